What follows belongs to an exercise in optimizing a design on an open flow for small area; a production flow would make more cautious choices. At most, simulation tests tie the RTL to the original design; equivalence was not proved. Order is by start time. A run may have started before the one above it ended, and the first run may already hold edits. The series may have gaps, and a smaller design here may also do less where the tests do not look. For run 2, only the layout was checked, not whether the RTL still works.

==> flow/design.v <==
module dff
#(
    parameter WIDTH = 32
)
(
    input wire clk, rst, en,
    input wire [WIDTH-1:0] in,
    output reg [WIDTH-1:0] out
);
    always @(posedge clk, negedge rst) begin
        if (!rst)
            out<=0;
        else if (en)
            out<= in;
    end
endmodule
module shift_reg
#(
    parameter len = 2*2,
    parameter WIDTH = 32
)
(
    input wire clk, rst, en,
    input wire [WIDTH-1:0] serial_in,
    output wire [len*WIDTH-1:0] out
);
wire [WIDTH-1:0] dff_in [0:len-1];
wire [WIDTH-1:0] dff_out [0:len-1];
wire [WIDTH-1:0] shift_wire [0:len];
genvar i;
generate
    for ( i = 0; i<len ; i=i+1) begin
        assign out [i*WIDTH +: WIDTH] = dff_out [i];
        assign dff_in [i] = shift_wire[i+1];
    end
endgenerate
assign shift_wire [len] = serial_in;
generate
    for ( i = 0; i<len ; i=i+1) begin
        dff #(
            .WIDTH(WIDTH)
        )mat_reg
        (
            .clk(clk), .rst(rst), .en(en),
            .in(dff_in[i]),
            .out(shift_wire[i])
        );
        assign dff_out[i] = shift_wire[i];
    end
endgenerate
endmodule
module mac
#(
    parameter X_WIDTH = 43,
    parameter X_FRAC = 32,
    parameter Y_WIDTH = 43,
    parameter Y_FRAC = 32,
    parameter OUT_WIDTH = 43,
    parameter OUT_FRAC = 32
)
(
    input wire clk, rst, en, clr,
    input wire signed [X_WIDTH-1:0] x,
    input wire signed [Y_WIDTH-1:0] y,
    output wire signed [OUT_WIDTH-1:0] out
);
wire signed [X_WIDTH+Y_WIDTH-1:0] product;
assign product = x*y;
wire signed [OUT_WIDTH-1:0] acc;
wire signed [OUT_WIDTH-1:0] feedback;
assign feedback = (clr)? product[OUT_FRAC +: OUT_WIDTH] : product[OUT_FRAC +: OUT_WIDTH]+acc;
dff#(
    .WIDTH(OUT_WIDTH)
) accumulator
(
    .clk(clk), .rst(rst), .en(en),
    .in(feedback),
    .out(acc)
);
assign out = feedback;
endmodule
module vect_adder
#(
    parameter WIDTH = 43,
    parameter FRAC = 32
)
(
    input wire [2*WIDTH-1:0] vect_a,
    input wire [2*WIDTH-1:0] vect_b,
    output wire [2*WIDTH-1:0] vect_out
);
genvar i, j;
wire signed [WIDTH-1:0] a_wires  [0:2-1];
wire signed [WIDTH-1:0] b_wires [0:2-1];
wire signed [WIDTH-1:0] out_wires [0:2-1];
generate
    for(i = 0; i<2; i=i+1) begin
        assign a_wires [i] = vect_a[i* WIDTH+:WIDTH];
        assign b_wires [i] = vect_b[i* WIDTH+:WIDTH];
        assign vect_out [i* WIDTH+:WIDTH] = out_wires [i];
    end    
endgenerate
generate
    for(i = 0; i<2; i=i+1) begin
        assign out_wires[i] = a_wires[i] + b_wires[i];
    end 
endgenerate
endmodule
module vect_mul
#(
    parameter MAT_WIDTH = 43,
    parameter MAT_FRAC = 32,
    parameter VECT_WIDTH = 43,
    parameter VECT_FRAC = 32
)
(
    input wire clk, rst, en, clr,
    input wire [2*2*MAT_WIDTH-1:0] mat,
    input wire [2*VECT_WIDTH-1:0] vect,
    input wire [7:0] N_config,
    output wire [2*VECT_WIDTH-1:0] out,
    output wire ready
);
wire signed [MAT_WIDTH-1:0] mat_multiplexed [0:2-1];
wire signed [VECT_WIDTH-1:0] vect_multiplexed;
wire signed [VECT_WIDTH-1:0] out_wires [0:2-1];
genvar i, j;
generate
    for (i = 0; i<2 ; i=i+1) begin
        assign out[i*VECT_WIDTH+:VECT_WIDTH] = out_wires[i];
    end
endgenerate
reg [7:0] count;
always @(posedge clk, negedge rst) begin
    if (!rst)
        count <= 0;
    else if(en)
        count <= (clr)? 0 :
                 (count == N_config)? count : count+1;
end
reg busy;
always @(posedge clk, negedge rst) begin
    if (!rst)
        busy <= 0;
    else if(en)
        busy <= (clr)? 1'b1 :
                (count == N_config)? 1'b0 : busy;
end
wire col_valid;
assign col_valid = (count<2) && (count<N_config) && !clr;
assign vect_multiplexed = col_valid? vect [count*VECT_WIDTH+:VECT_WIDTH]:0;
generate
    for (i = 0; i<2 ; i = i+1) begin
        assign mat_multiplexed[i] = col_valid?mat [((i*2)+count)*MAT_WIDTH +: MAT_WIDTH]:0;
        mac 
        #(
            .X_WIDTH(MAT_WIDTH),
            .X_FRAC(MAT_FRAC),
            .Y_WIDTH(VECT_WIDTH),
            .Y_FRAC(VECT_FRAC),
            .OUT_WIDTH(VECT_WIDTH),
            .OUT_FRAC(VECT_FRAC)
        )mac_vect
        (
            .clk(clk), .rst(rst), .en(en), .clr(clr),
            .x(mat_multiplexed[i]),
            .y(vect_multiplexed),
            .out(out_wires[i])
        );
    end
endgenerate
assign ready = (busy && count == N_config && !clr)? 1 : 0;
endmodule
module compute_blk
#(
    parameter PARAMETER_WIDTH = 43,
    parameter STATE_WIDTH = 43,
    parameter STATE_FRAC = 32,
    parameter PARAMETER_FRAC = 32
)
(
    input wire clk, rst, en, step, clear,
    input wire [2*2*PARAMETER_WIDTH-1:0]Ah_on,
    input wire [2*PARAMETER_WIDTH-1:0]Bh_on,
    input wire [2*2*PARAMETER_WIDTH-1:0]Ah_off,
    input wire [2*PARAMETER_WIDTH-1:0]Bh_off,
    input wire [2*2*PARAMETER_WIDTH-1:0]C,
    input wire [7:0] size,
    input wire signed [13:0] adc_ch1,
    input wire signed [13:0] adc_ch2,
    output wire [13:0] dac_ch1,
    output wire [13:0] dac_ch2,
    output wire signed [STATE_WIDTH-1:0] OUT1,
    output wire signed [STATE_WIDTH-1:0] OUT2,
    output wire comp_ready    
);
localparam signed [31:0] dac_scaling = 32'sh3333_3333;   
reg [2*STATE_WIDTH-1:0] x_reg;
wire [2*STATE_WIDTH-1:0] x_new;
wire x_new_ready;
wire res_ready;
always @(posedge clk, negedge rst) begin
    if (!rst)
        x_reg<=0;
    else if (clear)
        x_reg<=0;
    else if (en && x_new_ready)
        x_reg <= x_new; 
end
wire [2*2*PARAMETER_WIDTH-1:0] Ah;
wire [2*PARAMETER_WIDTH-1:0] Bh;
wire switch_on;
assign switch_on = (adc_ch1 > 14'h20D)? 1:0;
reg switch_reg;
reg delay_step;
always @(posedge clk, negedge rst) begin
    if (!rst) begin
        switch_reg <= 0;
    end
    else if (en && step) begin
        switch_reg <= switch_on;
    end
end
assign Ah = (switch_reg)? Ah_on : Ah_off;
assign Bh = (switch_reg)? Bh_on : Bh_off;
always @(posedge clk, negedge rst) begin
    if (!rst) begin
        delay_step <= 0;
    end
    else if (en) begin
        delay_step <= step;
    end
end
wire [2*STATE_WIDTH-1:0] Ax;
wire [2*STATE_WIDTH-1:0] Cx;
vect_mul #(
    .MAT_WIDTH(PARAMETER_WIDTH),
    .MAT_FRAC(PARAMETER_FRAC),
    .VECT_WIDTH(STATE_WIDTH),
    .VECT_FRAC(STATE_FRAC)
)ax_mul
(
    .clk(clk), .rst(rst), .en(en), .clr(delay_step),
    .mat(Ah),
    .vect(x_reg),
    .N_config(size),
    .out(Ax),
    .ready(x_new_ready)
);
vect_adder #(
    .WIDTH(STATE_WIDTH),
    .FRAC(STATE_FRAC)
)x_add
(
    .vect_a(Ax),
    .vect_b(Bh),
    .vect_out(x_new)
);
vect_mul#(
    .MAT_WIDTH(PARAMETER_WIDTH),
    .MAT_FRAC(PARAMETER_FRAC),
    .VECT_WIDTH(STATE_WIDTH),
    .VECT_FRAC(STATE_FRAC)
)cx_mul
(
    .clk(clk), .rst(rst), .en(en), .clr(delay_step),
    .mat(C),
    .vect(x_reg),
    .N_config(size),
    .out(Cx),
    .ready(res_ready)
);
wire [2*STATE_WIDTH-1:0] out_wires;
assign out_wires = Cx;
reg signed [STATE_WIDTH-1:0] out_1_reg, out_2_reg;
always @(posedge clk or negedge rst) begin
    if (!rst) begin
        out_1_reg <= 0;
        out_2_reg <= 0;
    end else if (en && res_ready) begin
        out_1_reg <= out_wires[0+:STATE_WIDTH];
        out_2_reg <= out_wires[STATE_WIDTH+:STATE_WIDTH];
    end
end
assign OUT1 = out_1_reg;
assign OUT2 = out_2_reg;
reg signed [2*STATE_WIDTH-1:0] out_1_scaled_reg, out_2_scaled_reg;
always @(posedge clk or negedge rst) begin
    if (!rst) begin
        out_1_scaled_reg <= 0;
        out_2_scaled_reg <= 0;
    end else if (en) begin
        out_1_scaled_reg <= out_1_reg * dac_scaling;
        out_2_scaled_reg <= out_2_reg * dac_scaling;
    end
end
reg signed [STATE_WIDTH-1-STATE_FRAC:0] out_1_int_reg, out_2_int_reg;
reg out_1_sign, out_2_sign;
reg [12:0] out_1_mag, out_2_mag;
always @(posedge clk or negedge rst) begin
    if (!rst) begin
        out_1_int_reg <= 0;
        out_2_int_reg <= 0;
        out_1_sign <= 0;
        out_2_sign <= 0;
        out_1_mag <= 0;
        out_2_mag <= 0;
    end else if (en) begin
        out_1_sign <= out_1_scaled_reg[2*STATE_WIDTH-1];
        out_2_sign <= out_2_scaled_reg[2*STATE_WIDTH-1];
        out_1_int_reg <= out_1_scaled_reg[STATE_WIDTH+STATE_FRAC-1 -: (STATE_WIDTH - STATE_FRAC)];
        out_2_int_reg <= out_2_scaled_reg[STATE_WIDTH+STATE_FRAC-1 -: (STATE_WIDTH - STATE_FRAC)];
        out_1_mag <= out_1_scaled_reg[2*STATE_FRAC-1 -: 13];
        out_2_mag <= out_2_scaled_reg[2*STATE_FRAC-1 -: 13];
    end
end
reg [13:0] dac_ch1_reg, dac_ch2_reg;
always @(posedge clk or negedge rst) begin
    if (!rst) begin
        dac_ch1_reg <= 14'd0;
        dac_ch2_reg <= 14'd0;
    end else if (en) begin
        if (!out_1_sign && out_1_int_reg > 0)
            dac_ch1_reg <= 14'sh1FFF;
        else if (out_1_sign && out_1_int_reg < -1)
            dac_ch1_reg <= 14'sh2000;
        else
            dac_ch1_reg <= {out_1_sign, out_1_mag};
        if (!out_2_sign && out_2_int_reg > 0)
            dac_ch2_reg <= 14'sh1FFF;
        else if (out_2_sign && out_2_int_reg < -1)
            dac_ch2_reg <= 14'sh2000;
        else
            dac_ch2_reg <= {out_2_sign, out_2_mag};
    end
end
assign dac_ch1 = dac_ch1_reg;
assign dac_ch2 = dac_ch2_reg;
reg [3:0] ready_pipeline;
always @(posedge clk or negedge rst) begin
    if (!rst)
        ready_pipeline <= 4'd0;
    else if (clear)
        ready_pipeline <= 4'd0;
    else
        ready_pipeline <= {ready_pipeline[2:0], x_new_ready && res_ready};
end
reg comp_ready_reg;
always @(posedge clk or negedge rst) begin
    if (!rst)
        comp_ready_reg <= 1'b0;
    else if (clear || (en && step))
        comp_ready_reg <= 1'b0;
    else if (ready_pipeline[3])
        comp_ready_reg <= 1'b1;
end
assign comp_ready = comp_ready_reg | ready_pipeline[3];
endmodule
module axis_interface
#(
    parameter DMA_WIDTH = 64,
    parameter PARAMETER_WIDTH = 43
)
(
    input wire clk, rst, en,
    input wire [DMA_WIDTH-1:0] s_axis_tdata,
    input wire  [7:0] s_axis_tkeep,
    input wire s_axis_tlast,
    input wire s_axis_tvalid,
    output wire s_axis_tready,
    output wire data_incoming, ready,
    output wire [2*2*PARAMETER_WIDTH-1:0]Ah_on,
    output wire [2*PARAMETER_WIDTH-1:0]Bh_on,
    output wire [2*2*PARAMETER_WIDTH-1:0]Ah_off,
    output wire [2*PARAMETER_WIDTH-1:0]Bh_off,
    output wire [2*2*PARAMETER_WIDTH-1:0]C,
    output wire [7:0] size,
    output wire [7:0] pwm
);
localparam IDLE = 0;
localparam GET_TYPE = 1;
localparam RECEIVING = 2;
localparam GET_AH_ON = 1;
localparam GET_BH_ON = 2;
localparam GET_AH_OFF = 3;
localparam GET_BH_OFF = 4;
localparam GET_C = 5;
localparam GET_SIZE = 6;
localparam DEBUG = 7;
localparam PWM = 8;
wire recv_data;
reg [64-1:0] pkt_type;
reg [2:0] state;
always @(posedge clk, negedge rst) begin
    if (!rst)
        state<= IDLE;
    else if (en)
        case (state)
            IDLE: state <= (recv_data) ? GET_TYPE : state;
            GET_TYPE: state <= (s_axis_tlast && s_axis_tvalid) ? IDLE :
                               ((!s_axis_tlast) && s_axis_tvalid) ? RECEIVING : state;
            RECEIVING: state <= (s_axis_tlast && s_axis_tvalid) ? IDLE : state;
            default: state <= IDLE;
        endcase 
end
assign data_incoming = (state == IDLE) && (s_axis_tvalid==1);
assign recv_data = data_incoming;
assign s_axis_tready = ((en==1) && (state != IDLE))? 1:0;
always @(posedge clk, negedge rst) begin
    if (!rst)
        pkt_type<=0;
    else if (en && state==GET_TYPE && s_axis_tvalid)
        pkt_type<=s_axis_tdata;
end
wire Ah_on_en, Bh_on_en, Ah_off_en, Bh_off_en, C_en, size_en, pwm_en;
assign Ah_on_en = ((en==1) && (state==RECEIVING) && s_axis_tvalid && (pkt_type ==  GET_AH_ON)) ? 1 : 0;
assign Bh_on_en = ((en==1) && (state==RECEIVING) && s_axis_tvalid && (pkt_type ==  GET_BH_ON)) ? 1 : 0;
assign Ah_off_en = ((en==1) && (state==RECEIVING) && s_axis_tvalid && (pkt_type ==  GET_AH_OFF)) ? 1 : 0;
assign Bh_off_en = ((en==1) && (state==RECEIVING) && s_axis_tvalid && (pkt_type ==  GET_BH_OFF)) ? 1 : 0;
assign C_en = ((en==1) && (state==RECEIVING) && s_axis_tvalid && (pkt_type ==  GET_C)) ? 1 : 0;
assign size_en = ((en==1) && (state==RECEIVING) && s_axis_tvalid && (pkt_type ==  GET_SIZE)) ? 1 : 0;
assign pwm_en = ((en==1) && (state==RECEIVING) && s_axis_tvalid && (pkt_type ==  PWM)) ? 1 : 0;
wire [PARAMETER_WIDTH-1:0] tdata_truncated;
assign tdata_truncated = s_axis_tdata[PARAMETER_WIDTH-1:0];
shift_reg
#(
    .len(2*2),
    .WIDTH(PARAMETER_WIDTH)
) reg_Ah_on
(
    .clk(clk), .rst(rst), .en(Ah_on_en),
    .serial_in(tdata_truncated),
    .out(Ah_on)
);
shift_reg 
#(
    .len(2),
    .WIDTH(PARAMETER_WIDTH)
)reg_Bh_on
(
    .clk(clk), .rst(rst), .en(Bh_on_en),
    .serial_in(tdata_truncated),
    .out(Bh_on)
);
shift_reg
#(
    .len(2*2),
    .WIDTH(PARAMETER_WIDTH)
) reg_Ah_off
(
    .clk(clk), .rst(rst), .en(Ah_off_en),
    .serial_in(tdata_truncated),
    .out(Ah_off)
);
shift_reg 
#(
    .len(2),
    .WIDTH(PARAMETER_WIDTH)
)reg_Bh_off
(
    .clk(clk), .rst(rst), .en(Bh_off_en),
    .serial_in(tdata_truncated),
    .out(Bh_off)
);
shift_reg
#(
    .len(2*2),
    .WIDTH(PARAMETER_WIDTH)
)reg_C
(
    .clk(clk), .rst(rst), .en(C_en),
    .serial_in(tdata_truncated),
    .out(C)
);
wire [DMA_WIDTH-1:0] size_64;
shift_reg 
#(
    .len(1),
    .WIDTH(DMA_WIDTH)
)reg_size
(
    .clk(clk), .rst(rst), .en(size_en),
    .serial_in(s_axis_tdata),
    .out(size_64)
);
assign size = size_64 [7:0];
wire [DMA_WIDTH-1:0] pwm_64;
shift_reg 
#(
    .len(1),
    .WIDTH(DMA_WIDTH)
)reg_pwm
(
    .clk(clk), .rst(rst), .en(pwm_en),
    .serial_in(s_axis_tdata),
    .out(pwm_64)
);
assign pwm = pwm_64 [7:0];
assign ready = (state ==  IDLE)? 1:0;
endmodule       
module phil_core
(
    input wire clk,
    input wire rst_n,
    input wire [64-1:0] s_axis_tdata,
    input wire s_axis_tlast,
    input wire s_axis_tvalid,
    output wire s_axis_tready,
    input wire step,
    input wire [13:0] adc_ch1,
    output wire [13:0] dac_ch1,
    output wire [13:0] dac_ch2,
    output wire [43-1:0] out1,
    output wire [43-1:0] out2,
    output wire comp_ready
);
wire data_incoming, load_done;
wire [2*2*43-1:0]Ah_on;
wire [2*43-1:0]Bh_on;
wire [2*2*43-1:0]Ah_off;
wire [2*43-1:0]Bh_off;
wire [2*2*43-1:0]C;
wire [7:0] size;
wire [7:0] pwm;
axis_interface axis_interface
(
    .clk(clk), .rst(rst_n), .en(1'b1),
    .data_incoming(data_incoming),
    .ready(load_done),
    .Ah_on(Ah_on),
    .Bh_on(Bh_on),
    .Ah_off(Ah_off),
    .Bh_off(Bh_off),
    .C(C),
    .size(size),
    .pwm(pwm),
    .s_axis_tdata(s_axis_tdata),
    .s_axis_tkeep(8'hFF),
    .s_axis_tlast(s_axis_tlast),
    .s_axis_tvalid(s_axis_tvalid),
    .s_axis_tready(s_axis_tready)
);
wire signed [43-1:0] cx0, cx1;
compute_blk compute_blk
(
    .clk(clk), .rst(rst_n), .en(1'b1), .step(step), .clear(data_incoming),
    .Ah_on(Ah_on),
    .Bh_on(Bh_on),
    .Ah_off(Ah_off),
    .Bh_off(Bh_off),
    .C(C),
    .size(size),
    .adc_ch1(adc_ch1),
    .adc_ch2(14'd0),
    .dac_ch1(dac_ch1),
    .dac_ch2(dac_ch2),
    .OUT1(cx0),
    .OUT2(cx1),
    .comp_ready(comp_ready)
);
assign out1 = cx0;
assign out2 = cx1;
endmodule
==> flow/config.mk <==
export PLATFORM = sky130hd
export DESIGN_NAME = phil_core
export DESIGN_NICKNAME = phil_core
export VERILOG_FILES = /design/flow/design.v
export SDC_FILE = /design/flow/constraint.sdc
export NUM_CORES = 8
export LEC_CHECK = 0
export CAP_MARGIN = 20
export CORE_MARGIN = 2
export CORE_UTILIZATION = 40
export SLEW_MARGIN = 20
==> flow/constraint.sdc <==
create_clock -name core_clock -period 25.0 [get_ports {clk}]
set_input_delay 5.0000 -clock core_clock [delete_from_list [all_inputs] [get_ports {clk}]]
set_output_delay 5.0000 -clock core_clock [all_outputs]
set_load 0.01 [all_outputs]
==> flow/run.sh <==
#!/bin/bash
# synth_recipe.tcl (not shown) runs the flow's synth.tcl, then flattens the netlist and writes it again
# the make line also repeats each setting of config.mk as NAME=value (left out here)
make -C /OpenROAD-flow-scripts/flow DESIGN_CONFIG=/design/flow/config.mk WORK_HOME=/design/flow/orfs CLKGATE_MAP_FILE= SYNTH_SCRIPT=/design/flow/synth_recipe.tcl finish
==> flow_summary.yaml, run 1 <==
final_layout:
  final_layout_size_suffix_gt1_share_pct: 7.80
  reg.largest.list: "axis_interface.reg_Ah_off.genblk2.mat_reg.out (172), axis_interface.reg_Ah_on.genblk2.mat_reg.out (172), axis_interface.reg_C.genblk2.mat_reg.out (172)"
  num-fill-cells: 81200
  nets: 45300
  fin_cells: 46100
  area_growth_pct: 7.05
logic_synthesis:
  yosys_warnings: 9
  syn_area_um2: 334000
  yosysUniqueCellTypes: 107
  synth-async-reset-ratio_pct: 100
  synth.area.top_cells: "fa_1 51%, inv_1 9.9%, dfrtp_1 9.4%, ha_1 7.4%, nand2_1 6.0%"
  syn_nets: 45600
  synth_seq_area_share_pct: 9.38
  synth.most_common_cell: "inv_1"
  synthTopCellsByCount: "8844 x inv_1, 8442 x fa_1, 5302 x nand2_1"
  avgSynthCellArea_um2: 9.50
  yosys_register_bits: 1251
  yosysTopAreaCellShare_pct: 50.6
  ys.flop_type: "dfrtp_1"
  synth_edf_count: 0
  synth_top_area_cell: "fa_1"
  synthCells: 35100
sta:
  slew_violations: 0
  slew_headroom_pct: 8.42
  rsz0062_at_grt: "no"
  fin_crit_ns: 19.98
  finalSetupViolations: 0
  tightest_slew_ns: 1.37
  hold_viol: 0
  fin_crit_sh_pct: 79.9
  clock.fmax_mhz: 50.0
  skew_ns: 0.0829
  fin_tns_setup_ns: 0
cts:
  cts-hold-fix-buffers: 0
  cts_tree: "yes"
  insertion_delay_ns: 0.96
  cts_resized: 0
  clk_pin_slew_worst_paths_ns: 0.06
  cts.sinks: 1251
  cts_buffer_depth: 4
  numCtsBuffers: 155
  post_cts_buffers: 0
  cts_root_buf: "clkbuf_16"
  htreeDepth: 4
worst_setup_path:
  start_kind: "register"
  endpoint_kind: "register"
  path_class: "register to register"
  critPathRequiredTime_ns: 25.75
  path_common_cell: "fa_1"
  path_max_fanout: 60
  cpPeakStageDelay_ns: 0.91
  reg2reg_depth: 63
  critPathSlowestCell: "a2111oi_1"
  critPathArrivalTime_ns: 20.74
flow_run:
  cap_violations: 0
floorplanning:
  die_area_um2: 842000
  coreArea_um2: 832000
  num_io_pins: 199
  start_util_pct: 40.1
  fp.dieW_um: 917
  rows: 335
  die_h_um: 917
grt:
  overflow: 0
  grt_antenna_before_repair: 137
  grt_max_degree: 183
  grt_pass1_vias: 270000
  grt_first_pass_wirelength_mm: 1940
  grtUsageTotal_pct: 32.3
outcome:
  status: "complete, no violations"
place:
  port_buffers: 197
  place_hpwl_mm: 1060
  gp_congestion: 1.03
  placed_cells: 45700
min_path:
  holdPathStages: 0
  hold_class: "register to register"
drt:
  antenna_left: 0
  drt-wirelength-per-cell_um: 29.3
  vias: 255000
  detail_route.iter0.violations: 26900
  wl_mm: 1350
  drcViolationCount: 0
  dr.pass1.iters: 9
  vias_per_cell: 5.53
per-stage QoR:
stage / hold WS (ns) / worst slack (ns) / instance area, um^2 / util, %
2_1_floorplan: 0.331 / 8.51 / 334000 / -
3_3_place_gp: 0.332 / 5.38 / 351000 / 42.2
3_5_place_dp: 0.335 / 5.43 / 351000 / 42.3
5_1_grt: 0.348 / 4.51 / 357000 / 42.9
6_report: 0.339 / 5.02 / 357000 / 43.0
4_1_cts: 0.342 / 5.30 / 357000 / 42.9
critical path: cells and delay by family (launching register included):
| kind | cells | cell delay [ns] |
|---|---|---|
| adder cells (fa/ha/maj) | 13 | 5.87 |
| AND/OR/NAND/NOR | 16 | 4.21 |
| XOR/XNOR | 3 | 0.93 |
| AO/OA/AOI/OAI | 22 | 5.92 |
| buffers and inverters | 9 | 2.20 |
| flip-flops | 1 | 0.43 |
kinds of logic (layout without fill, tap and decap cells):
| logic type | after synthesis | in the layout | share of synthesized area (%) |
|---|---|---|---|
| adders and majority gates | 10400 | 10400 | 58.1 |
| muxes | 1344 | 1344 | 4.62 |
| other | 0 | 111 | 0 |
| and+or+nand+nor | 9256 | 9256 | 11.0 |
| xor gates and xnor gates | 647 | 647 | 1.71 |
| DFF | 1251 | 1251 | 9.38 |
| AOI/OAI and AO/OA | 1840 | 1840 | 3.50 |
| buffers and inverters | 10400 | 10100 | 11.7 |
placed cells by master (no fill, tap or decap), types with 277 or more instances in the layout:
master / instances
o21ai_0: 517
nand2_1: 5268
nor2_1: 2926
xnor2_1: 438
inv_1: 8842
mux2_2: 1139
ha_1: 1973
a21oi_1: 423
fa_1: 8441
buf_4: 806
a21o_1: 277
dfrtp_1: 1241
path summary, 6_finish.rpt:
| path | startpoint | to | slack (ns) |
|---|---|---|---|
| max in group asynchronous | rst_n | async pin | 16.29 |
| max | compute_blk.ax_mul.count[7] | compute_blk.x_reg[38] | 5.02 |
| min in group asynchronous | rst_n | compute_blk.out_2_reg[40] | 3.93 |
| min reg2reg | compute_blk.out_2_scaled_reg[52] | compute_blk.out_2_mag[1] | 0.34 |
| min | compute_blk.out_2_scaled_reg[52] | compute_blk.out_2_mag[1] | 0.34 |
| max reg2reg | compute_blk.ax_mul.count[7] | compute_blk.x_reg[38] | 5.02 |
layer usage:
metal	track usage, %	vias to the layer above	wire length (um)
met4	16.8	76	88700
met3	11.0	3519	175000
met2	46.7	15400	566000
met1	42.9	134000	521000
li1	-	102000	-
met5	0.241	-	754
area by class of cell:
type	instances	area, um^2	share of cell area [%]
clock inverter	77	1060	0.298
inverter	8845	33200	9.29
timing repair buffer	1016	8200	2.30
multi-input combinational	23500	265000	74.1
tap	11100	13900	3.90
sequential	1251	31300	8.77
antenna	111	278	0.0778
clock buffer	208	4420	1.24
Power of run 1 is not shown: the default activity estimate is doubtful for this run.
==> run 2: changes to the inputs <==
==> flow/design.v (replaced) <==
module pring
(
    input wire clk,
    input wire hb,
    input wire wr,
    input wire [13:0] wd,
    input wire ws,
    output wire [13:0] tap,
    output wire sgn
);
reg [13:0] st0, st1, st2, st3, st4, st5;
reg sa, sb;
always @(posedge clk) begin
    st0 <= st1;
    st1 <= st2;
    st2 <= st3;
    st3 <= st4;
    st4 <= st5;
    st5 <= wr ? wd : st0;
    if (wr && !hb) sa <= ws;
    if (wr &&  hb) sb <= ws;
end
assign tap = st0;
assign sgn = hb ? sb : sa;
endmodule
module phil_mul(
    input  wire [13:0] pc,
    input  wire        ps,
    input  wire        pprev,
    input  wire        d2,
    input  wire [42:0] x,
    input  wire [43:0] r,
    input  wire [42:0] ex,
    output wire [57:0] s
);
wire [15:0] pb = {ps, ps, pc};
wire [16:0] pe = {pb, pprev};   
wire [44:0] xs = {x[42], x[42], x};   
wire b0_m1 = pe[0], b0_0 = pe[1], b0_p1 = pe[2];
wire one0 = b0_m1 ^ b0_0;
wire two0 = (b0_p1 & ~b0_0 & ~b0_m1) | (~b0_p1 & b0_0 & b0_m1);
wire neg0 = b0_p1;
wire [43:0] m0 = ({44{one0}} & xs[43:0]) | ({44{two0}} & {xs[42:0],1'b0});
wire [43:0] q0 = m0 ^ {44{neg0}};
wire b1_m1 = pe[2], b1_0 = pe[3], b1_p1 = pe[4];
wire one1 = b1_m1 ^ b1_0;
wire two1 = (b1_p1 & ~b1_0 & ~b1_m1) | (~b1_p1 & b1_0 & b1_m1);
wire neg1 = b1_p1;
wire [43:0] m1 = ({44{one1}} & xs[43:0]) | ({44{two1}} & {xs[42:0],1'b0});
wire [43:0] q1 = m1 ^ {44{neg1}};
wire b2_m1 = pe[4], b2_0 = pe[5], b2_p1 = pe[6];
wire one2 = b2_m1 ^ b2_0;
wire two2 = (b2_p1 & ~b2_0 & ~b2_m1) | (~b2_p1 & b2_0 & b2_m1);
wire neg2 = b2_p1;
wire [43:0] m2 = ({44{one2}} & xs[43:0]) | ({44{two2}} & {xs[42:0],1'b0});
wire [43:0] q2 = m2 ^ {44{neg2}};
wire b3_m1 = pe[6], b3_0 = pe[7], b3_p1 = pe[8];
wire one3 = b3_m1 ^ b3_0;
wire two3 = (b3_p1 & ~b3_0 & ~b3_m1) | (~b3_p1 & b3_0 & b3_m1);
wire neg3 = b3_p1;
wire [43:0] m3 = ({44{one3}} & xs[43:0]) | ({44{two3}} & {xs[42:0],1'b0});
wire [43:0] q3 = m3 ^ {44{neg3}};
wire b4_m1 = pe[8], b4_0 = pe[9], b4_p1 = pe[10];
wire one4 = b4_m1 ^ b4_0;
wire two4 = (b4_p1 & ~b4_0 & ~b4_m1) | (~b4_p1 & b4_0 & b4_m1);
wire neg4 = b4_p1;
wire [43:0] m4 = ({44{one4}} & xs[43:0]) | ({44{two4}} & {xs[42:0],1'b0});
wire [43:0] q4 = m4 ^ {44{neg4}};
wire b5_m1 = pe[10], b5_0 = pe[11], b5_p1 = pe[12];
wire one5 = b5_m1 ^ b5_0;
wire two5 = (b5_p1 & ~b5_0 & ~b5_m1) | (~b5_p1 & b5_0 & b5_m1);
wire neg5 = b5_p1;
wire [43:0] m5 = ({44{one5}} & xs[43:0]) | ({44{two5}} & {xs[42:0],1'b0});
wire [43:0] q5 = m5 ^ {44{neg5}};
wire b6_m1 = pe[12], b6_0 = pe[13], b6_p1 = pe[14];
wire one6 = b6_m1 ^ b6_0;
wire two6 = (b6_p1 & ~b6_0 & ~b6_m1) | (~b6_p1 & b6_0 & b6_m1);
wire neg6 = b6_p1;
wire [43:0] m6 = ({44{one6}} & xs[43:0]) | ({44{two6}} & {xs[42:0],1'b0});
wire [43:0] q6 = m6 ^ {44{neg6}};
wire one7 = d2 & (pc[13] ^ ps);
wire neg7 = d2 & ps & ~pc[13];
wire [42:0] q7 = ({43{one7}} & x) ^ {43{neg7}};
wire hs1 = q0[12] ^ q1[10];
wire hc1 = q0[12] & q1[10];
wire hs2 = q0[13] ^ q1[11];
wire hc2 = q0[13] & q1[11];
wire fs3 = q0[14] ^ q1[12] ^ q2[10];
wire fc3 = (q0[14] & q1[12]) | (q0[14] & q2[10]) | (q1[12] & q2[10]);
wire hs4 = q3[8] ^ q4[6];
wire hc4 = q3[8] & q4[6];
wire fs5 = q0[15] ^ q1[13] ^ q2[11];
wire fc5 = (q0[15] & q1[13]) | (q0[15] & q2[11]) | (q1[13] & q2[11]);
wire hs6 = q3[9] ^ q4[7];
wire hc6 = q3[9] & q4[7];
wire fs7 = q0[16] ^ q1[14] ^ q2[12];
wire fc7 = (q0[16] & q1[14]) | (q0[16] & q2[12]) | (q1[14] & q2[12]);
wire hs8 = q3[10] ^ q4[8];
wire hc8 = q3[10] & q4[8];
wire fs9 = q0[17] ^ q1[15] ^ q2[13];
wire fc9 = (q0[17] & q1[15]) | (q0[17] & q2[13]) | (q1[15] & q2[13]);
wire hs10 = q3[11] ^ q4[9];
wire hc10 = q3[11] & q4[9];
wire fs11 = q0[18] ^ q1[16] ^ q2[14];
wire fc11 = (q0[18] & q1[16]) | (q0[18] & q2[14]) | (q1[16] & q2[14]);
wire hs12 = q3[12] ^ q4[10];
wire hc12 = q3[12] & q4[10];
wire fs13 = q0[19] ^ q1[17] ^ q2[15];
wire fc13 = (q0[19] & q1[17]) | (q0[19] & q2[15]) | (q1[17] & q2[15]);
wire hs14 = q3[13] ^ q4[11];
wire hc14 = q3[13] & q4[11];
wire fs15 = q0[20] ^ q1[18] ^ q2[16];
wire fc15 = (q0[20] & q1[18]) | (q0[20] & q2[16]) | (q1[18] & q2[16]);
wire hs16 = q3[14] ^ q4[12];
wire hc16 = q3[14] & q4[12];
wire fs17 = q0[21] ^ q1[19] ^ q2[17];
wire fc17 = (q0[21] & q1[19]) | (q0[21] & q2[17]) | (q1[19] & q2[17]);
wire hs18 = q3[15] ^ q4[13];
wire hc18 = q3[15] & q4[13];
wire fs19 = q0[22] ^ q1[20] ^ q2[18];
wire fc19 = (q0[22] & q1[20]) | (q0[22] & q2[18]) | (q1[20] & q2[18]);
wire hs20 = q3[16] ^ q4[14];
wire hc20 = q3[16] & q4[14];
wire fs21 = q0[23] ^ q1[21] ^ q2[19];
wire fc21 = (q0[23] & q1[21]) | (q0[23] & q2[19]) | (q1[21] & q2[19]);
wire hs22 = q3[17] ^ q4[15];
wire hc22 = q3[17] & q4[15];
wire fs23 = q0[24] ^ q1[22] ^ q2[20];
wire fc23 = (q0[24] & q1[22]) | (q0[24] & q2[20]) | (q1[22] & q2[20]);
wire hs24 = q3[18] ^ q4[16];
wire hc24 = q3[18] & q4[16];
wire fs25 = q0[25] ^ q1[23] ^ q2[21];
wire fc25 = (q0[25] & q1[23]) | (q0[25] & q2[21]) | (q1[23] & q2[21]);
wire hs26 = q3[19] ^ q4[17];
wire hc26 = q3[19] & q4[17];
wire fs27 = q0[26] ^ q1[24] ^ q2[22];
wire fc27 = (q0[26] & q1[24]) | (q0[26] & q2[22]) | (q1[24] & q2[22]);
wire hs28 = q3[20] ^ q4[18];
wire hc28 = q3[20] & q4[18];
wire fs29 = q0[27] ^ q1[25] ^ q2[23];
wire fc29 = (q0[27] & q1[25]) | (q0[27] & q2[23]) | (q1[25] & q2[23]);
wire hs30 = q3[21] ^ q4[19];
wire hc30 = q3[21] & q4[19];
wire fs31 = q0[28] ^ q1[26] ^ q2[24];
wire fc31 = (q0[28] & q1[26]) | (q0[28] & q2[24]) | (q1[26] & q2[24]);
wire hs32 = q3[22] ^ q4[20];
wire hc32 = q3[22] & q4[20];
wire fs33 = q0[29] ^ q1[27] ^ q2[25];
wire fc33 = (q0[29] & q1[27]) | (q0[29] & q2[25]) | (q1[27] & q2[25]);
wire hs34 = q3[23] ^ q4[21];
wire hc34 = q3[23] & q4[21];
wire fs35 = q0[30] ^ q1[28] ^ q2[26];
wire fc35 = (q0[30] & q1[28]) | (q0[30] & q2[26]) | (q1[28] & q2[26]);
wire hs36 = q3[24] ^ q4[22];
wire hc36 = q3[24] & q4[22];
wire fs37 = q0[31] ^ q1[29] ^ q2[27];
wire fc37 = (q0[31] & q1[29]) | (q0[31] & q2[27]) | (q1[29] & q2[27]);
wire hs38 = q3[25] ^ q4[23];
wire hc38 = q3[25] & q4[23];
wire fs39 = q0[32] ^ q1[30] ^ q2[28];
wire fc39 = (q0[32] & q1[30]) | (q0[32] & q2[28]) | (q1[30] & q2[28]);
wire hs40 = q3[26] ^ q4[24];
wire hc40 = q3[26] & q4[24];
wire fs41 = q0[33] ^ q1[31] ^ q2[29];
wire fc41 = (q0[33] & q1[31]) | (q0[33] & q2[29]) | (q1[31] & q2[29]);
wire hs42 = q3[27] ^ q4[25];
wire hc42 = q3[27] & q4[25];
wire fs43 = q0[34] ^ q1[32] ^ q2[30];
wire fc43 = (q0[34] & q1[32]) | (q0[34] & q2[30]) | (q1[32] & q2[30]);
wire hs44 = q3[28] ^ q4[26];
wire hc44 = q3[28] & q4[26];
wire fs45 = q0[35] ^ q1[33] ^ q2[31];
wire fc45 = (q0[35] & q1[33]) | (q0[35] & q2[31]) | (q1[33] & q2[31]);
wire hs46 = q3[29] ^ q4[27];
wire hc46 = q3[29] & q4[27];
wire fs47 = q0[36] ^ q1[34] ^ q2[32];
wire fc47 = (q0[36] & q1[34]) | (q0[36] & q2[32]) | (q1[34] & q2[32]);
wire hs48 = q3[30] ^ q4[28];
wire hc48 = q3[30] & q4[28];
wire fs49 = q0[37] ^ q1[35] ^ q2[33];
wire fc49 = (q0[37] & q1[35]) | (q0[37] & q2[33]) | (q1[35] & q2[33]);
wire hs50 = q3[31] ^ q4[29];
wire hc50 = q3[31] & q4[29];
wire fs51 = q0[38] ^ q1[36] ^ q2[34];
wire fc51 = (q0[38] & q1[36]) | (q0[38] & q2[34]) | (q1[36] & q2[34]);
wire hs52 = q3[32] ^ q4[30];
wire hc52 = q3[32] & q4[30];
wire fs53 = q0[39] ^ q1[37] ^ q2[35];
wire fc53 = (q0[39] & q1[37]) | (q0[39] & q2[35]) | (q1[37] & q2[35]);
wire hs54 = q3[33] ^ q4[31];
wire hc54 = q3[33] & q4[31];
wire fs55 = q0[40] ^ q1[38] ^ q2[36];
wire fc55 = (q0[40] & q1[38]) | (q0[40] & q2[36]) | (q1[38] & q2[36]);
wire hs56 = q3[34] ^ q4[32];
wire hc56 = q3[34] & q4[32];
wire fs57 = q0[41] ^ q1[39] ^ q2[37];
wire fc57 = (q0[41] & q1[39]) | (q0[41] & q2[37]) | (q1[39] & q2[37]);
wire hs58 = q3[35] ^ q4[33];
wire hc58 = q3[35] & q4[33];
wire fs59 = q0[42] ^ q1[40] ^ q2[38];
wire fc59 = (q0[42] & q1[40]) | (q0[42] & q2[38]) | (q1[40] & q2[38]);
wire hs60 = q3[36] ^ q4[34];
wire hc60 = q3[36] & q4[34];
wire fs61 = ~q0[43] ^ q1[41] ^ q2[39];
wire fc61 = (~q0[43] & q1[41]) | (~q0[43] & q2[39]) | (q1[41] & q2[39]);
wire hs62 = q3[37] ^ q4[35];
wire hc62 = q3[37] & q4[35];
wire fs63 = q1[42] ^ q2[40] ^ q3[38];
wire fc63 = (q1[42] & q2[40]) | (q1[42] & q3[38]) | (q2[40] & q3[38]);
wire hs64 = q0[6] ^ q1[4];
wire hc64 = q0[6] & q1[4];
wire hs65 = q0[7] ^ q1[5];
wire hc65 = q0[7] & q1[5];
wire fs66 = q0[8] ^ q1[6] ^ q2[4];
wire fc66 = (q0[8] & q1[6]) | (q0[8] & q2[4]) | (q1[6] & q2[4]);
wire hs67 = q3[2] ^ q4[0];
wire hc67 = q3[2] & q4[0];
wire fs68 = q0[9] ^ q1[7] ^ q2[5];
wire fc68 = (q0[9] & q1[7]) | (q0[9] & q2[5]) | (q1[7] & q2[5]);
wire hs69 = q3[3] ^ q4[1];
wire hc69 = q3[3] & q4[1];
wire fs70 = q0[10] ^ q1[8] ^ q2[6];
wire fc70 = (q0[10] & q1[8]) | (q0[10] & q2[6]) | (q1[8] & q2[6]);
wire fs71 = q3[4] ^ q4[2] ^ q5[0];
wire fc71 = (q3[4] & q4[2]) | (q3[4] & q5[0]) | (q4[2] & q5[0]);
wire hs72 = neg5 ^ r[10];
wire hc72 = neg5 & r[10];
wire fs73 = q0[11] ^ q1[9] ^ q2[7];
wire fc73 = (q0[11] & q1[9]) | (q0[11] & q2[7]) | (q1[9] & q2[7]);
wire fs74 = q3[5] ^ q4[3] ^ q5[1];
wire fc74 = (q3[5] & q4[3]) | (q3[5] & q5[1]) | (q4[3] & q5[1]);
wire hs75 = r[11] ^ ex[7];
wire hc75 = r[11] & ex[7];
wire fs76 = hs1 ^ q2[8] ^ q3[6];
wire fc76 = (hs1 & q2[8]) | (hs1 & q3[6]) | (q2[8] & q3[6]);
wire fs77 = q4[4] ^ q5[2] ^ q6[0];
wire fc77 = (q4[4] & q5[2]) | (q4[4] & q6[0]) | (q5[2] & q6[0]);
wire fs78 = neg6 ^ r[12] ^ ex[8];
wire fc78 = (neg6 & r[12]) | (neg6 & ex[8]) | (r[12] & ex[8]);
wire fs79 = hs2 ^ q2[9] ^ q3[7];
wire fc79 = (hs2 & q2[9]) | (hs2 & q3[7]) | (q2[9] & q3[7]);
wire fs80 = q4[5] ^ q5[3] ^ q6[1];
wire fc80 = (q4[5] & q5[3]) | (q4[5] & q6[1]) | (q5[3] & q6[1]);
wire fs81 = r[13] ^ ex[9] ^ hc1;
wire fc81 = (r[13] & ex[9]) | (r[13] & hc1) | (ex[9] & hc1);
wire fs82 = fs3 ^ hs4 ^ q5[4];
wire fc82 = (fs3 & hs4) | (fs3 & q5[4]) | (hs4 & q5[4]);
wire fs83 = q6[2] ^ q7[0] ^ neg7;
wire fc83 = (q6[2] & q7[0]) | (q6[2] & neg7) | (q7[0] & neg7);
wire fs84 = r[14] ^ ex[10] ^ hc2;
wire fc84 = (r[14] & ex[10]) | (r[14] & hc2) | (ex[10] & hc2);
wire fs85 = fs5 ^ hs6 ^ q5[5];
wire fc85 = (fs5 & hs6) | (fs5 & q5[5]) | (hs6 & q5[5]);
wire fs86 = q6[3] ^ q7[1] ^ r[15];
wire fc86 = (q6[3] & q7[1]) | (q6[3] & r[15]) | (q7[1] & r[15]);
wire fs87 = ex[11] ^ fc3 ^ hc4;
wire fc87 = (ex[11] & fc3) | (ex[11] & hc4) | (fc3 & hc4);
wire fs88 = fs7 ^ hs8 ^ q5[6];
wire fc88 = (fs7 & hs8) | (fs7 & q5[6]) | (hs8 & q5[6]);
wire fs89 = q6[4] ^ q7[2] ^ r[16];
wire fc89 = (q6[4] & q7[2]) | (q6[4] & r[16]) | (q7[2] & r[16]);
wire fs90 = ex[12] ^ fc5 ^ hc6;
wire fc90 = (ex[12] & fc5) | (ex[12] & hc6) | (fc5 & hc6);
wire fs91 = fs9 ^ hs10 ^ q5[7];
wire fc91 = (fs9 & hs10) | (fs9 & q5[7]) | (hs10 & q5[7]);
wire fs92 = q6[5] ^ q7[3] ^ r[17];
wire fc92 = (q6[5] & q7[3]) | (q6[5] & r[17]) | (q7[3] & r[17]);
wire fs93 = ex[13] ^ fc7 ^ hc8;
wire fc93 = (ex[13] & fc7) | (ex[13] & hc8) | (fc7 & hc8);
wire fs94 = fs11 ^ hs12 ^ q5[8];
wire fc94 = (fs11 & hs12) | (fs11 & q5[8]) | (hs12 & q5[8]);
wire fs95 = q6[6] ^ q7[4] ^ r[18];
wire fc95 = (q6[6] & q7[4]) | (q6[6] & r[18]) | (q7[4] & r[18]);
wire fs96 = ex[14] ^ fc9 ^ hc10;
wire fc96 = (ex[14] & fc9) | (ex[14] & hc10) | (fc9 & hc10);
wire fs97 = fs13 ^ hs14 ^ q5[9];
wire fc97 = (fs13 & hs14) | (fs13 & q5[9]) | (hs14 & q5[9]);
wire fs98 = q6[7] ^ q7[5] ^ r[19];
wire fc98 = (q6[7] & q7[5]) | (q6[7] & r[19]) | (q7[5] & r[19]);
wire fs99 = ex[15] ^ fc11 ^ hc12;
wire fc99 = (ex[15] & fc11) | (ex[15] & hc12) | (fc11 & hc12);
wire fs100 = fs15 ^ hs16 ^ q5[10];
wire fc100 = (fs15 & hs16) | (fs15 & q5[10]) | (hs16 & q5[10]);
wire fs101 = q6[8] ^ q7[6] ^ r[20];
wire fc101 = (q6[8] & q7[6]) | (q6[8] & r[20]) | (q7[6] & r[20]);
wire fs102 = ex[16] ^ fc13 ^ hc14;
wire fc102 = (ex[16] & fc13) | (ex[16] & hc14) | (fc13 & hc14);
wire fs103 = fs17 ^ hs18 ^ q5[11];
wire fc103 = (fs17 & hs18) | (fs17 & q5[11]) | (hs18 & q5[11]);
wire fs104 = q6[9] ^ q7[7] ^ r[21];
wire fc104 = (q6[9] & q7[7]) | (q6[9] & r[21]) | (q7[7] & r[21]);
wire fs105 = ex[17] ^ fc15 ^ hc16;
wire fc105 = (ex[17] & fc15) | (ex[17] & hc16) | (fc15 & hc16);
wire fs106 = fs19 ^ hs20 ^ q5[12];
wire fc106 = (fs19 & hs20) | (fs19 & q5[12]) | (hs20 & q5[12]);
wire fs107 = q6[10] ^ q7[8] ^ r[22];
wire fc107 = (q6[10] & q7[8]) | (q6[10] & r[22]) | (q7[8] & r[22]);
wire fs108 = ex[18] ^ fc17 ^ hc18;
wire fc108 = (ex[18] & fc17) | (ex[18] & hc18) | (fc17 & hc18);
wire fs109 = fs21 ^ hs22 ^ q5[13];
wire fc109 = (fs21 & hs22) | (fs21 & q5[13]) | (hs22 & q5[13]);
wire fs110 = q6[11] ^ q7[9] ^ r[23];
wire fc110 = (q6[11] & q7[9]) | (q6[11] & r[23]) | (q7[9] & r[23]);
wire fs111 = ex[19] ^ fc19 ^ hc20;
wire fc111 = (ex[19] & fc19) | (ex[19] & hc20) | (fc19 & hc20);
wire fs112 = fs23 ^ hs24 ^ q5[14];
wire fc112 = (fs23 & hs24) | (fs23 & q5[14]) | (hs24 & q5[14]);
wire fs113 = q6[12] ^ q7[10] ^ r[24];
wire fc113 = (q6[12] & q7[10]) | (q6[12] & r[24]) | (q7[10] & r[24]);
wire fs114 = ex[20] ^ fc21 ^ hc22;
wire fc114 = (ex[20] & fc21) | (ex[20] & hc22) | (fc21 & hc22);
wire fs115 = fs25 ^ hs26 ^ q5[15];
wire fc115 = (fs25 & hs26) | (fs25 & q5[15]) | (hs26 & q5[15]);
wire fs116 = q6[13] ^ q7[11] ^ r[25];
wire fc116 = (q6[13] & q7[11]) | (q6[13] & r[25]) | (q7[11] & r[25]);
wire fs117 = ex[21] ^ fc23 ^ hc24;
wire fc117 = (ex[21] & fc23) | (ex[21] & hc24) | (fc23 & hc24);
wire fs118 = fs27 ^ hs28 ^ q5[16];
wire fc118 = (fs27 & hs28) | (fs27 & q5[16]) | (hs28 & q5[16]);
wire fs119 = q6[14] ^ q7[12] ^ r[26];
wire fc119 = (q6[14] & q7[12]) | (q6[14] & r[26]) | (q7[12] & r[26]);
wire fs120 = ex[22] ^ fc25 ^ hc26;
wire fc120 = (ex[22] & fc25) | (ex[22] & hc26) | (fc25 & hc26);
wire fs121 = fs29 ^ hs30 ^ q5[17];
wire fc121 = (fs29 & hs30) | (fs29 & q5[17]) | (hs30 & q5[17]);
wire fs122 = q6[15] ^ q7[13] ^ r[27];
wire fc122 = (q6[15] & q7[13]) | (q6[15] & r[27]) | (q7[13] & r[27]);
wire fs123 = ex[23] ^ fc27 ^ hc28;
wire fc123 = (ex[23] & fc27) | (ex[23] & hc28) | (fc27 & hc28);
wire fs124 = fs31 ^ hs32 ^ q5[18];
wire fc124 = (fs31 & hs32) | (fs31 & q5[18]) | (hs32 & q5[18]);
wire fs125 = q6[16] ^ q7[14] ^ r[28];
wire fc125 = (q6[16] & q7[14]) | (q6[16] & r[28]) | (q7[14] & r[28]);
wire fs126 = ex[24] ^ fc29 ^ hc30;
wire fc126 = (ex[24] & fc29) | (ex[24] & hc30) | (fc29 & hc30);
wire fs127 = fs33 ^ hs34 ^ q5[19];
wire fc127 = (fs33 & hs34) | (fs33 & q5[19]) | (hs34 & q5[19]);
wire fs128 = q6[17] ^ q7[15] ^ r[29];
wire fc128 = (q6[17] & q7[15]) | (q6[17] & r[29]) | (q7[15] & r[29]);
wire fs129 = ex[25] ^ fc31 ^ hc32;
wire fc129 = (ex[25] & fc31) | (ex[25] & hc32) | (fc31 & hc32);
wire fs130 = fs35 ^ hs36 ^ q5[20];
wire fc130 = (fs35 & hs36) | (fs35 & q5[20]) | (hs36 & q5[20]);
wire fs131 = q6[18] ^ q7[16] ^ r[30];
wire fc131 = (q6[18] & q7[16]) | (q6[18] & r[30]) | (q7[16] & r[30]);
wire fs132 = ex[26] ^ fc33 ^ hc34;
wire fc132 = (ex[26] & fc33) | (ex[26] & hc34) | (fc33 & hc34);
wire fs133 = fs37 ^ hs38 ^ q5[21];
wire fc133 = (fs37 & hs38) | (fs37 & q5[21]) | (hs38 & q5[21]);
wire fs134 = q6[19] ^ q7[17] ^ r[31];
wire fc134 = (q6[19] & q7[17]) | (q6[19] & r[31]) | (q7[17] & r[31]);
wire fs135 = ex[27] ^ fc35 ^ hc36;
wire fc135 = (ex[27] & fc35) | (ex[27] & hc36) | (fc35 & hc36);
wire fs136 = fs39 ^ hs40 ^ q5[22];
wire fc136 = (fs39 & hs40) | (fs39 & q5[22]) | (hs40 & q5[22]);
wire fs137 = q6[20] ^ q7[18] ^ r[32];
wire fc137 = (q6[20] & q7[18]) | (q6[20] & r[32]) | (q7[18] & r[32]);
wire fs138 = ex[28] ^ fc37 ^ hc38;
wire fc138 = (ex[28] & fc37) | (ex[28] & hc38) | (fc37 & hc38);
wire fs139 = fs41 ^ hs42 ^ q5[23];
wire fc139 = (fs41 & hs42) | (fs41 & q5[23]) | (hs42 & q5[23]);
wire fs140 = q6[21] ^ q7[19] ^ r[33];
wire fc140 = (q6[21] & q7[19]) | (q6[21] & r[33]) | (q7[19] & r[33]);
wire fs141 = ex[29] ^ fc39 ^ hc40;
wire fc141 = (ex[29] & fc39) | (ex[29] & hc40) | (fc39 & hc40);
wire fs142 = fs43 ^ hs44 ^ q5[24];
wire fc142 = (fs43 & hs44) | (fs43 & q5[24]) | (hs44 & q5[24]);
wire fs143 = q6[22] ^ q7[20] ^ r[34];
wire fc143 = (q6[22] & q7[20]) | (q6[22] & r[34]) | (q7[20] & r[34]);
wire fs144 = ex[30] ^ fc41 ^ hc42;
wire fc144 = (ex[30] & fc41) | (ex[30] & hc42) | (fc41 & hc42);
wire fs145 = fs45 ^ hs46 ^ q5[25];
wire fc145 = (fs45 & hs46) | (fs45 & q5[25]) | (hs46 & q5[25]);
wire fs146 = q6[23] ^ q7[21] ^ r[35];
wire fc146 = (q6[23] & q7[21]) | (q6[23] & r[35]) | (q7[21] & r[35]);
wire fs147 = ex[31] ^ fc43 ^ hc44;
wire fc147 = (ex[31] & fc43) | (ex[31] & hc44) | (fc43 & hc44);
wire fs148 = fs47 ^ hs48 ^ q5[26];
wire fc148 = (fs47 & hs48) | (fs47 & q5[26]) | (hs48 & q5[26]);
wire fs149 = q6[24] ^ q7[22] ^ r[36];
wire fc149 = (q6[24] & q7[22]) | (q6[24] & r[36]) | (q7[22] & r[36]);
wire fs150 = ex[32] ^ fc45 ^ hc46;
wire fc150 = (ex[32] & fc45) | (ex[32] & hc46) | (fc45 & hc46);
wire fs151 = fs49 ^ hs50 ^ q5[27];
wire fc151 = (fs49 & hs50) | (fs49 & q5[27]) | (hs50 & q5[27]);
wire fs152 = q6[25] ^ q7[23] ^ r[37];
wire fc152 = (q6[25] & q7[23]) | (q6[25] & r[37]) | (q7[23] & r[37]);
wire fs153 = ex[33] ^ fc47 ^ hc48;
wire fc153 = (ex[33] & fc47) | (ex[33] & hc48) | (fc47 & hc48);
wire fs154 = fs51 ^ hs52 ^ q5[28];
wire fc154 = (fs51 & hs52) | (fs51 & q5[28]) | (hs52 & q5[28]);
wire fs155 = q6[26] ^ q7[24] ^ r[38];
wire fc155 = (q6[26] & q7[24]) | (q6[26] & r[38]) | (q7[24] & r[38]);
wire fs156 = ex[34] ^ fc49 ^ hc50;
wire fc156 = (ex[34] & fc49) | (ex[34] & hc50) | (fc49 & hc50);
wire fs157 = fs53 ^ hs54 ^ q5[29];
wire fc157 = (fs53 & hs54) | (fs53 & q5[29]) | (hs54 & q5[29]);
wire fs158 = q6[27] ^ q7[25] ^ r[39];
wire fc158 = (q6[27] & q7[25]) | (q6[27] & r[39]) | (q7[25] & r[39]);
wire fs159 = ex[35] ^ fc51 ^ hc52;
wire fc159 = (ex[35] & fc51) | (ex[35] & hc52) | (fc51 & hc52);
wire fs160 = fs55 ^ hs56 ^ q5[30];
wire fc160 = (fs55 & hs56) | (fs55 & q5[30]) | (hs56 & q5[30]);
wire fs161 = q6[28] ^ q7[26] ^ r[40];
wire fc161 = (q6[28] & q7[26]) | (q6[28] & r[40]) | (q7[26] & r[40]);
wire fs162 = ex[36] ^ fc53 ^ hc54;
wire fc162 = (ex[36] & fc53) | (ex[36] & hc54) | (fc53 & hc54);
wire fs163 = fs57 ^ hs58 ^ q5[31];
wire fc163 = (fs57 & hs58) | (fs57 & q5[31]) | (hs58 & q5[31]);
wire fs164 = q6[29] ^ q7[27] ^ r[41];
wire fc164 = (q6[29] & q7[27]) | (q6[29] & r[41]) | (q7[27] & r[41]);
wire fs165 = ex[37] ^ fc55 ^ hc56;
wire fc165 = (ex[37] & fc55) | (ex[37] & hc56) | (fc55 & hc56);
wire fs166 = fs59 ^ hs60 ^ q5[32];
wire fc166 = (fs59 & hs60) | (fs59 & q5[32]) | (hs60 & q5[32]);
wire fs167 = q6[30] ^ q7[28] ^ r[42];
wire fc167 = (q6[30] & q7[28]) | (q6[30] & r[42]) | (q7[28] & r[42]);
wire fs168 = ex[38] ^ fc57 ^ hc58;
wire fc168 = (ex[38] & fc57) | (ex[38] & hc58) | (fc57 & hc58);
wire fs169 = fs61 ^ hs62 ^ q5[33];
wire fc169 = (fs61 & hs62) | (fs61 & q5[33]) | (hs62 & q5[33]);
wire fs170 = q6[31] ^ q7[29] ^ ~r[43];
wire fc170 = (q6[31] & q7[29]) | (q6[31] & ~r[43]) | (q7[29] & ~r[43]);
wire fs171 = ex[39] ^ fc59 ^ hc60;
wire fc171 = (ex[39] & fc59) | (ex[39] & hc60) | (fc59 & hc60);
wire fs172 = fs63 ^ q4[36] ^ q5[34];
wire fc172 = (fs63 & q4[36]) | (fs63 & q5[34]) | (q4[36] & q5[34]);
wire fs173 = q6[32] ^ q7[30] ^ ex[40];
wire fc173 = (q6[32] & q7[30]) | (q6[32] & ex[40]) | (q7[30] & ex[40]);
wire fs174 = 1'b1 ^ fc61 ^ hc62;
wire fc174 = (1'b1 & fc61) | (1'b1 & hc62) | (fc61 & hc62);
wire fs175 = ~q1[43] ^ q2[41] ^ q3[39];
wire fc175 = (~q1[43] & q2[41]) | (~q1[43] & q3[39]) | (q2[41] & q3[39]);
wire fs176 = q4[37] ^ q5[35] ^ q6[33];
wire fc176 = (q4[37] & q5[35]) | (q4[37] & q6[33]) | (q5[35] & q6[33]);
wire fs177 = q7[31] ^ ex[41] ^ fc63;
wire fc177 = (q7[31] & ex[41]) | (q7[31] & fc63) | (ex[41] & fc63);
wire fs178 = q2[42] ^ q3[40] ^ q4[38];
wire fc178 = (q2[42] & q3[40]) | (q2[42] & q4[38]) | (q3[40] & q4[38]);
wire fs179 = q5[36] ^ q6[34] ^ q7[32];
wire fc179 = (q5[36] & q6[34]) | (q5[36] & q7[32]) | (q6[34] & q7[32]);
wire hs180 = ex[42] ^ 1'b1;
wire hc180 = ex[42] & 1'b1;
wire fs181 = ~q2[43] ^ q3[41] ^ q4[39];
wire fc181 = (~q2[43] & q3[41]) | (~q2[43] & q4[39]) | (q3[41] & q4[39]);
wire hs182 = q5[37] ^ q6[35];
wire hc182 = q5[37] & q6[35];
wire fs183 = q3[42] ^ q4[40] ^ q5[38];
wire fc183 = (q3[42] & q4[40]) | (q3[42] & q5[38]) | (q4[40] & q5[38]);
wire fs184 = q0[4] ^ q1[2] ^ q2[0];
wire fc184 = (q0[4] & q1[2]) | (q0[4] & q2[0]) | (q1[2] & q2[0]);
wire fs185 = q0[5] ^ q1[3] ^ q2[1];
wire fc185 = (q0[5] & q1[3]) | (q0[5] & q2[1]) | (q1[3] & q2[1]);
wire fs186 = hs64 ^ q2[2] ^ q3[0];
wire fc186 = (hs64 & q2[2]) | (hs64 & q3[0]) | (q2[2] & q3[0]);
wire hs187 = neg3 ^ r[6];
wire hc187 = neg3 & r[6];
wire fs188 = hs65 ^ q2[3] ^ q3[1];
wire fc188 = (hs65 & q2[3]) | (hs65 & q3[1]) | (q2[3] & q3[1]);
wire fs189 = r[7] ^ ex[3] ^ hc64;
wire fc189 = (r[7] & ex[3]) | (r[7] & hc64) | (ex[3] & hc64);
wire fs190 = fs66 ^ hs67 ^ neg4;
wire fc190 = (fs66 & hs67) | (fs66 & neg4) | (hs67 & neg4);
wire fs191 = r[8] ^ ex[4] ^ hc65;
wire fc191 = (r[8] & ex[4]) | (r[8] & hc65) | (ex[4] & hc65);
wire fs192 = fs68 ^ hs69 ^ r[9];
wire fc192 = (fs68 & hs69) | (fs68 & r[9]) | (hs69 & r[9]);
wire fs193 = ex[5] ^ fc66 ^ hc67;
wire fc193 = (ex[5] & fc66) | (ex[5] & hc67) | (fc66 & hc67);
wire fs194 = fs70 ^ fs71 ^ hs72;
wire fc194 = (fs70 & fs71) | (fs70 & hs72) | (fs71 & hs72);
wire fs195 = ex[6] ^ fc68 ^ hc69;
wire fc195 = (ex[6] & fc68) | (ex[6] & hc69) | (fc68 & hc69);
wire fs196 = fs73 ^ fs74 ^ hs75;
wire fc196 = (fs73 & fs74) | (fs73 & hs75) | (fs74 & hs75);
wire fs197 = fc70 ^ fc71 ^ hc72;
wire fc197 = (fc70 & fc71) | (fc70 & hc72) | (fc71 & hc72);
wire fs198 = fs76 ^ fs77 ^ fs78;
wire fc198 = (fs76 & fs77) | (fs76 & fs78) | (fs77 & fs78);
wire fs199 = fc73 ^ fc74 ^ hc75;
wire fc199 = (fc73 & fc74) | (fc73 & hc75) | (fc74 & hc75);
wire fs200 = fs79 ^ fs80 ^ fs81;
wire fc200 = (fs79 & fs80) | (fs79 & fs81) | (fs80 & fs81);
wire fs201 = fc76 ^ fc77 ^ fc78;
wire fc201 = (fc76 & fc77) | (fc76 & fc78) | (fc77 & fc78);
wire fs202 = fs82 ^ fs83 ^ fs84;
wire fc202 = (fs82 & fs83) | (fs82 & fs84) | (fs83 & fs84);
wire fs203 = fc79 ^ fc80 ^ fc81;
wire fc203 = (fc79 & fc80) | (fc79 & fc81) | (fc80 & fc81);
wire fs204 = fs85 ^ fs86 ^ fs87;
wire fc204 = (fs85 & fs86) | (fs85 & fs87) | (fs86 & fs87);
wire fs205 = fc82 ^ fc83 ^ fc84;
wire fc205 = (fc82 & fc83) | (fc82 & fc84) | (fc83 & fc84);
wire fs206 = fs88 ^ fs89 ^ fs90;
wire fc206 = (fs88 & fs89) | (fs88 & fs90) | (fs89 & fs90);
wire fs207 = fc85 ^ fc86 ^ fc87;
wire fc207 = (fc85 & fc86) | (fc85 & fc87) | (fc86 & fc87);
wire fs208 = fs91 ^ fs92 ^ fs93;
wire fc208 = (fs91 & fs92) | (fs91 & fs93) | (fs92 & fs93);
wire fs209 = fc88 ^ fc89 ^ fc90;
wire fc209 = (fc88 & fc89) | (fc88 & fc90) | (fc89 & fc90);
wire fs210 = fs94 ^ fs95 ^ fs96;
wire fc210 = (fs94 & fs95) | (fs94 & fs96) | (fs95 & fs96);
wire fs211 = fc91 ^ fc92 ^ fc93;
wire fc211 = (fc91 & fc92) | (fc91 & fc93) | (fc92 & fc93);
wire fs212 = fs97 ^ fs98 ^ fs99;
wire fc212 = (fs97 & fs98) | (fs97 & fs99) | (fs98 & fs99);
wire fs213 = fc94 ^ fc95 ^ fc96;
wire fc213 = (fc94 & fc95) | (fc94 & fc96) | (fc95 & fc96);
wire fs214 = fs100 ^ fs101 ^ fs102;
wire fc214 = (fs100 & fs101) | (fs100 & fs102) | (fs101 & fs102);
wire fs215 = fc97 ^ fc98 ^ fc99;
wire fc215 = (fc97 & fc98) | (fc97 & fc99) | (fc98 & fc99);
wire fs216 = fs103 ^ fs104 ^ fs105;
wire fc216 = (fs103 & fs104) | (fs103 & fs105) | (fs104 & fs105);
wire fs217 = fc100 ^ fc101 ^ fc102;
wire fc217 = (fc100 & fc101) | (fc100 & fc102) | (fc101 & fc102);
wire fs218 = fs106 ^ fs107 ^ fs108;
wire fc218 = (fs106 & fs107) | (fs106 & fs108) | (fs107 & fs108);
wire fs219 = fc103 ^ fc104 ^ fc105;
wire fc219 = (fc103 & fc104) | (fc103 & fc105) | (fc104 & fc105);
wire fs220 = fs109 ^ fs110 ^ fs111;
wire fc220 = (fs109 & fs110) | (fs109 & fs111) | (fs110 & fs111);
wire fs221 = fc106 ^ fc107 ^ fc108;
wire fc221 = (fc106 & fc107) | (fc106 & fc108) | (fc107 & fc108);
wire fs222 = fs112 ^ fs113 ^ fs114;
wire fc222 = (fs112 & fs113) | (fs112 & fs114) | (fs113 & fs114);
wire fs223 = fc109 ^ fc110 ^ fc111;
wire fc223 = (fc109 & fc110) | (fc109 & fc111) | (fc110 & fc111);
wire fs224 = fs115 ^ fs116 ^ fs117;
wire fc224 = (fs115 & fs116) | (fs115 & fs117) | (fs116 & fs117);
wire fs225 = fc112 ^ fc113 ^ fc114;
wire fc225 = (fc112 & fc113) | (fc112 & fc114) | (fc113 & fc114);
wire fs226 = fs118 ^ fs119 ^ fs120;
wire fc226 = (fs118 & fs119) | (fs118 & fs120) | (fs119 & fs120);
wire fs227 = fc115 ^ fc116 ^ fc117;
wire fc227 = (fc115 & fc116) | (fc115 & fc117) | (fc116 & fc117);
wire fs228 = fs121 ^ fs122 ^ fs123;
wire fc228 = (fs121 & fs122) | (fs121 & fs123) | (fs122 & fs123);
wire fs229 = fc118 ^ fc119 ^ fc120;
wire fc229 = (fc118 & fc119) | (fc118 & fc120) | (fc119 & fc120);
wire fs230 = fs124 ^ fs125 ^ fs126;
wire fc230 = (fs124 & fs125) | (fs124 & fs126) | (fs125 & fs126);
wire fs231 = fc121 ^ fc122 ^ fc123;
wire fc231 = (fc121 & fc122) | (fc121 & fc123) | (fc122 & fc123);
wire fs232 = fs127 ^ fs128 ^ fs129;
wire fc232 = (fs127 & fs128) | (fs127 & fs129) | (fs128 & fs129);
wire fs233 = fc124 ^ fc125 ^ fc126;
wire fc233 = (fc124 & fc125) | (fc124 & fc126) | (fc125 & fc126);
wire fs234 = fs130 ^ fs131 ^ fs132;
wire fc234 = (fs130 & fs131) | (fs130 & fs132) | (fs131 & fs132);
wire fs235 = fc127 ^ fc128 ^ fc129;
wire fc235 = (fc127 & fc128) | (fc127 & fc129) | (fc128 & fc129);
wire fs236 = fs133 ^ fs134 ^ fs135;
wire fc236 = (fs133 & fs134) | (fs133 & fs135) | (fs134 & fs135);
wire fs237 = fc130 ^ fc131 ^ fc132;
wire fc237 = (fc130 & fc131) | (fc130 & fc132) | (fc131 & fc132);
wire fs238 = fs136 ^ fs137 ^ fs138;
wire fc238 = (fs136 & fs137) | (fs136 & fs138) | (fs137 & fs138);
wire fs239 = fc133 ^ fc134 ^ fc135;
wire fc239 = (fc133 & fc134) | (fc133 & fc135) | (fc134 & fc135);
wire fs240 = fs139 ^ fs140 ^ fs141;
wire fc240 = (fs139 & fs140) | (fs139 & fs141) | (fs140 & fs141);
wire fs241 = fc136 ^ fc137 ^ fc138;
wire fc241 = (fc136 & fc137) | (fc136 & fc138) | (fc137 & fc138);
wire fs242 = fs142 ^ fs143 ^ fs144;
wire fc242 = (fs142 & fs143) | (fs142 & fs144) | (fs143 & fs144);
wire fs243 = fc139 ^ fc140 ^ fc141;
wire fc243 = (fc139 & fc140) | (fc139 & fc141) | (fc140 & fc141);
wire fs244 = fs145 ^ fs146 ^ fs147;
wire fc244 = (fs145 & fs146) | (fs145 & fs147) | (fs146 & fs147);
wire fs245 = fc142 ^ fc143 ^ fc144;
wire fc245 = (fc142 & fc143) | (fc142 & fc144) | (fc143 & fc144);
wire fs246 = fs148 ^ fs149 ^ fs150;
wire fc246 = (fs148 & fs149) | (fs148 & fs150) | (fs149 & fs150);
wire fs247 = fc145 ^ fc146 ^ fc147;
wire fc247 = (fc145 & fc146) | (fc145 & fc147) | (fc146 & fc147);
wire fs248 = fs151 ^ fs152 ^ fs153;
wire fc248 = (fs151 & fs152) | (fs151 & fs153) | (fs152 & fs153);
wire fs249 = fc148 ^ fc149 ^ fc150;
wire fc249 = (fc148 & fc149) | (fc148 & fc150) | (fc149 & fc150);
wire fs250 = fs154 ^ fs155 ^ fs156;
wire fc250 = (fs154 & fs155) | (fs154 & fs156) | (fs155 & fs156);
wire fs251 = fc151 ^ fc152 ^ fc153;
wire fc251 = (fc151 & fc152) | (fc151 & fc153) | (fc152 & fc153);
wire fs252 = fs157 ^ fs158 ^ fs159;
wire fc252 = (fs157 & fs158) | (fs157 & fs159) | (fs158 & fs159);
wire fs253 = fc154 ^ fc155 ^ fc156;
wire fc253 = (fc154 & fc155) | (fc154 & fc156) | (fc155 & fc156);
wire fs254 = fs160 ^ fs161 ^ fs162;
wire fc254 = (fs160 & fs161) | (fs160 & fs162) | (fs161 & fs162);
wire fs255 = fc157 ^ fc158 ^ fc159;
wire fc255 = (fc157 & fc158) | (fc157 & fc159) | (fc158 & fc159);
wire fs256 = fs163 ^ fs164 ^ fs165;
wire fc256 = (fs163 & fs164) | (fs163 & fs165) | (fs164 & fs165);
wire fs257 = fc160 ^ fc161 ^ fc162;
wire fc257 = (fc160 & fc161) | (fc160 & fc162) | (fc161 & fc162);
wire fs258 = fs166 ^ fs167 ^ fs168;
wire fc258 = (fs166 & fs167) | (fs166 & fs168) | (fs167 & fs168);
wire fs259 = fc163 ^ fc164 ^ fc165;
wire fc259 = (fc163 & fc164) | (fc163 & fc165) | (fc164 & fc165);
wire fs260 = fs169 ^ fs170 ^ fs171;
wire fc260 = (fs169 & fs170) | (fs169 & fs171) | (fs170 & fs171);
wire fs261 = fc166 ^ fc167 ^ fc168;
wire fc261 = (fc166 & fc167) | (fc166 & fc168) | (fc167 & fc168);
wire fs262 = fs172 ^ fs173 ^ fs174;
wire fc262 = (fs172 & fs173) | (fs172 & fs174) | (fs173 & fs174);
wire fs263 = fc169 ^ fc170 ^ fc171;
wire fc263 = (fc169 & fc170) | (fc169 & fc171) | (fc170 & fc171);
wire fs264 = fs175 ^ fs176 ^ fs177;
wire fc264 = (fs175 & fs176) | (fs175 & fs177) | (fs176 & fs177);
wire fs265 = fc172 ^ fc173 ^ fc174;
wire fc265 = (fc172 & fc173) | (fc172 & fc174) | (fc173 & fc174);
wire fs266 = fs178 ^ fs179 ^ hs180;
wire fc266 = (fs178 & fs179) | (fs178 & hs180) | (fs179 & hs180);
wire fs267 = fc175 ^ fc176 ^ fc177;
wire fc267 = (fc175 & fc176) | (fc175 & fc177) | (fc176 & fc177);
wire fs268 = fs181 ^ hs182 ^ q7[33];
wire fc268 = (fs181 & hs182) | (fs181 & q7[33]) | (hs182 & q7[33]);
wire fs269 = fc178 ^ fc179 ^ hc180;
wire fc269 = (fc178 & fc179) | (fc178 & hc180) | (fc179 & hc180);
wire fs270 = fs183 ^ q6[36] ^ q7[34];
wire fc270 = (fs183 & q6[36]) | (fs183 & q7[34]) | (q6[36] & q7[34]);
wire fs271 = 1'b1 ^ fc181 ^ hc182;
wire fc271 = (1'b1 & fc181) | (1'b1 & hc182) | (fc181 & hc182);
wire fs272 = ~q3[43] ^ q4[41] ^ q5[39];
wire fc272 = (~q3[43] & q4[41]) | (~q3[43] & q5[39]) | (q4[41] & q5[39]);
wire fs273 = q6[37] ^ q7[35] ^ fc183;
wire fc273 = (q6[37] & q7[35]) | (q6[37] & fc183) | (q7[35] & fc183);
wire fs274 = q4[42] ^ q5[40] ^ q6[38];
wire fc274 = (q4[42] & q5[40]) | (q4[42] & q6[38]) | (q5[40] & q6[38]);
wire hs275 = q7[36] ^ 1'b1;
wire hc275 = q7[36] & 1'b1;
wire fs276 = ~q4[43] ^ q5[41] ^ q6[39];
wire fc276 = (~q4[43] & q5[41]) | (~q4[43] & q6[39]) | (q5[41] & q6[39]);
wire hs277 = q5[42] ^ q6[40];
wire hc277 = q5[42] & q6[40];
wire hs278 = q0[2] ^ q1[0];
wire hc278 = q0[2] & q1[0];
wire hs279 = q0[3] ^ q1[1];
wire hc279 = q0[3] & q1[1];
wire fs280 = fs184 ^ neg2 ^ r[4];
wire fc280 = (fs184 & neg2) | (fs184 & r[4]) | (neg2 & r[4]);
wire fs281 = fs185 ^ r[5] ^ ex[1];
wire fc281 = (fs185 & r[5]) | (fs185 & ex[1]) | (r[5] & ex[1]);
wire fs282 = fs186 ^ hs187 ^ ex[2];
wire fc282 = (fs186 & hs187) | (fs186 & ex[2]) | (hs187 & ex[2]);
wire fs283 = fs188 ^ fs189 ^ fc186;
wire fc283 = (fs188 & fs189) | (fs188 & fc186) | (fs189 & fc186);
wire fs284 = fs190 ^ fs191 ^ fc188;
wire fc284 = (fs190 & fs191) | (fs190 & fc188) | (fs191 & fc188);
wire fs285 = fs192 ^ fs193 ^ fc190;
wire fc285 = (fs192 & fs193) | (fs192 & fc190) | (fs193 & fc190);
wire fs286 = fs194 ^ fs195 ^ fc192;
wire fc286 = (fs194 & fs195) | (fs194 & fc192) | (fs195 & fc192);
wire fs287 = fs196 ^ fs197 ^ fc194;
wire fc287 = (fs196 & fs197) | (fs196 & fc194) | (fs197 & fc194);
wire fs288 = fs198 ^ fs199 ^ fc196;
wire fc288 = (fs198 & fs199) | (fs198 & fc196) | (fs199 & fc196);
wire fs289 = fs200 ^ fs201 ^ fc198;
wire fc289 = (fs200 & fs201) | (fs200 & fc198) | (fs201 & fc198);
wire fs290 = fs202 ^ fs203 ^ fc200;
wire fc290 = (fs202 & fs203) | (fs202 & fc200) | (fs203 & fc200);
wire fs291 = fs204 ^ fs205 ^ fc202;
wire fc291 = (fs204 & fs205) | (fs204 & fc202) | (fs205 & fc202);
wire fs292 = fs206 ^ fs207 ^ fc204;
wire fc292 = (fs206 & fs207) | (fs206 & fc204) | (fs207 & fc204);
wire fs293 = fs208 ^ fs209 ^ fc206;
wire fc293 = (fs208 & fs209) | (fs208 & fc206) | (fs209 & fc206);
wire fs294 = fs210 ^ fs211 ^ fc208;
wire fc294 = (fs210 & fs211) | (fs210 & fc208) | (fs211 & fc208);
wire fs295 = fs212 ^ fs213 ^ fc210;
wire fc295 = (fs212 & fs213) | (fs212 & fc210) | (fs213 & fc210);
wire fs296 = fs214 ^ fs215 ^ fc212;
wire fc296 = (fs214 & fs215) | (fs214 & fc212) | (fs215 & fc212);
wire fs297 = fs216 ^ fs217 ^ fc214;
wire fc297 = (fs216 & fs217) | (fs216 & fc214) | (fs217 & fc214);
wire fs298 = fs218 ^ fs219 ^ fc216;
wire fc298 = (fs218 & fs219) | (fs218 & fc216) | (fs219 & fc216);
wire fs299 = fs220 ^ fs221 ^ fc218;
wire fc299 = (fs220 & fs221) | (fs220 & fc218) | (fs221 & fc218);
wire fs300 = fs222 ^ fs223 ^ fc220;
wire fc300 = (fs222 & fs223) | (fs222 & fc220) | (fs223 & fc220);
wire fs301 = fs224 ^ fs225 ^ fc222;
wire fc301 = (fs224 & fs225) | (fs224 & fc222) | (fs225 & fc222);
wire fs302 = fs226 ^ fs227 ^ fc224;
wire fc302 = (fs226 & fs227) | (fs226 & fc224) | (fs227 & fc224);
wire fs303 = fs228 ^ fs229 ^ fc226;
wire fc303 = (fs228 & fs229) | (fs228 & fc226) | (fs229 & fc226);
wire fs304 = fs230 ^ fs231 ^ fc228;
wire fc304 = (fs230 & fs231) | (fs230 & fc228) | (fs231 & fc228);
wire fs305 = fs232 ^ fs233 ^ fc230;
wire fc305 = (fs232 & fs233) | (fs232 & fc230) | (fs233 & fc230);
wire fs306 = fs234 ^ fs235 ^ fc232;
wire fc306 = (fs234 & fs235) | (fs234 & fc232) | (fs235 & fc232);
wire fs307 = fs236 ^ fs237 ^ fc234;
wire fc307 = (fs236 & fs237) | (fs236 & fc234) | (fs237 & fc234);
wire fs308 = fs238 ^ fs239 ^ fc236;
wire fc308 = (fs238 & fs239) | (fs238 & fc236) | (fs239 & fc236);
wire fs309 = fs240 ^ fs241 ^ fc238;
wire fc309 = (fs240 & fs241) | (fs240 & fc238) | (fs241 & fc238);
wire fs310 = fs242 ^ fs243 ^ fc240;
wire fc310 = (fs242 & fs243) | (fs242 & fc240) | (fs243 & fc240);
wire fs311 = fs244 ^ fs245 ^ fc242;
wire fc311 = (fs244 & fs245) | (fs244 & fc242) | (fs245 & fc242);
wire fs312 = fs246 ^ fs247 ^ fc244;
wire fc312 = (fs246 & fs247) | (fs246 & fc244) | (fs247 & fc244);
wire fs313 = fs248 ^ fs249 ^ fc246;
wire fc313 = (fs248 & fs249) | (fs248 & fc246) | (fs249 & fc246);
wire fs314 = fs250 ^ fs251 ^ fc248;
wire fc314 = (fs250 & fs251) | (fs250 & fc248) | (fs251 & fc248);
wire fs315 = fs252 ^ fs253 ^ fc250;
wire fc315 = (fs252 & fs253) | (fs252 & fc250) | (fs253 & fc250);
wire fs316 = fs254 ^ fs255 ^ fc252;
wire fc316 = (fs254 & fs255) | (fs254 & fc252) | (fs255 & fc252);
wire fs317 = fs256 ^ fs257 ^ fc254;
wire fc317 = (fs256 & fs257) | (fs256 & fc254) | (fs257 & fc254);
wire fs318 = fs258 ^ fs259 ^ fc256;
wire fc318 = (fs258 & fs259) | (fs258 & fc256) | (fs259 & fc256);
wire fs319 = fs260 ^ fs261 ^ fc258;
wire fc319 = (fs260 & fs261) | (fs260 & fc258) | (fs261 & fc258);
wire fs320 = fs262 ^ fs263 ^ fc260;
wire fc320 = (fs262 & fs263) | (fs262 & fc260) | (fs263 & fc260);
wire fs321 = fs264 ^ fs265 ^ fc262;
wire fc321 = (fs264 & fs265) | (fs264 & fc262) | (fs265 & fc262);
wire fs322 = fs266 ^ fs267 ^ fc264;
wire fc322 = (fs266 & fs267) | (fs266 & fc264) | (fs267 & fc264);
wire fs323 = fs268 ^ fs269 ^ fc266;
wire fc323 = (fs268 & fs269) | (fs268 & fc266) | (fs269 & fc266);
wire fs324 = fs270 ^ fs271 ^ fc268;
wire fc324 = (fs270 & fs271) | (fs270 & fc268) | (fs271 & fc268);
wire fs325 = fs272 ^ fs273 ^ fc270;
wire fc325 = (fs272 & fs273) | (fs272 & fc270) | (fs273 & fc270);
wire fs326 = fs274 ^ hs275 ^ fc272;
wire fc326 = (fs274 & hs275) | (fs274 & fc272) | (hs275 & fc272);
wire fs327 = fs276 ^ q7[37] ^ fc274;
wire fc327 = (fs276 & q7[37]) | (fs276 & fc274) | (q7[37] & fc274);
wire fs328 = hs277 ^ q7[38] ^ 1'b1;
wire fc328 = (hs277 & q7[38]) | (hs277 & 1'b1) | (q7[38] & 1'b1);
wire fs329 = ~q5[43] ^ q6[41] ^ q7[39];
wire fc329 = (~q5[43] & q6[41]) | (~q5[43] & q7[39]) | (q6[41] & q7[39]);
wire hs330 = q6[42] ^ q7[40];
wire hc330 = q6[42] & q7[40];
wire hs331 = q0[0] ^ neg0;
wire hc331 = q0[0] & neg0;
wire hs332 = q0[1] ^ r[1];
wire hc332 = q0[1] & r[1];
wire fs333 = hs278 ^ neg1 ^ r[2];
wire fc333 = (hs278 & neg1) | (hs278 & r[2]) | (neg1 & r[2]);
wire fs334 = hs279 ^ r[3] ^ hc278;
wire fc334 = (hs279 & r[3]) | (hs279 & hc278) | (r[3] & hc278);
wire fs335 = fs280 ^ ex[0] ^ hc279;
wire fc335 = (fs280 & ex[0]) | (fs280 & hc279) | (ex[0] & hc279);
wire fs336 = fs281 ^ fc184 ^ fc280;
wire fc336 = (fs281 & fc184) | (fs281 & fc280) | (fc184 & fc280);
wire fs337 = fs282 ^ fc185 ^ fc281;
wire fc337 = (fs282 & fc185) | (fs282 & fc281) | (fc185 & fc281);
wire fs338 = fs283 ^ hc187 ^ fc282;
wire fc338 = (fs283 & hc187) | (fs283 & fc282) | (hc187 & fc282);
wire fs339 = fs284 ^ fc189 ^ fc283;
wire fc339 = (fs284 & fc189) | (fs284 & fc283) | (fc189 & fc283);
wire fs340 = fs285 ^ fc191 ^ fc284;
wire fc340 = (fs285 & fc191) | (fs285 & fc284) | (fc191 & fc284);
wire fs341 = fs286 ^ fc193 ^ fc285;
wire fc341 = (fs286 & fc193) | (fs286 & fc285) | (fc193 & fc285);
wire fs342 = fs287 ^ fc195 ^ fc286;
wire fc342 = (fs287 & fc195) | (fs287 & fc286) | (fc195 & fc286);
wire fs343 = fs288 ^ fc197 ^ fc287;
wire fc343 = (fs288 & fc197) | (fs288 & fc287) | (fc197 & fc287);
wire fs344 = fs289 ^ fc199 ^ fc288;
wire fc344 = (fs289 & fc199) | (fs289 & fc288) | (fc199 & fc288);
wire fs345 = fs290 ^ fc201 ^ fc289;
wire fc345 = (fs290 & fc201) | (fs290 & fc289) | (fc201 & fc289);
wire fs346 = fs291 ^ fc203 ^ fc290;
wire fc346 = (fs291 & fc203) | (fs291 & fc290) | (fc203 & fc290);
wire fs347 = fs292 ^ fc205 ^ fc291;
wire fc347 = (fs292 & fc205) | (fs292 & fc291) | (fc205 & fc291);
wire fs348 = fs293 ^ fc207 ^ fc292;
wire fc348 = (fs293 & fc207) | (fs293 & fc292) | (fc207 & fc292);
wire fs349 = fs294 ^ fc209 ^ fc293;
wire fc349 = (fs294 & fc209) | (fs294 & fc293) | (fc209 & fc293);
wire fs350 = fs295 ^ fc211 ^ fc294;
wire fc350 = (fs295 & fc211) | (fs295 & fc294) | (fc211 & fc294);
wire fs351 = fs296 ^ fc213 ^ fc295;
wire fc351 = (fs296 & fc213) | (fs296 & fc295) | (fc213 & fc295);
wire fs352 = fs297 ^ fc215 ^ fc296;
wire fc352 = (fs297 & fc215) | (fs297 & fc296) | (fc215 & fc296);
wire fs353 = fs298 ^ fc217 ^ fc297;
wire fc353 = (fs298 & fc217) | (fs298 & fc297) | (fc217 & fc297);
wire fs354 = fs299 ^ fc219 ^ fc298;
wire fc354 = (fs299 & fc219) | (fs299 & fc298) | (fc219 & fc298);
wire fs355 = fs300 ^ fc221 ^ fc299;
wire fc355 = (fs300 & fc221) | (fs300 & fc299) | (fc221 & fc299);
wire fs356 = fs301 ^ fc223 ^ fc300;
wire fc356 = (fs301 & fc223) | (fs301 & fc300) | (fc223 & fc300);
wire fs357 = fs302 ^ fc225 ^ fc301;
wire fc357 = (fs302 & fc225) | (fs302 & fc301) | (fc225 & fc301);
wire fs358 = fs303 ^ fc227 ^ fc302;
wire fc358 = (fs303 & fc227) | (fs303 & fc302) | (fc227 & fc302);
wire fs359 = fs304 ^ fc229 ^ fc303;
wire fc359 = (fs304 & fc229) | (fs304 & fc303) | (fc229 & fc303);
wire fs360 = fs305 ^ fc231 ^ fc304;
wire fc360 = (fs305 & fc231) | (fs305 & fc304) | (fc231 & fc304);
wire fs361 = fs306 ^ fc233 ^ fc305;
wire fc361 = (fs306 & fc233) | (fs306 & fc305) | (fc233 & fc305);
wire fs362 = fs307 ^ fc235 ^ fc306;
wire fc362 = (fs307 & fc235) | (fs307 & fc306) | (fc235 & fc306);
wire fs363 = fs308 ^ fc237 ^ fc307;
wire fc363 = (fs308 & fc237) | (fs308 & fc307) | (fc237 & fc307);
wire fs364 = fs309 ^ fc239 ^ fc308;
wire fc364 = (fs309 & fc239) | (fs309 & fc308) | (fc239 & fc308);
wire fs365 = fs310 ^ fc241 ^ fc309;
wire fc365 = (fs310 & fc241) | (fs310 & fc309) | (fc241 & fc309);
wire fs366 = fs311 ^ fc243 ^ fc310;
wire fc366 = (fs311 & fc243) | (fs311 & fc310) | (fc243 & fc310);
wire fs367 = fs312 ^ fc245 ^ fc311;
wire fc367 = (fs312 & fc245) | (fs312 & fc311) | (fc245 & fc311);
wire fs368 = fs313 ^ fc247 ^ fc312;
wire fc368 = (fs313 & fc247) | (fs313 & fc312) | (fc247 & fc312);
wire fs369 = fs314 ^ fc249 ^ fc313;
wire fc369 = (fs314 & fc249) | (fs314 & fc313) | (fc249 & fc313);
wire fs370 = fs315 ^ fc251 ^ fc314;
wire fc370 = (fs315 & fc251) | (fs315 & fc314) | (fc251 & fc314);
wire fs371 = fs316 ^ fc253 ^ fc315;
wire fc371 = (fs316 & fc253) | (fs316 & fc315) | (fc253 & fc315);
wire fs372 = fs317 ^ fc255 ^ fc316;
wire fc372 = (fs317 & fc255) | (fs317 & fc316) | (fc255 & fc316);
wire fs373 = fs318 ^ fc257 ^ fc317;
wire fc373 = (fs318 & fc257) | (fs318 & fc317) | (fc257 & fc317);
wire fs374 = fs319 ^ fc259 ^ fc318;
wire fc374 = (fs319 & fc259) | (fs319 & fc318) | (fc259 & fc318);
wire fs375 = fs320 ^ fc261 ^ fc319;
wire fc375 = (fs320 & fc261) | (fs320 & fc319) | (fc261 & fc319);
wire fs376 = fs321 ^ fc263 ^ fc320;
wire fc376 = (fs321 & fc263) | (fs321 & fc320) | (fc263 & fc320);
wire fs377 = fs322 ^ fc265 ^ fc321;
wire fc377 = (fs322 & fc265) | (fs322 & fc321) | (fc265 & fc321);
wire fs378 = fs323 ^ fc267 ^ fc322;
wire fc378 = (fs323 & fc267) | (fs323 & fc322) | (fc267 & fc322);
wire fs379 = fs324 ^ fc269 ^ fc323;
wire fc379 = (fs324 & fc269) | (fs324 & fc323) | (fc269 & fc323);
wire fs380 = fs325 ^ fc271 ^ fc324;
wire fc380 = (fs325 & fc271) | (fs325 & fc324) | (fc271 & fc324);
wire fs381 = fs326 ^ fc273 ^ fc325;
wire fc381 = (fs326 & fc273) | (fs326 & fc325) | (fc273 & fc325);
wire fs382 = fs327 ^ hc275 ^ fc326;
wire fc382 = (fs327 & hc275) | (fs327 & fc326) | (hc275 & fc326);
wire fs383 = fs328 ^ fc276 ^ fc327;
wire fc383 = (fs328 & fc276) | (fs328 & fc327) | (fc276 & fc327);
wire fs384 = fs329 ^ hc277 ^ fc328;
wire fc384 = (fs329 & hc277) | (fs329 & fc328) | (hc277 & fc328);
wire fs385 = hs330 ^ 1'b1 ^ fc329;
wire fc385 = (hs330 & 1'b1) | (hs330 & fc329) | (1'b1 & fc329);
wire fs386 = ~q6[43] ^ q7[41] ^ hc330;
wire fc386 = (~q6[43] & q7[41]) | (~q6[43] & hc330) | (q7[41] & hc330);
wire [57:0] ra = {1'b1, ~q7[42], fs386, fs385, fs384, fs383, fs382, fs381, fs380, fs379, fs378, fs377, fs376, fs375, fs374, fs373, fs372, fs371, fs370, fs369, fs368, fs367, fs366, fs365, fs364, fs363, fs362, fs361, fs360, fs359, fs358, fs357, fs356, fs355, fs354, fs353, fs352, fs351, fs350, fs349, fs348, fs347, fs346, fs345, fs344, fs343, fs342, fs341, fs340, fs339, fs338, fs337, fs336, fs335, fs334, fs333, hs332, hs331};
wire [57:0] rb = {1'b0, fc386, fc385, fc384, fc383, fc382, fc381, fc380, fc379, fc378, fc377, fc376, fc375, fc374, fc373, fc372, fc371, fc370, fc369, fc368, fc367, fc366, fc365, fc364, fc363, fc362, fc361, fc360, fc359, fc358, fc357, fc356, fc355, fc354, fc353, fc352, fc351, fc350, fc349, fc348, fc347, fc346, fc345, fc344, fc343, fc342, fc341, fc340, fc339, fc338, fc337, fc336, fc335, fc334, fc333, hc332, hc331, r[0]};
wire [58:0] cc;
assign cc[0] = 1'b0;
genvar gi;
generate for (gi = 0; gi < 58; gi = gi + 1) begin : rip
    assign s[gi] = ra[gi] ^ rb[gi] ^ cc[gi];
    assign cc[gi+1] = (ra[gi] & rb[gi]) | (ra[gi] & cc[gi]) | (rb[gi] & cc[gi]);
end endgenerate
endmodule
module phil_dac
(
    input wire [42:0] y,
    output wire [13:0] q
);
wire sg = y[42];
wire z = ~|y[31:0];
wire [18:0] kk = {{8{~sg}}, ~y[42:32]};
wire [19:0] c;
assign c[0] = z;
genvar i;
generate for (i = 0; i < 19; i = i + 1) begin : cch
    assign c[i+1] = (y[i] & kk[i]) | (y[i] & c[i]) | (kk[i] & c[i]);
end endgenerate
wire c19 = c[19];
wire inc = sg & c19;
wire dec = ~sg & ~c19;
wire [23:0] a = y[42:19];
wire [24:0] t;           
assign t[0] = inc | dec;
wire [23:0] v;
generate for (i = 0; i < 24; i = i + 1) begin : incdec
    assign v[i] = a[i] ^ t[i];
    assign t[i+1] = t[i] & (inc ? a[i] : ~a[i]);
end endgenerate
wire vneg = v[23];
wire vhi_pos = ($signed(v) >= 24'sd40960);
wire vlo_neg = ($signed(v) < -24'sd40960);
wire satp = ~sg & vhi_pos;
wire satn = sg & vlo_neg;
wire [2:0] r [0:17];
wire [15:0] u;
assign r[16] = v[16] ? 3'd4 : 3'd0;
generate for (i = 15; i >= 0; i = i - 1) begin : dv
    wire [3:0] tt = {r[i+1], v[i]};
    assign u[i] = (tt >= 4'd5);
    assign r[i] = (tt >= 4'd5) ? tt - 4'd5 : tt[2:0];
end endgenerate
assign q = satp ? 14'h1FFF : satn ? 14'h2000 : {sg, u[12:0]};
endmodule
module phil_core
(
    input wire clk,
    input wire rst_n,
    input wire [64-1:0] s_axis_tdata,
    input wire s_axis_tlast,
    input wire s_axis_tvalid,
    output wire s_axis_tready,
    input wire step,
    input wire [13:0] adc_ch1,
    output wire [13:0] dac_ch1,
    output wire [13:0] dac_ch2,
    output wire [43-1:0] out1,
    output wire [43-1:0] out2,
    output wire comp_ready
);
reg [1:0] ph3;       
reg       hb;        
always @(posedge clk or negedge rst_n) begin
    if (!rst_n) begin
        ph3 <= 2'd0;
        hb  <= 1'b0;
    end else begin
        ph3 <= ph3[1] ? 2'd0 : ph3 + 2'd1;
        if (ph3[1]) hb <= ~hb;
    end
end
wire d0 = (ph3 == 2'd0);
wire d2 = ph3[1];
reg       lst;           
reg [2:0] ptype;         
reg [1:0] widx;          
reg       al;            
wire [2:0] tcode = (s_axis_tdata[63:3] == 61'd0 && s_axis_tdata[2:0] != 3'd7) ?
                   s_axis_tdata[2:0] : 3'd0;
wire is_ring = lst && (ptype != 3'd0) && (ptype != 3'd6);
reg hbt;
always @* begin
    case (ptype)
        3'd1, 3'd3: hbt = ~(widx[0] ^ widx[1]);   
        3'd2, 3'd4: hbt = ~widx[0];                
        default:    hbt = widx[0];                 
    endcase
end
wire wr_any = is_ring && s_axis_tvalid && (hb == hbt) && (d0 || al);
assign s_axis_tready = !lst || !is_ring || (wr_any && d2);
wire xfer = s_axis_tvalid && s_axis_tready;
wire clear = !lst && s_axis_tvalid;      
always @(posedge clk or negedge rst_n) begin
    if (!rst_n) begin
        lst <= 1'b0;
        ptype <= 3'd0;
        widx <= 2'd0;
        al <= 1'b0;
    end else begin
        al <= wr_any && !d2;
        if (xfer) begin
            if (!lst) begin
                ptype <= tcode;
                widx <= 2'd0;
                lst <= !s_axis_tlast;
            end else begin
                widx <= widx + 2'd1;
                if (s_axis_tlast) lst <= 1'b0;
            end
        end
    end
end
reg nz, ge2;
always @(posedge clk) begin
    if (lst && xfer && ptype == 3'd6) begin
        nz  <= (s_axis_tdata[7:0] != 8'd0);
        ge2 <= (s_axis_tdata[7:1] != 7'd0);
    end
end
wire [13:0] wdig = ph3[1] ? s_axis_tdata[41:28] : ph3[0] ? s_axis_tdata[27:14] : s_axis_tdata[13:0];
wire wsgn = s_axis_tdata[42];
wire wr_aon0  = wr_any && ptype == 3'd1 && !widx[0];
wire wr_aon1  = wr_any && ptype == 3'd1 &&  widx[0];
wire wr_aoff0 = wr_any && ptype == 3'd3 && !widx[0];
wire wr_aoff1 = wr_any && ptype == 3'd3 &&  widx[0];
wire wr_bon   = wr_any && ptype == 3'd2;
wire wr_boff  = wr_any && ptype == 3'd4;
wire wr_c0    = wr_any && ptype == 3'd5 && !widx[1];
wire wr_c1    = wr_any && ptype == 3'd5 &&  widx[1];
wire [13:0] t_aon0, t_aon1, t_aoff0, t_aoff1, t_bon, t_boff, t_c0, t_c1;
wire s_aon0, s_aon1, s_aoff0, s_aoff1, s_bon, s_boff, s_c0, s_c1;
pring r_aon0 (.clk(clk), .hb(hb), .wr(wr_aon0), .wd(wdig), .ws(wsgn), .tap(t_aon0), .sgn(s_aon0));
pring r_aon1 (.clk(clk), .hb(hb), .wr(wr_aon1), .wd(wdig), .ws(wsgn), .tap(t_aon1), .sgn(s_aon1));
pring r_aoff0(.clk(clk), .hb(hb), .wr(wr_aoff0), .wd(wdig), .ws(wsgn), .tap(t_aoff0), .sgn(s_aoff0));
pring r_aoff1(.clk(clk), .hb(hb), .wr(wr_aoff1), .wd(wdig), .ws(wsgn), .tap(t_aoff1), .sgn(s_aoff1));
pring r_bon  (.clk(clk), .hb(hb), .wr(wr_bon), .wd(wdig), .ws(wsgn), .tap(t_bon), .sgn(s_bon));
pring r_boff (.clk(clk), .hb(hb), .wr(wr_boff), .wd(wdig), .ws(wsgn), .tap(t_boff), .sgn(s_boff));
pring r_c0   (.clk(clk), .hb(hb), .wr(wr_c0), .wd(wdig), .ws(wsgn), .tap(t_c0), .sgn(s_c0));
pring r_c1   (.clk(clk), .hb(hb), .wr(wr_c1), .wd(wdig), .ws(wsgn), .tap(t_c1), .sgn(s_c1));
reg pend, run;
reg [2:0] k;
reg selon;
wire go = run || (pend && d0);
wire [2:0] kk = run ? k : 3'd0;
wire kend = go && d2;
always @(posedge clk or negedge rst_n) begin
    if (!rst_n) begin
        pend <= 1'b0;
        run <= 1'b0;
        k <= 3'd0;
    end else begin
        if (pend && d0) begin
            pend <= 1'b0;
            run <= 1'b1;
            k <= 3'd0;
        end else if (kend) begin
            k <= k + 3'd1;
            if (k == 3'd7) run <= 1'b0;
        end
        if (step) pend <= 1'b1;
    end
end
always @(posedge clk) if (step) selon <= (adc_ch1 > 14'd525);
wire [13:0] t_a0 = selon ? t_aon0 : t_aoff0;
wire [13:0] t_a1 = selon ? t_aon1 : t_aoff1;
wire        s_a0 = selon ? s_aon0 : s_aoff0;
wire        s_a1 = selon ? s_aon1 : s_aoff1;
wire [13:0] pc = kk[2] ? (kk[1] ? t_a1 : t_a0) : (kk[1] ? t_c1 : t_c0);
wire        ps = kk[2] ? (kk[1] ? s_a1 : s_a0) : (kk[1] ? s_c1 : s_c0);
reg pprev;
always @(posedge clk) pprev <= pc[13];
reg [42:0] XP, XQ;      
reg sw;                 
reg xz;                 
wire xj = kk[2] ? kk[1] : hb;                 
wire xuse = !xz && (xj ? ge2 : nz);
wire [42:0] xop = (xj ^ sw) ? XQ : XP;
wire [42:0] xm = xuse ? xop : 43'd0;
reg [42:0] H;
wire [42:0] F = sw ? XQ : XP;
wire addA = d2 && (kk == 3'd1 || kk == 3'd3 || kk == 3'd6 || kk == 3'd7);
wire addB = (kk == 3'd4 || kk == 3'd5);
wire [42:0] addv = (kk == 3'd6) ? F : H;
wire [13:0] bd = selon ? t_bon : t_boff;
wire        bs = selon ? s_bon : s_boff;
wire [14:0] bdig = {d2 & bs, bd};
wire [42:0] ex;
assign ex[27:0]  = addA ? addv[27:0] : 28'd0;
assign ex[42:28] = addA ? addv[42:28] : (addB ? bdig : 15'd0);
reg [43:0] R;
wire [43:0] rin = d0 ? 44'd0 : R;
wire [57:0] sm;
phil_mul mul (.pc(pc), .ps(ps), .pprev(pprev & !d0), .d2(d2), .x(xm), .r(rin), .ex(ex), .s(sm));
always @(posedge clk) R <= sm[57:14];
wire [42:0] T = sm[46:4];
reg [42:0] o1, o2;
reg [13:0] q1, q2;
reg crdy;
wire [13:0] dq;
phil_dac dac (.y(H), .q(dq));
always @(posedge clk) begin
    if (kend && kk <= 3'd4) H <= T;
    if (kend && kk == 3'd2) begin o1 <= H; q1 <= dq; end
    if (kend && kk == 3'd4) begin o2 <= H; q2 <= dq; end
    if (kend && (((kk == 3'd5 || kk == 3'd6) && !sw) || (kk == 3'd7 && sw))) XP <= T;
    if (kend && (((kk == 3'd5 || kk == 3'd6) &&  sw) || (kk == 3'd7 && !sw))) XQ <= T;
end
always @(posedge clk or negedge rst_n) begin
    if (!rst_n) begin
        sw <= 1'b0;
        xz <= 1'b1;
        crdy <= 1'b0;
    end else begin
        if (kend && kk == 3'd7) begin
            sw <= sw ^ ~hb;
            xz <= 1'b0;
        end
        if (kend && kk == 3'd4) crdy <= 1'b1;
        if (step) crdy <= 1'b0;
        if (clear) begin
            xz <= 1'b1;
            crdy <= 1'b0;
        end
    end
end
assign out1 = o1;
assign out2 = o2;
assign dac_ch1 = q1;
assign dac_ch2 = q2;
assign comp_ready = crdy;
endmodule
--- a/flow/config.mk
+++ b/flow/config.mk
@@ -6,4 +6,5 @@
 export NUM_CORES = 8
 export LEC_CHECK = 0
+export ABC_AREA = 1
 export CAP_MARGIN = 20
 export CORE_MARGIN = 2
==> run 2 against run 1 <==
Still clean on timing, DRC and antenna. Synthesized cell count fell by 87%. Final cell count fell by 86%. Non-clock buffer count fell by 699. Clock skew fell by 0.031 ns. Cell area fell by 85%. Maximum frequency fell by 18%.
==> flow_summary.yaml, run 2 <==
outcome:
  status: "complete, no violations"
cts:
  cts.sinks: 997
  insertion_delay_ns: 0.70
  cts_tree: "yes"
  numCtsBuffers: 98
  clk_pin_slew_worst_paths_ns: 0.06
  cts_buffer_depth: 3
  htreeDepth: 3
  cts_root_buf: "clkbuf_16"
sta:
  skew_ns: 0.0521
  hold_viol: 0
  rsz0062_at_grt: "no"
  tightest_slew_ns: 1.04
  finalSetupViolations: 0
  slew_violations: 0
  fin_crit_sh_pct: 97.1
  clock.fmax_mhz: 41.2
  fin_tns_setup_ns: 0
  fin_crit_ns: 24.27
  fin_hold_ws_ns: 0.292
  slew_headroom_pct: 30.2
worst_setup_path:
  critPathSlowestCell: "fa_1"
  path_class: "register to register"
  start_kind: "register"
  path_common_cell: "fa_1"
  cp_top_family: "adder cells"
  endpoint_kind: "register"
  critPathRequiredTime_ns: 25.58
  cpPeakStageDelay_ns: 0.55
  path_max_fanout: 21
  cp.buffers_inverters: 13
  critPathArrivalTime_ns: 24.84
final_layout:
  final_common_cell: "inv_1"
  regMostFlops: "R"
  final_area_um2: 54400
  fin_cells: 6246
  area_growth_pct: 16.0
  layout_common_cells: "746 x inv_1, 717 x dfxtp_1, 458 x nand2_1"
  final_layout_size_suffix_gt1_share_pct: 9.23
  nets: 5192
  n_antenna_cell: 0
  largest_reg_flops: 44
floorplanning:
  fp.dieW_um: 346
  rows: 125
  die_area_um2: 120000
  num_io_pins: 199
  coreArea_um2: 116000
  start_util_pct: 40.3
  die_h_um: 346
logic_synthesis:
  synth.area.top_cells: "dfxtp_1 31%, edfxtp_1 17%, fa_1 17%, xor2_1 6.0%, inv_1 6.0%"
  yosys_warnings: 3
  synth_top_area_cell: "dfxtp_1"
  ys.flop_type: "dfxtp_1"
  syn_area_um2: 46900
  synth-async-reset-ratio_pct: 1.81
  synth_seq_area_share_pct: 48.4
  synthTopCellsByCount: "750 x inv_1, 717 x dfxtp_1, 459 x nand2_1"
  avgSynthCellArea_um2: 10.5
  synth_edf_count: 262
  yosysUniqueCellTypes: 59
  yosys_register_bits: 997
  synthCells: 4450
  syn_nets: 5004
  synth.most_common_cell: "inv_1"
  yosysTopAreaCellShare_pct: 30.6
place:
  port_buffers: 197
  gp_congestion: 0.904
  place_area_um2: 50900
  placed_cells: 6062
  place_hpwl_mm: 93.3
drt:
  drt-wirelength-per-cell_um: 20.7
  antenna_left: 0
  vias_per_cell: 5.11
  vias: 31900
  wl_mm: 129
  drcViolationCount: 0
  detail_route.iter0.violations: 2815
  dr.pass1.iters: 6
grt:
  grt_antenna_before_repair: 1
  grt_pass1_vias: 31500
  overflow: 0
  grt_first_pass_wirelength_mm: 196
  grtUsageTotal_pct: 21.5
  grt_max_degree: 58
flow_run:
  cap_violations: 0
min_path:
  hold_class: "register to register"
-- run 2: cell count changes after synthesis, sizes merged, moves of 363 or more --
| cell | before | now |
|---|---|---|
| a21oi | 423 | 35 |
| fa | 8442 | 387 |
| xnor2 | 440 | 3 |
| dfrtp | 1251 | 17 |
| dfxtp | 0 | 717 |
| o21ai | 566 | 203 |
| nand2 | 5302 | 488 |
| inv | 8844 | 755 |
| mux2 | 1142 | 24 |
| clkbuf | 1278 | 211 |
| nor2 | 3051 | 258 |
| ha | 1975 | 84 |
-- run 2: cell families (layout without fill, tap and decap cells) --
family	after synthesis	in the layout	synth area share (%)
flip-flops	997	997	48.4
multiplexers	24	24	0.577
AO/OA/AOI/OAI	711	711	9.39
XOR/XNOR	327	327	6.17
buffers and inverters	995	1267	8.03
AND/OR/NAND/NOR	925	925	8.67
adder cells (fa/ha/maj)	471	471	18.8
-- run 2: final timing paths --
path | startpoint | endpoint | slack (ns) | cells after the start
min in group asynchronous | rst_n | crdy | 4.83 | 1
worst max register to register | k[2] | R[42] | 0.73 | 76
worst max-delay path | k[2] | R[42] | 0.73 | 76
worst min-delay path | r_bon.st1[1] | r_bon.st0[1] | 0.29 | 0
max in group asynchronous | rst_n | sw | 19.53 | 1
worst min register to register | r_bon.st1[1] | r_bon.st0[1] | 0.29 | 0
-- run 2: final cells by class --
type / instances / area [um^2]
repair buffers: 317 / 2900
inverters: 766 / 2880
fillers: 10600 / 61800
multi-input cells: 2458 / 20600
clock inverters: 53 / 642
well taps: 1524 / 1910
flip-flops and latches: 997 / 22700
clock buffers: 131 / 2770
-- run 2: layer usage --
| layer | vias to the layer above | global-route usage, % | part of all wire (%) |
|---|---|---|---|
| met5 | - | 0 | 0 |
| met4 | 0 | 8.14 | 4.1 |
| met3 | 246 | 3.92 | 7.9 |
| met2 | 1276 | 34.1 | 45 |
| met1 | 15700 | 29.4 | 43 |
| li1 | 14700 | - | - |
-- run 2: what timing repair did --
item | CTS | global route
endpoints found under the hold margin | 0 | 0
resized for setup | 0 | 12
hold buffers | 0 | 0
setup endpoints to repair | 0 | 2
buffers inserted | 0 | 0
-- run 2: stage by stage --
| step | setup WS, ns | utilization [%] |
|---|---|---|
| 2_1_floorplan | 2.11 | - |
| 3_3_place_gp | 0.693 | 43.8 |
| 3_5_place_dp | 0.569 | 43.8 |
| 4_1_cts | 0.475 | 46.7 |
| 5_1_grt | 0.0225 | 46.8 |
| 6_report | 0.734 | 46.8 |
Power of run 2 is not shown: the default activity estimate is doubtful for this run.
==> run 3: changes to the inputs <==
--- a/flow/design.v
+++ b/flow/design.v
@@ -890,6 +890,6 @@
 end endgenerate
 wire vneg = v[23];
-wire vhi_pos = ($signed(v) >= 24'sd40960);
-wire vlo_neg = ($signed(v) < -24'sd40960);
+wire vhi_pos = ~v[23] & (v[22:0] >= 23'd40960);
+wire vlo_neg = v[23] & (v[22:0] < 23'd8347648);    
 wire satp = ~sg & vhi_pos;
 wire satn = sg & vlo_neg;
==> run 3 against run 2 <==
Critical path depth grew 3. Critical path type unchanged. Worst hold slack gained 0.018 ns. Maximum frequency grew 0.54%. Cell area grew 0.40%. Setup slack gained 0.13 ns. Register-to-register slack gained 0.13 ns. Global-route usage grew 0.47 points. Final cell count grew 0.80%. Core utilization grew 0.19 points. Non-clock buffer count grew 38. Clock-buffer cell count shrank 5. Sequential share of layout area shrank 0.17 points.
==> flow_summary.yaml, run 3 <==
sta:
  fin_crit_sh_pct: 96.5
  tightest_slew_ns: 1.12
  finalSetupViolations: 0
  slew_headroom_pct: 24.9
  clock.fmax_mhz: 41.4
  fin_tns_setup_ns: 0
  hold_viol: 0
  slew_violations: 0
  rsz0062_at_grt: "no"
  skew_ns: 0.0524
  fin_crit_ns: 24.13
worst_setup_path:
  path_max_fanout: 9
  critPathSlowestCell: "fa_1"
  start_kind: "register"
  path_class: "register to register"
  endpoint_kind: "register"
  path_common_cell: "fa_1"
  cpPeakStageDelay_ns: 0.53
  critPathArrivalTime_ns: 24.71
  r2r_setup_slack_ns: 0.87
  cp.buffers_inverters: 16
  critPathRequiredTime_ns: 25.57
  cp_top_family: "adder cells"
floorplanning:
  coreArea_um2: 116000
  rows: 125
  die_area_um2: 120000
  fp.dieW_um: 346
  die_h_um: 346
  num_io_pins: 199
  start_util_pct: 40.3
final_layout:
  num-fill-cells: 10700
  final_common_cell: "inv_1"
  final_layout_size_suffix_gt1_share_pct: 10.2
  nets: 5243
  multi_input_area_um2: 20700
  register_area_um2: 22700
  largest_reg_flops: 44
  regMostFlops: "R"
  area_growth_pct: 16.5
  layout_common_cells: "729 x inv_1, 717 x dfxtp_1, 462 x nand2_1"
grt:
  grt_antenna_before_repair: 4
  grtUsageTotal_pct: 22.0
  grt_first_pass_wirelength_mm: 201
  overflow: 0
  grt_max_degree: 59
  grt_pass1_vias: 32600
logic_synthesis:
  syn_nets: 5021
  yosys_warnings: 3
  yosys_register_bits: 997
  yosysUniqueCellTypes: 59
  synth.area.top_cells: "dfxtp_1 31%, edfxtp_1 17%, fa_1 17%, xor2_1 6.0%, inv_1 5.9%"
  yosysTopAreaCellShare_pct: 30.6
  ys.flop_type: "dfxtp_1"
  avgSynthCellArea_um2: 10.5
  syn_area_um2: 46900
  synth-async-reset-ratio_pct: 1.81
  synth_edf_count: 262
  synthTopCellsByCount: "734 x inv_1, 717 x dfxtp_1, 465 x nand2_1"
  synth_top_area_cell: "dfxtp_1"
  synth.most_common_cell: "inv_1"
  synthCells: 4469
  synth_seq_area_share_pct: 48.4
drt:
  drcViolationCount: 0
  vias: 32600
  top_layer: "met5"
  met2_length_mm: 60.5
  vias_per_cell: 5.17
  wl_met1_mm: 55.3
  wl_met3_mm: 9.27
  dr.pass1.iters: 6
  wl_mm: 132
  drt-wirelength-per-cell_um: 20.9
  antenna_left: 0
  detail_route.iter0.violations: 2821
outcome:
  status: "complete, no violations"
cts:
  cts.sinks: 997
  cts_buffer_depth: 3
  htreeDepth: 3
  numCtsBuffers: 94
  cts-hold-fix-buffers: 0
  clk_pin_slew_worst_paths_ns: 0.06
  cts_root_buf: "clkbuf_16"
  cts_tree: "yes"
  insertion_delay_ns: 0.68
place:
  gp_congestion: 0.917
  port_buffers: 197
  place_hpwl_mm: 96.4
flow_run:
  cap_violations: 0
min_path:
  hold_class: "register to register"
==> run 3: per-layer routing <==
| layer | vias up | global-route usage [%] |
|---|---|---|
| li1 | 14800 | - |
| met1 | 16100 | 28.9 |
| met2 | 1359 | 35.3 |
| met3 | 332 | 3.73 |
| met4 | 6 | 10.4 |
| met5 | - | 0.280 |
==> run 3: kinds of logic after synthesis <==
kind of cell | share of synthesized area [%]
AND/OR/NAND/NOR | 9.13
XOR/XNOR | 6.08
AO/OA/AOI/OAI | 9.63
multiplexers | 0.168
flip-flops | 48.4
buffers and inverters | 7.88
adder cells (fa/ha/maj) | 18.7
==> run 3: what timing repair did <==
item                       CTS  global route
setup endpoints to repair    0             3
buffers inserted             0             1
gates resized for setup      0             9
==> run 3: stage by stage <==
step | setup WS (ns) | cell area, um^2 | utilization (%) | hold slack, ns | instances
2_1_floorplan | 2.12 | 46900 | - | 0.310 | 4469
3_3_place_gp | 0.485 | 51200 | 44.1 | 0.310 | 6117
3_5_place_dp | 0.496 | 51200 | 44.1 | 0.312 | 6118
4_1_cts | 0.378 | 54500 | 46.9 | 0.302 | 6294
5_1_grt | 0.0122 | 54600 | 47.0 | 0.318 | 6295
6_report | 0.865 | 54600 | 47.0 | 0.309 | 6296
==> run 3: worst paths after layout <==
kind | cells past startpoint | endpoint | startpoint
worst max-delay path | 79 | R[42] | k[2]
worst min-delay path | 0 | r_boff.st1[1] | r_boff.st2[1]
worst max register to register | 79 | R[42] | k[2]
worst min register to register | 0 | r_boff.st1[1] | r_boff.st2[1]
max in group asynchronous | 1 | xz | rst_n
min in group asynchronous | 1 | al | rst_n
==> run 3: worst reg2reg max path: cells and delay by family, from the launching register on <==
kind | cells | cell delay, ns
AND/OR/NAND/NOR | 4 | 0.51
buffers and inverters | 16 | 1.41
flip-flops | 1 | 0.47
XOR/XNOR | 1 | 0.11
adder cells (fa/ha/maj) | 56 | 21.06
AO/OA/AOI/OAI | 2 | 0.48
==> run 3: final cells by class <==
class	instances	area share, %
Antenna cell	1	0.00458
Clock buffer	126	5.02
Clock inverter	50	1.06
Inverter	750	5.17
Multi-Input combinational cell	2493	37.8
Sequential cell	997	41.5
Tap cell	1524	3.49
Timing Repair Buffer	355	5.87
Power of run 3 is not shown: the default activity estimate is doubtful for this run.
==> run 4: changes to the inputs <==
--- a/flow/config.mk
+++ b/flow/config.mk
@@ -10,3 +10,4 @@
 export CORE_MARGIN = 2
 export CORE_UTILIZATION = 40
+export CTS_BUF_LIST = sky130_fd_sc_hd__clkbuf_4
 export SLEW_MARGIN = 20
==> run 4 against run 3 <==
Still clean. Critical path depth is 1 lower. Register-to-register slack gained 0.04 ns. Worst hold slack worse by 0.038 ns. Cell area down 0.63%. Sequential share of layout area grew 0.26 points. Clock-buffer cell count is 199 higher. Synthesized area stayed put. Critical endpoint unchanged. Largest cell class unchanged. Highest routed layer unchanged.
==> flow_summary.yaml, run 4 <==
floorplanning:
  die_h_um: 346
  fp.dieW_um: 346
  rows: 125
  die_area_um2: 120000
  start_util_pct: 40.3
  coreArea_um2: 116000
  num_io_pins: 199
worst_setup_path:
  reg2reg_depth: 78
  critPathRequiredTime_ns: 26.01
  path_common_cell: "fa_1"
  path_max_fanout: 9
  critPathArrivalTime_ns: 25.11
  path_class: "register to register"
  cpPeakStageDelay_ns: 0.53
  start_kind: "register"
  critPathSlowestCell: "fa_1"
  endpoint_kind: "register"
logic_synthesis:
  syn_nets: 5021
  synth.area.top_cells: "dfxtp_1 31%, edfxtp_1 17%, fa_1 17%, xor2_1 6.0%, inv_1 5.9%"
  synthCells: 4469
  synth_top_area_cell: "dfxtp_1"
  yosys_warnings: 3
  synthTopCellsByCount: "734 x inv_1, 717 x dfxtp_1, 465 x nand2_1"
  synth-async-reset-ratio_pct: 1.81
  yosysTopAreaCellShare_pct: 30.6
  yosysUniqueCellTypes: 59
  syn_area_um2: 46900
  synth.most_common_cell: "inv_1"
  avgSynthCellArea_um2: 10.5
  synth_edf_count: 262
  synth_seq_area_share_pct: 48.4
  yosys_register_bits: 997
  ys.flop_type: "dfxtp_1"
place:
  pre_cts_ws_ns: 0.496
  place_hpwl_mm: 96.4
  gp_congestion: 0.917
  placed_cells: 6118
  port_buffers: 197
cts:
  clk_pin_slew_worst_paths_ns: 0.06
  cts_tree: "yes"
  insertion_delay_ns: 1.18
  cts_root_buf: "clkbuf_4"
  cts-hold-fix-buffers: 0
  cts_buffer_depth: 3
  cts.sinks: 997
  htreeDepth: 4
  numCtsBuffers: 231
drt:
  vias_per_cell: 5.12
  drcViolationCount: 0
  wl_mm: 133
  antenna_left: 0
  detail_route.iter0.violations: 2708
  drt-wirelength-per-cell_um: 20.4
  vias: 33400
  dr.pass1.iters: 6
sta:
  fin_crit_sh_pct: 96.4
  fin_tns_setup_ns: 0
  fin_crit_ns: 24.10
  fin_hold_ws_ns: 0.272
  finalSetupViolations: 0
  hold_viol: 0
  rsz0062_at_grt: "no"
  clock.fmax_mhz: 41.5
  slew_violations: 0
  tightest_slew_ns: 1.13
  layout_setup_ws_ns: 0.903
  skew_ns: 0.116
  slew_headroom_pct: 23.6
final_layout:
  area_growth_pct: 15.8
  fin_cells: 6526
  final_layout_size_suffix_gt1_share_pct: 13.6
  nets: 5380
  largest_reg_flops: 44
  final_common_cell: "inv_1"
  num-fill-cells: 10900
  regMostFlops: "R"
  layout_common_cells: "729 x inv_1, 717 x dfxtp_1, 462 x nand2_1"
grt:
  grt_first_pass_wirelength_mm: 202
  grtUsageTotal_pct: 22.2
  overflow: 0
  grt_pass1_vias: 33700
  grt_antenna_before_repair: 5
  grt_max_degree: 59
flow_run:
  cap_violations: 0
min_path:
  holdPathStages: 0
  hold_class: "register to register"
outcome:
  status: "complete, no violations"
[run 4: worst max-delay path: cells and delay by family (launching register included)]
family	cells	cell delay, ns
adder cells (fa/ha/maj)	56	20.99
buffers and inverters	15	1.46
AND/OR/NAND/NOR	4	0.59
flip-flops	1	0.49
AO/OA/AOI/OAI	2	0.30
XOR/XNOR	1	0.12
[run 4: kinds of logic after synthesis]
kind of cell | after synthesis | synth area share (%)
fa+ha+maj | 469 | 18.7
compound gates | 736 | 9.63
simple gates | 956 | 9.13
buf+inv | 979 | 7.88
flops | 997 | 48.4
mux | 7 | 0.168
xor+xnor | 325 | 6.08
[run 4: per-stage QoR]
| step | util, % | cell area, um^2 |
|---|---|---|
| 2_1_floorplan | - | 46900 |
| 3_3_place_gp | 44.1 | 51200 |
| 3_5_place_dp | 44.1 | 51200 |
| 4_1_cts | 46.6 | 54200 |
| 5_1_grt | 46.7 | 54200 |
| 6_report | 46.7 | 54200 |
[run 4: timing repair]
| action | in CTS | in global routing |
|---|---|---|
| buffers inserted | 0 | 1 |
| endpoints found under the setup margin | 0 | 3 |
| gates resized for setup | 0 | 9 |
[run 4: final cells by class]
class | count | area, um^2 | area share [%]
repair buffers | 355 | 3210 | 5.91
clock buffers | 325 | 2440 | 4.50
clock inverters | 78 | 526 | 0.969
multi-input cells | 2493 | 20700 | 38.1
inverters | 750 | 2820 | 5.21
diodes | 4 | 10.0 | 0.0185
well taps | 1524 | 1910 | 3.52
flip-flops and latches | 997 | 22700 | 41.8
[run 4: worst paths after layout]
kind                            startpoint              end  slack [ns]
max in group asynchronous            rst_n               xz       20.77
min reg2reg                r_aoff0.st3[13]  r_aoff0.st2[13]        0.27
min in group asynchronous            rst_n          widx[0]        3.82
max reg2reg                           k[2]            R[42]        0.90
max                                   k[2]            R[42]        0.90
min                        r_aoff0.st3[13]  r_aoff0.st2[13]        0.27
[run 4: routing by layer]
layer  up-vias  track usage [%]  share of wire [%]
met2      1487             35.7                 46
met1     16400             28.6                 41
li1      15200                -                  -
met3       317             4.59                7.6
met5         -                0              0.026
met4         4             10.8                4.7
Power of run 4 is not shown: the default activity estimate is doubtful for this run.
==> run 5: changes to the inputs <==
--- a/flow/config.mk
+++ b/flow/config.mk
@@ -10,4 +10,5 @@
 export CORE_MARGIN = 2
 export CORE_UTILIZATION = 40
-export CTS_BUF_LIST = sky130_fd_sc_hd__clkbuf_4
+export CTS_BUF_LIST = sky130_fd_sc_hd__clkbuf_8
+export CTS_CLUSTER_SIZE = 25
 export SLEW_MARGIN = 20
==> run 5 against run 4 <==
Sequential share of layout area fell by 0.23 points. Final cell count fell by 2.0%. Still clean on timing, DRC and antenna. First-iteration DRC count rose by 4.7%. Maximum frequency barely moved. Synthesized cell count did not move. Synthesized area did not move. Via count fell by 1.9%. Core utilization rose by 0.26 points. Critical path depth rose by 1. Sequential cell count did not move. Cell area rose by 0.56%. Critical path type unchanged. Clock skew fell by 0.066 ns.
==> flow_summary.yaml, run 5 <==
final_layout:
  nets: 5301
  final_layout_size_suffix_gt1_share_pct: 11.2
  final_common_cell: "inv_1"
  layout_common_cells: "771 x inv_1, 717 x dfxtp_1, 462 x nand2_1"
  largest_reg_flops: 44
  area_growth_pct: 16.4
  final_util_pct: 46.9
  final_area_um2: 54500
  regMostFlops: "R"
logic_synthesis:
  syn_nets: 5021
  synth-async-reset-ratio_pct: 1.81
  synth.most_common_cell: "inv_1"
  ys.flop_type: "dfxtp_1"
  synth_seq_area_share_pct: 48.4
  yosysTopAreaCellShare_pct: 30.6
  synthCells: 4469
  synth_top_area_cell: "dfxtp_1"
  synth_edf_count: 262
  yosys_register_bits: 997
  avgSynthCellArea_um2: 10.5
  syn_area_um2: 46900
  yosys_warnings: 3
  yosysUniqueCellTypes: 59
  synth.area.top_cells: "dfxtp_1 31%, edfxtp_1 17%, fa_1 17%, xor2_1 6.0%, inv_1 5.9%"
  synthTopCellsByCount: "734 x inv_1, 717 x dfxtp_1, 465 x nand2_1"
floorplanning:
  start_util_pct: 40.3
  num_io_pins: 199
  coreArea_um2: 116000
  fp.dieW_um: 346
  die_h_um: 346
  die_area_um2: 120000
  rows: 125
cts:
  clk_pin_slew_worst_paths_ns: 0.07
  cts_root_buf: "clkbuf_8"
  cts_buffer_depth: 3
  cts.sinks: 997
  cts-hold-fix-buffers: 0
  cts_tree: "yes"
  htreeDepth: 4
  numCtsBuffers: 152
  insertion_delay_ns: 0.84
worst_setup_path:
  critPathRequiredTime_ns: 25.74
  path_class: "register to register"
  critPathSlowestCell: "fa_1"
  cpPeakStageDelay_ns: 0.53
  path_max_fanout: 16
  endpoint_kind: "register"
  start_kind: "register"
  critPathArrivalTime_ns: 24.82
  path_common_cell: "fa_1"
drt:
  vias_per_cell: 5.13
  wl_met3_mm: 9.70
  drt-wirelength-per-cell_um: 20.8
  top_layer: "met5"
  antenna_left: 0
  dr.pass1.iters: 5
  met2_length_mm: 60.8
  wl_met1_mm: 55.4
  wl_mm: 133
  detail_route.iter0.violations: 2834
  vias: 32800
  drcViolationCount: 0
grt:
  grt_max_degree: 59
  grt_first_pass_wirelength_mm: 202
  overflow: 0
  grt_pass1_vias: 33100
  grt_antenna_before_repair: 5
  grtUsageTotal_pct: 22.2
sta:
  skew_ns: 0.0509
  slew_headroom_pct: 20.9
  slew_violations: 0
  hold_viol: 0
  clock.fmax_mhz: 41.5
  finalSetupViolations: 0
  tightest_slew_ns: 1.17
  rsz0062_at_grt: "no"
  fin_crit_ns: 24.08
  fin_crit_sh_pct: 96.3
  fin_tns_setup_ns: 0
outcome:
  status: "complete, no violations"
place:
  place_hpwl_mm: 96.4
  port_buffers: 197
  place_area_um2: 51200
  gp_congestion: 0.917
flow_run:
  cap_violations: 0
min_path:
  hold_class: "register to register"
## run 5: cells by family after synthesis
| family | share of synthesized area (%) |
|---|---|
| fa+ha+maj | 18.7 |
| xor+xnor | 6.08 |
| flops | 48.4 |
| buf+inv | 7.88 |
| simple gates | 9.13 |
| mux | 0.168 |
| compound gates | 9.63 |
## run 5: worst max-delay path, delay by kind of cell (launching register included)
| kind | cells | cell delay (ns) |
|---|---|---|
| AOI/OAI and AO/OA | 2 | 0.45 |
| xor gates and xnor gates | 1 | 0.11 |
| adders and majority gates | 56 | 21.01 |
| buffers and inverters | 16 | 1.43 |
| DFF | 1 | 0.44 |
| and+or+nand+nor | 4 | 0.56 |
## run 5: path summary, 6_finish.rpt
check | slack, ns | to | cells after the start | from
hold reg to reg | 0.31 | r_aoff0.st4[0] | 0 | r_aoff0.st5[0]
setup / recovery | 0.92 | R[42] | 79 | run
max in group asynchronous | 19.62 | hb | 1 | rst_n
hold / removal | 0.31 | r_aoff0.st4[0] | 0 | r_aoff0.st5[0]
setup reg to reg | 0.92 | R[42] | 79 | run
min in group asynchronous | 4.73 | lst | 1 | rst_n
## run 5: area by class of cell
class | instances | area (um^2)
antenna | 3 | 7.51
clock buffer | 176 | 2420
clock inverter | 95 | 847
fill | 10700 | 61700
inverter | 750 | 2820
multi-input combinational | 2493 | 20700
sequential | 997 | 22700
tap | 1524 | 1910
timing repair buffer | 355 | 3210
## run 5: what timing repair did
item / 4_1_cts / 5_1_grt
endpoints found under the setup margin: 0 / 3
setup buffers: 0 / 1
resized for setup: 0 / 8
## run 5: per-layer routing
metal | up-vias | global-route usage, %
li1 | 14900 | -
met1 | 16100 | 28.8
met2 | 1404 | 35.4
met3 | 342 | 4.57
met4 | 4 | 11.1
met5 | - | 0
## run 5: per-stage QoR
| stage | std cells | hold slack (ns) | worst slack (ns) |
|---|---|---|---|
| 3_3_place_gp | 6117 | 0.310 | 0.485 |
| 5_1_grt | 6392 | 0.303 | 0.00100 |
| 6_report | 6393 | 0.307 | 0.924 |
| 3_5_place_dp | 6118 | 0.312 | 0.496 |
| 4_1_cts | 6389 | 0.291 | 0.443 |
| 2_1_floorplan | 4469 | 0.310 | 2.12 |
Power of run 5 is not shown: the default activity estimate is doubtful for this run.
==> run 6: changes to the inputs <==
--- a/flow/config.mk
+++ b/flow/config.mk
@@ -10,5 +10,6 @@
 export CORE_MARGIN = 2
 export CORE_UTILIZATION = 40
-export CTS_BUF_LIST = sky130_fd_sc_hd__clkbuf_8
+export CTS_BUF_LIST = sky130_fd_sc_hd__clkbuf_16
+export CTS_CLUSTER_DIAMETER = 100
 export CTS_CLUSTER_SIZE = 25
 export SLEW_MARGIN = 20
==> run 6 against run 5 <==
Worst hold slack worse by 0.012 ns. Critical path type unchanged. Highest routed layer is now met4. Register-to-register slack worse by 0.08 ns. Clock-buffer cell count down 124.
==> flow_summary.yaml, run 6 <==
logic_synthesis:
  synth_top_area_cell: "dfxtp_1"
  synthCells: 4469
  yosysUniqueCellTypes: 59
  synthTopCellsByCount: "734 x inv_1, 717 x dfxtp_1, 465 x nand2_1"
  avgSynthCellArea_um2: 10.5
  synth-async-reset-ratio_pct: 1.81
  yosysTopAreaCellShare_pct: 30.6
  synth.most_common_cell: "inv_1"
  ys.flop_type: "dfxtp_1"
  yosys_warnings: 3
  synth.area.top_cells: "dfxtp_1 31%, edfxtp_1 17%, fa_1 17%, xor2_1 6.0%, inv_1 5.9%"
  yosys_register_bits: 997
  synth_seq_area_share_pct: 48.4
  synth_edf_count: 262
  syn_nets: 5021
  syn_area_um2: 46900
final_layout:
  final_layout_size_suffix_gt1_share_pct: 8.44
  final_common_cell: "inv_1"
  area_growth_pct: 13.0
  register_area_um2: 22700
  layout_common_cells: "746 x inv_1, 717 x dfxtp_1, 462 x nand2_1"
  nets: 5201
  num-fill-cells: 10800
  regMostFlops: "R"
  largest_reg_flops: 44
  multi_input_area_um2: 20700
worst_setup_path:
  reg2reg_from: "k[2]"
  endpoint_kind: "register"
  path_class: "register to register"
  rr_endpoint: "R[42]"
  critPathArrivalTime_ns: 24.72
  cpPeakStageDelay_ns: 0.59
  critPathRequiredTime_ns: 25.56
  r2r_setup_slack_ns: 0.84
  path_max_fanout: 22
  cp-startpoint: "k[2]"
  path_common_cell: "fa_1"
  reg2reg_depth: 73
  start_kind: "register"
  worstSetupEndpoint: "R[42]"
  critPathSlowestCell: "fa_1"
drt:
  drcViolationCount: 0
  antenna_left: 0
  detail_route.iter0.violations: 2771
  dr.pass1.iters: 7
  drt-wirelength-per-cell_um: 21.1
  vias_per_cell: 5.17
  vias: 32100
  wl_mm: 131
sta:
  fin_tns_setup_ns: 0
  fin_crit_sh_pct: 96.6
  finalSetupViolations: 0
  hold_viol: 0
  rsz0062_at_grt: "no"
  clock.fmax_mhz: 41.4
  fin_hold_ws_ns: 0.296
  tightest_slew_ns: 1.12
  slew_violations: 0
  slew_headroom_pct: 24.4
  skew_ns: 0.0716
  fin_crit_ns: 24.16
flow_run:
  cap_violations: 0
grt:
  overflow: 0
  grt_pass1_vias: 32000
  grt_max_degree: 59
  grt_first_pass_wirelength_mm: 198
  grtUsageTotal_pct: 21.7
  grt_antenna_before_repair: 0
floorplanning:
  rows: 125
  coreArea_um2: 116000
  die_h_um: 346
  start_util_pct: 40.3
  fp.dieW_um: 346
  num_io_pins: 199
  die_area_um2: 120000
min_path:
  hold_class: "register to register"
cts:
  clk_pin_slew_worst_paths_ns: 0.11
  cts_tree: "yes"
  numCtsBuffers: 52
  cts-hold-fix-buffers: 0
  htreeDepth: 2
  cts_root_buf: "clkbuf_16"
  insertion_delay_ns: 0.70
  cts.sinks: 997
  cts_buffer_depth: 3
place:
  gp_congestion: 0.917
  place_hpwl_mm: 96.4
  port_buffers: 197
outcome:
  status: "complete, no violations"
## run 6: cell types whose count changed in the layout (fill, tap and decap cells not counted), sizes merged
cell	change
clkinvlp	-2
clkbuf	-124
bufinv	-9
clkinv	-25
diode	-2
inv	-27
## run 6: worst max-delay path: cells and delay by family, from the launching register on
family | cells | cell delay [ns]
buf+inv | 12 | 1.40
xor+xnor | 1 | 0.17
simple gates | 4 | 0.70
fa+ha+maj | 53 | 20.67
compound gates | 3 | 0.58
flops | 1 | 0.48
## run 6: per-stage QoR
stage	utilization [%]	worst slack, ns	instance area, um^2	std cells
finish	45.6	0.839	52900	6204
floorplan	-	2.12	46900	4469
global route	45.6	0.0309	52900	6203
detailed placement	44.1	0.496	51200	6118
CTS	45.5	0.390	52900	6202
global placement	44.1	0.485	51200	6117
## run 6: timing repair
| action | 4_1_cts | 5_1_grt |
|---|---|---|
| setup endpoints to repair | 0 | 3 |
| hold endpoints to repair | 0 | 0 |
| gates resized for setup | 0 | 10 |
| setup buffers | 0 | 1 |
## run 6: per-layer routing
| metal | part of all wire [%] | track usage, % | routed length (um) |
|---|---|---|---|
| met1 | 42 | 28.8 | 54900 |
| met2 | 46 | 35.0 | 60300 |
| met3 | 7.1 | 3.39 | 9250 |
| met4 | 4.9 | 9.72 | 6370 |
| met5 | 0 | 0 | 0 |
## run 6: worst min-delay path by stage
stage	start	to	slack, ns	cells past startpoint
final	r_boff.st2[1]	r_boff.st1[1]	0.30	0
after global routing	r_boff.st2[1]	r_boff.st1[1]	0.31	0
after CTS	r_boff.st2[1]	r_boff.st1[1]	0.29	0
after detailed placement	r_boff.st1[5]	r_boff.st0[5]	0.31	0
after global placement	r_aoff1.st2[12]	r_aoff1.st1[12]	0.31	0
after floorplan	r_aoff0.st1[0]	r_aoff0.st0[0]	0.31	0
## run 6: kinds of logic (layout without fill, tap and decap cells)
| logic type | after synthesis | count (layout) | share of synthesized area, % |
|---|---|---|---|
| flip-flops | 997 | 997 | 48.4 |
| buffers and inverters | 979 | 1189 | 7.88 |
| AND/OR/NAND/NOR | 956 | 956 | 9.13 |
| AO/OA/AOI/OAI | 736 | 736 | 9.63 |
| adder cells (fa/ha/maj) | 469 | 469 | 18.7 |
| XOR/XNOR | 325 | 325 | 6.08 |
| multiplexers | 7 | 7 | 0.168 |
| other | 0 | 1 | 0 |
## run 6: layout make-up
class,instances,area share (%)
clock buffers,52,2.46
multi-input cells,2493,39.0
diodes,1,0.00473
flip-flops and latches,997,42.8
clock inverters,32,0.669
inverters,750,5.33
repair buffers,355,6.07
well taps,1524,3.60
Power of run 6 is not shown: the default activity estimate is doubtful for this run.

re-timing with driven ports:
No port has a modelled driver above. Below, the same layouts with a new extraction and two added sets of constraints.
Step 1 (the two cells are an assumption about what drives the block):
set clk [get_ports {clk}]
set_driving_cell -lib_cell sky130_fd_sc_hd__clkbuf_16 $clk
set_driving_cell -lib_cell sky130_fd_sc_hd__buf_2 [delete_from_list [all_inputs] $clk]
Step 2 adds t to the input delays and takes it off the output delays; t is the mean of the earliest and latest rising clock arrival at the registers after step 1. Input paths then give back, and output paths get back, about the clock's delay inside the block.
Slacks: ideal / step 1 / step 2; pairs: ideal / step 1.
| run | shift t [ns] | setup slack, ns | worst hold slack (ns) | slew at the worst register clock pin (ns) | worst slew at a driven data input, ns |
|---|---|---|---|---|---|
| run 1 | 1.073 | 5.016 / 5.016 / 5.016 | 0.339 / 0.339 / 0.339 | 0.09 / 0.09 | 0.35 |
| run 2 | 0.740 | 0.734 / 0.734 / 0.734 | 0.292 / 0.292 / 0.292 | 0.07 / 0.07 | 0.06 |
| run 3 | 0.731 | 0.865 / 0.865 / 0.865 | 0.309 / 0.309 / 0.309 | 0.07 / 0.07 | 0.07 |
| run 4 | 1.189 | 0.903 / 0.903 / 0.903 | 0.272 / 0.272 / 0.272 | 0.09 / 0.09 | 0.06 |
| run 5 | 0.889 | 0.924 / 0.924 / 0.924 | 0.307 / 0.307 / 0.307 | 0.07 / 0.07 | 0.06 |
| run 6 | 0.734 | 0.839 / 0.839 / 0.839 | 0.296 / 0.296 / 0.296 | 0.11 / 0.11 | 0.08 |
After both steps setup and hold are still met in every run listed.
